From an optimization exercise on the open Yosys and OpenROAD flow, aimed at small area; shortcuts taken in it are not production practice.
RTL that was checked went through simulation tests only; none was proved equivalent to the original.
Runs are listed by start time; runs that overlapped did not see each other's results, and the first one shown may already differ from the original design.
The series may have gaps, and a smaller design here may also do less where the tests do not look.
The RTL of runs 2 to 4 was laid out without a check of its function.
The clock cells of runs 8 to 11 come from the design's own scripts or RTL, not from TritonCTS.
The flow treats the clock pin as an ideal source. Dropping or thinning the clock tree relies on that and would not hold on a real chip.

==> flow/design.v <==
module InputProcessor (
    input clk,               
    input [2:0] switches,    
    input confirm_key1,       
input confirm_key2,
    input reset_key,       
    output reg [2:0] column, 
    output reg confirm1,       
output reg confirm2,
    output reg reset        
);
    always @(posedge clk) begin
        column <= switches; 
    end
    always @(posedge clk) begin
        confirm1 <= !confirm_key1; 
	confirm2 <= !confirm_key2;
        reset <= !reset_key;      
    end
endmodule
module gameLogic(
    input clk,
    input reset,
    input [2:0] column,
    input player,
    input confirm_move,
    output reg [1:0] win,
    output reg [1:0] winner
);
    reg [83:0] grid;
    reg [83:0] grid_next;
    reg token_placed;
    reg confirm_prev;
    reg [1:0] win_next;
    wire [1:0] token = player ? 2'b01 : 2'b10;
    wire place = confirm_move && !confirm_prev;
    integer i, j;
function automatic [1:0] checkWin(input [83:0] g, input [1:0] playerToken);
    integer col, row, count, i;
begin
    checkWin = 2'b00;
    for (row = 0; row < 6; row = row + 1) begin
        count = 0;
        for (col = 0; col < 7; col = col + 1) begin
            if (g[(col*6+row)*2 +: 2] == playerToken) begin
                count = count + 1;
                if (count == 4) begin
                    checkWin = 2'b01;
                end
            end else count = 0;
        end
    end
    for (col = 0; col < 7; col = col + 1) begin
        count = 0;
        for (row = 0; row < 6; row = row + 1) begin
            if (g[(col*6+row)*2 +: 2] == playerToken) begin
                count = count + 1;
                if (count == 4) begin
                    checkWin = 2'b01;
                end
            end else count = 0;
        end
    end
    for (row = 0; row < 3; row = row + 1) begin
        for (col = 0; col < 4; col = col + 1) begin
            count = 0;
            for (i = 0; i < 4; i = i + 1) begin
                if (g[((col+i)*6+(row+i))*2 +: 2] == playerToken) begin
                    count = count + 1;
                    if (count == 4) begin
                        checkWin = 2'b01;
                    end
                end else count = 0;
            end
        end
    end
    for (row = 3; row < 6; row = row + 1) begin
        for (col = 0; col < 4; col = col + 1) begin
            count = 0;
            for (i = 0; i < 4; i = i + 1) begin
                if (g[((col+i)*6+(row-i))*2 +: 2] == playerToken) begin
                    count = count + 1;
                    if (count == 4) begin
                        checkWin = 2'b01;
                    end
                end else count = 0;
            end
        end
    end
end
endfunction
    always @* begin
        grid_next = grid;
        token_placed = 0;
        for (i = 0; i < 7; i = i + 1) begin
            if (column == i) begin
                for (j = 0; j < 6; j = j + 1) begin
                    if (!token_placed && grid[(i*6+j)*2 +: 2] == 2'b00) begin
                        grid_next[(i*6+j)*2 +: 2] = token;
                        token_placed = 1;
                    end
                end
            end
        end
        win_next = checkWin(grid_next, token);
    end
    always @(posedge clk) begin
        confirm_prev <= confirm_move;
    end
    always @(posedge clk or posedge reset) begin
        if (reset) begin
            grid <= 84'd0;
            win <= 2'b00;
            winner <= 2'b00;
        end else if (place && token_placed) begin
            grid <= grid_next;
            win <= win_next;
            winner <= win_next[0] ? token : 2'b00;
        end
    end
endmodule
module control(
    input clk,                 
    input reset,               
    input [2:0] column_select, 
    input confirm_move1,
    input confirm_move2,       
    output reg [1:0] current_player, 
    output reg game_over,      
	 output [1:0] winner
);
    parameter IDLE_STATE = 3'b000,
              PLAYER1_TURN = 3'b001,
              PLAYER2_TURN = 3'b010,
              CHECK_MOVE = 3'b011,
				  win_state = 3'b100;
    reg [2:0] state; 
wire confirm_move = (current_player==2'b01)?confirm_move1:confirm_move2;
    wire [1:0]win;
    gameLogic game_logic(
        .clk(clk),
        .reset(reset),
        .column(column_select),
        .player(current_player == 2'b01), 
        .confirm_move(confirm_move),
        .win(win),
		  .winner(winner)
    );
    always @(posedge clk or posedge reset) begin
        if (reset) begin
            state <= IDLE_STATE;
            current_player <= 2'b01;  
            game_over <= 0;
        end
        else begin
            case (state)
                IDLE_STATE: begin
                    if (confirm_move) begin
                        state <= CHECK_MOVE;
                    end
                end
                PLAYER1_TURN: begin
                    if (confirm_move) begin
                        state <= CHECK_MOVE;
                    end
                end
                PLAYER2_TURN: begin
                    if (confirm_move) begin
                        state <= CHECK_MOVE;
                    end
                end
                CHECK_MOVE: begin
                    if (win) begin
                        state <= win_state; 
                    end else begin
                        current_player <= (current_player == 2'b01) ? 2'b10 : 2'b01;
                        state <= (current_player == 2'b01) ? PLAYER1_TURN : PLAYER2_TURN;
                    end
                end
					 win_state: begin
					 game_over <= 1; 
					 end
                default: state <= IDLE_STATE;
            endcase
        end
    end
endmodule
module TopLevelModule(
    input clk,                    
    input [2:0] switches,        
    input confirm_key1,   
input confirm_key2,     
    input reset_key,            
    output [1:0] player_led,     
    output [1:0] winner_led           
);
    wire [2:0] column_select;
    wire confirm_move1;
wire confirm_move2;
    wire reset_game;
    wire [1:0] current_player;
    wire game_over;
    InputProcessor input_proc(
        .clk(clk),
        .switches(switches),
        .confirm_key1(confirm_key1),
        .confirm_key2(confirm_key2),
        .reset_key(reset_key),
        .column(column_select),
        .confirm1(confirm_move1),
.confirm2(confirm_move2),
        .reset(reset_game)
    );
    control control_unit(
        .clk(clk),
        .reset(reset_game),
        .column_select(column_select),
        .confirm_move1(confirm_move1),
        .confirm_move2(confirm_move2),
        .current_player(current_player),
        .game_over(game_over), .winner(winner_led)
    );
    assign player_led = current_player;
endmodule
==> flow/run.sh <==
#!/bin/bash
# synth_recipe.tcl (not shown) runs the flow's synth.tcl, then flattens the netlist and writes it again
# the make line also repeats each setting of config.mk as NAME=value (left out here)
make -C /OpenROAD-flow-scripts/flow DESIGN_CONFIG=/design/flow/config.mk WORK_HOME=/design/flow/orfs CLKGATE_MAP_FILE= SYNTH_SCRIPT=/design/flow/synth_recipe.tcl finish
==> flow/config.mk <==
export PLATFORM = sky130hd
export DESIGN_NAME = TopLevelModule
export DESIGN_NICKNAME = TopLevelModule
export VERILOG_FILES = /design/flow/design.v
export SDC_FILE = /design/flow/constraint.sdc
export NUM_CORES = 4
export LEC_CHECK = 0
export CAP_MARGIN = 20
export CORE_MARGIN = 2
export CORE_UTILIZATION = 40
export SLEW_MARGIN = 20
==> flow/constraint.sdc <==
create_clock -name core_clock -period 10.0 [get_ports {clk}]
set_input_delay 2.0000 -clock core_clock [delete_from_list [all_inputs] [get_ports {clk}]]
set_output_delay 2.0000 -clock core_clock [all_outputs]
set_load 0.01 [all_outputs]
==> summary.md, run 1 <==
| Metric | Value |
|---|---|
| Core region area | `19650 um2` |
| Most common cell on crit path | `sky130_fd_sc_hd__ha_1` |
| Sequential area share after synthesis | `30.26%` |
| Cell at the root of the clock tree | `sky130_fd_sc_hd__clkbuf_16` |
| Slew @ Worst Pin | `0.9065 ns` |
| Maximum buffer depth of the clock tree | `2` |
| Reg-to-reg endpoint | `control_unit.game_logic.winner[1]` |
| Total of cells resized after clock tree synthesis | `0` |
| Placed Area | `8434 um2` |
| Post-DP HPWL | `18.95 mm` |
| Cell area after layout | `8747 um2` |
| Number of vias in the routed layout | `7655` |
| Fraction of final layout cells sized beyond drive strength 1 | `9.119%` |
| Category of the critical setup timing path | `flop to flop` |
| Post-synthesis area per instance | `8.456 um2` |
| Yosys warning total | `3` |
| Antenna violations before repair | `0` |
| Buffers added on ports | `10` |
| Global placement routability congestion | `1.008` |
| TritonCTS buffer count | `9` |
| Length in cells of the worst reg-to-reg path | `17` |
| ANT nets after route | `0` |
| Biggest cell delay along the critical path | `0.72 ns` |
| Ys async rst share | `92.93%` |
| Largest net degree at the start of global routing | `58` |
| Clock tree from TritonCTS | `built` |
| Vias per inst | `6.280` |
| Setup crit start | `control_unit.current_player[0]` |
| Hold Vio Cnt, Final | `0` |
| # nets final | `996` |
| Slew Limit Headroom | `39.56%` |
| Final-report setup violation count | `0` |
| Cells along the critical path | `nor2b_4 > buf_4 > mux2i_1 > nand2_1 > nor2_1 > ha_1 > and2_1 > ha_1 > and2_1 > ha_1 > inv_1 > o32a_1 > o2111ai_1 > nor4_1 > nand4_1 > a2111oi_4 > a21oi_1` |
| Count of inserted antenna diode cells | `0` |
| Post-synthesis instance total | `955` |
| CP Depth | `17` |
| Crit. End Element | `flop` |
| Ratio of final minimum period to clock period | `58.05%` |
| Number of distinct library cell variants in the gate-level netlist after synthesis | `97` |
| Setup crit start kind | `flop` |
| Setup tns final | `0 ns` |
| Remaining DRCs | `0` |
| Largest delay contributor family on the critical path | `simple AND/OR/NAND/NOR gates` |
| Wirelength per Cell | `20.58 um` |
| FF-to-FF Start | `control_unit.current_player[0]` |
| Vertical extent of the die | `146.1 um` |
| Number of placed I/O pins | `11` |
| Total length of routed wires | `25.09 mm` |
| Tightest Hold Check Type | `flop to async pin` |
| Result of the run | `finished clean` |
| Largest driver fanout on the critical path | `46` |
| Netlist Area Pre-Place | `8075 um2` |
| Combined buffer and inverter count along the critical path | `2` |
| CP Data Arrival Time | `6.04 ns` |
| Pre-antenna DRT Iters | `5` |
| Max cap viols | `0` |
| Fmax achieved | `172.3 MHz` |
| Number of H-tree levels | `3` |
| Total gr overflow | `0` |
| RSZ-0062 raised after global routing | `false` |
| Worst Skew | `0.005839 ns` |
| Number of DRC violations after detailed-routing iteration 0 | `672` |
| Number of hold buffers added after CTS | `0` |
| R2R Setup Slk | `4.19 ns` |
| EDFF count, synth | `0` |
| Register bit count reported by yosys | `99` |
| Critical path's slowest cell | `sky130_fd_sc_hd__dfstp_2` |
| Initial Util | `41.09%` |
| Width of the chip | `146.1 um` |
| Clk slew on worst S/H paths | `0.07 ns` |
| First-pass GRT wire length | `40.33 mm` |
| Ys flop type | `sky130_fd_sc_hd__dfrtp_1` |
| Number of max-slew violations in the final report | `0` |
| Signed area change from the synthesized netlist to the final layout | `8.320%` |
| Final period demand of the worst path | `5.805 ns` |
| Count of clock tree sinks | `99` |
| Clock latency (worst-skew pair) | `0.36 ns` |
| GRT Resource Usage Total | `23.76%` |
| Via count of the first global-routing pass | `7211` |
| Area of the die | `21340 um2` |
| Number of cell rows | `51` |
| Syn_nets | `1002` |
| CP required | `10.23 ns` |
| Buffers inserted by post-CTS timing repair | `0` |
-- worst register-to-register path, stage by stage (launching register included) --
cell,delay (ns)
sky130_fd_sc_hd__dfstp_2,0.72
sky130_fd_sc_hd__nor2b_4,0.52
sky130_fd_sc_hd__buf_4,0.62
sky130_fd_sc_hd__mux2i_1,0.68
sky130_fd_sc_hd__nand2_1,0.27
sky130_fd_sc_hd__nor2_1,0.32
sky130_fd_sc_hd__ha_1,0.31
sky130_fd_sc_hd__and2_1,0.15
sky130_fd_sc_hd__ha_1,0.31
sky130_fd_sc_hd__and2_1,0.15
sky130_fd_sc_hd__ha_1,0.21
sky130_fd_sc_hd__inv_1,0.08
sky130_fd_sc_hd__o32a_1,0.16
sky130_fd_sc_hd__o2111ai_1,0.11
sky130_fd_sc_hd__nor4_1,0.34
sky130_fd_sc_hd__nand4_1,0.19
sky130_fd_sc_hd__a2111oi_4,0.41
sky130_fd_sc_hd__a21oi_1,0.11
-- placed cells by master, fill, tap and decap left out, types with 17 or more instances in the layout --
| master | netlist | routed |
|---|---|---|
| sky130_fd_sc_hd__mux2i_1 | 18 | 18 |
| sky130_fd_sc_hd__dfrtp_1 | 91 | 91 |
| sky130_fd_sc_hd__a21oi_1 | 29 | 27 |
| sky130_fd_sc_hd__ha_1 | 40 | 40 |
| sky130_fd_sc_hd__nor2_1 | 105 | 105 |
| sky130_fd_sc_hd__o21ai_0 | 30 | 30 |
| sky130_fd_sc_hd__o31ai_1 | 39 | 39 |
| sky130_fd_sc_hd__nand2_1 | 61 | 61 |
| sky130_fd_sc_hd__inv_1 | 78 | 77 |
| sky130_fd_sc_hd__and2_1 | 29 | 29 |
| sky130_fd_sc_hd__nor3_1 | 17 | 17 |
-- stage by stage --
step	setup slack [ns]	hold WS, ns	util, %	std cells
final	4.195	0.2224	44.51	1219
after global routing	3.797	0.2854	44.51	1219
after CTS	4.314	0.2528	44.51	1219
after detailed placement	4.316	0.2464	42.91	1203
after global placement	4.563	0.2402	42.91	1203
after floorplan	5.314	0.4121	-	955
-- registers in the layout, summed over array words and instances, names as in the netlist --
name and count:
control_unit.game_logic.grid 84, control_unit.state 3, input_proc.column 3, control_unit.current_player 2
control_unit.game_logic.winner 2, control_unit.game_logic.confirm_prev 1, control_unit.game_logic.win 1, input_proc.confirm1 1
input_proc.confirm2 1, input_proc.reset 1
-- worst max path at each step --
| stage | endpoint | slack (ns) |
|---|---|---|
| 3_3_place_gp | control_unit.game_logic.win[0] | 4.56 |
| 3_5_place_dp | control_unit.game_logic.winner[0] | 4.32 |
| 4_1_cts | control_unit.game_logic.win[0] | 4.31 |
| 2_1_floorplan | control_unit.game_logic.win[0] | 5.31 |
| 6_report | control_unit.game_logic.winner[1] | 4.19 |
| 5_1_grt | control_unit.game_logic.winner[0] | 3.80 |
-- area by class of cell --
cell class | instances | area [um2]
Fill cell | 2024 | 10910
Multi-Input combinational cell | 740 | 5181
Sequential cell | 99 | 2444
Inverter | 78 | 295.3
Timing Repair Buffer | 21 | 182.7
Clock buffer | 11 | 252.7
Tap cell | 265 | 331.6
Clock inverter | 5 | 60.06
-- cells by family (layout without fill, tap and decap cells) --
kind of cell             count (synthesis)  count (layout)  synth area share, %
AND/OR/NAND/NOR                        357             357                23.60
XOR/XNOR                                 6               6               0.8213
flip-flops                              99              99                30.26
buffers and inverters                  116             115                5.764
AO/OA/AOI/OAI                          314             314                30.43
multiplexers                            23              23                2.928
adder cells (fa/ha/maj)                 40              40                6.198
-- cell usage after synthesis (16+ instances only) --
library cell               instances  share of area (%)
sky130_fd_sc_hd__a21oi_1          29                1.8
sky130_fd_sc_hd__and2_1           29                2.2
sky130_fd_sc_hd__clkbuf_1         20               0.93
sky130_fd_sc_hd__dfrtp_1          91                 28
sky130_fd_sc_hd__ha_1             40                6.2
sky130_fd_sc_hd__inv_1            78                3.6
sky130_fd_sc_hd__mux2i_1          18                2.2
sky130_fd_sc_hd__nand2_1          61                2.8
sky130_fd_sc_hd__nand3_1          16               0.99
sky130_fd_sc_hd__nor2_1          105                4.9
sky130_fd_sc_hd__nor3_1           17                1.1
sky130_fd_sc_hd__o21ai_0          30                1.9
sky130_fd_sc_hd__o31ai_1          39                3.6
-- per-layer routing --
metal,share of wire (%),up-vias,GRT usage [%]
li1,-,3633,-
met1,47,3720,33.64
met2,45,255,36.79
met3,5.5,47,3.469
met4,3.4,0,9.078
met5,0,-,0
Power of run 1 is not shown: the default activity estimate is doubtful for this run.
==> inputs of run 2 (changes only) <==
==> flow/design.v (replaced) <==
module InputProcessor (
    input clk,
    input [2:0] switches,
    input confirm_key1,
    input confirm_key2,
    input reset_key,
    output reg [2:0] column,
    output reg confirm1,
    output reg confirm2,
    output reg reset
);
    always @(posedge clk) begin
        column <= switches;
        confirm1 <= !confirm_key1;
        confirm2 <= !confirm_key2;
        reset <= !reset_key;
    end
endmodule
module gameLogic(
    input clk,
    input clear,
    input [2:0] column,
    input p2,
    input place,
    output placed,
    output line
);
    reg [48:0] board;           
    reg [41:0] mine;            
    reg [48:0] board_next;
    reg [6:0] sel;
    reg any;
    integer c, r, k;
    function automatic mc(input [41:0] m, input integer cc, input integer rr);
        mc = m[cc*6+rr];
    endfunction
    reg found;
    always @* begin
        any = 1'b0;
        for (c = 0; c < 7; c = c + 1) begin
            sel[c] = (column == c) && !board[c*7+6];
            any = any | sel[c];
        end
        board_next = board;
        for (c = 0; c < 7; c = c + 1) begin
            for (r = 0; r < 6; r = r + 1) begin
                mine[c*6+r] = ((|(board[c*7 +: 7] >> (r+1))) && (board[c*7+r] == p2))
                            || (sel[c] && board[c*7+r] && !(|(board[c*7 +: 7] >> (r+1))));
                if (sel[c] && board[c*7+r] && !(|(board[c*7 +: 7] >> (r+1)))) begin
                    board_next[c*7+r] = p2;
                    board_next[c*7+r+1] = 1'b1;
                end
            end
        end
        found = 1'b0;
        for (r = 0; r < 6; r = r + 1)
            for (c = 0; c < 4; c = c + 1)
                if (mc(mine,c,r) && mc(mine,c+1,r) && mc(mine,c+2,r) && mc(mine,c+3,r)) found = 1'b1;
        for (c = 0; c < 7; c = c + 1)
            for (r = 0; r < 3; r = r + 1)
                if (mc(mine,c,r) && mc(mine,c,r+1) && mc(mine,c,r+2) && mc(mine,c,r+3)) found = 1'b1;
        for (r = 0; r < 3; r = r + 1)
            for (c = 0; c < 4; c = c + 1) begin
                if (mc(mine,c,r) && mc(mine,c+1,r+1) && mc(mine,c+2,r+2) && mc(mine,c+3,r+3)) found = 1'b1;
                if (mc(mine,c,r+3) && mc(mine,c+1,r+2) && mc(mine,c+2,r+1) && mc(mine,c+3,r)) found = 1'b1;
            end
    end
    assign placed = any;
    assign line = found;
    always @(posedge clk) begin
        if (clear) begin
            for (c = 0; c < 7; c = c + 1) board[c*7 +: 7] <= 7'b0000001;
        end else if (place) begin
            board <= board_next;
        end
    end
endmodule
module control(
    input clk,
    input clear,
    input [2:0] column_select,
    input confirm_move1,
    input confirm_move2,
    output [1:0] player_led,
    output [1:0] winner_led
);
    reg chk, won, p2, confirm_prev;
    wire confirm_move = p2 ? confirm_move2 : confirm_move1;
    wire place = confirm_move && !confirm_prev;
    wire placed, line;
    gameLogic game_logic(
        .clk(clk),
        .clear(clear),
        .column(column_select),
        .p2(p2),
        .place(place),
        .placed(placed),
        .line(line)
    );
    always @(posedge clk) begin
        confirm_prev <= confirm_move;
    end
    always @(posedge clk) begin
        if (clear) begin
            chk <= 1'b0;
            won <= 1'b0;
            p2 <= 1'b0;
        end else begin
            chk <= !chk && !won && confirm_move;
            p2 <= p2 ^ (chk && !won);
            if (place && placed && line) won <= 1'b1;
        end
    end
    assign player_led = {p2, !p2};
    assign winner_led = {won && p2, won && !p2};
endmodule
module TopLevelModule(
    input clk,
    input [2:0] switches,
    input confirm_key1,
    input confirm_key2,
    input reset_key,
    output [1:0] player_led,
    output [1:0] winner_led
);
    wire [2:0] column_select;
    wire confirm_move1;
    wire confirm_move2;
    wire reset_game;
    InputProcessor input_proc(
        .clk(clk),
        .switches(switches),
        .confirm_key1(confirm_key1),
        .confirm_key2(confirm_key2),
        .reset_key(reset_key),
        .column(column_select),
        .confirm1(confirm_move1),
        .confirm2(confirm_move2),
        .reset(reset_game)
    );
    control control_unit(
        .clk(clk),
        .clear(reset_game | !reset_key),
        .column_select(column_select),
        .confirm_move1(confirm_move1),
        .confirm_move2(confirm_move2),
        .player_led(player_led),
        .winner_led(winner_led)
    );
endmodule
--- a/flow/config.mk
+++ b/flow/config.mk
@@ -6,4 +6,6 @@
 export NUM_CORES = 4
 export LEC_CHECK = 0
+export ABC_AREA = 1
+export ABC_CLOCK_PERIOD_IN_PS = 10000
 export CAP_MARGIN = 20
 export CORE_MARGIN = 2
==> run 2 against run 1 <==
Critical endpoint is now winner_led[1]. Largest cell class unchanged. Synthesized cell count is 15% lower. Cell area is 41% lower. Highest routed layer unchanged. Final cell count is 21% lower. Die area is 42% lower. Critical path type is now flop to primary output. First-iteration DRC count is 42% lower. Register-to-register slack better by 3.1 ns. Critical path depth is 13 lower. Flip-flop and latch count is 40 lower.
==> summary.md, run 2 <==
| Metric | Value |
|---|---|
| Result of the run | `finished clean` |
| Sequential area share after synthesis | `25.88%` |
| Worst Hold Depth | `1` |
| RSZ-0062 raised after global routing | `false` |
| Number of vias in the routed layout | `5108` |
| Area of combinational cells with multiple inputs | `2935 um2` |
| Dominant combinational cell family by area after synthesis | `simple AND/OR/NAND/NOR gates` |
| EDFF count, synth | `0` |
| Netlist Area Pre-Place | `4563 um2` |
| Slew @ Worst Pin | `0.7590 ns` |
| Cell area after layout | `5126 um2` |
| XOR/XNOR Fraction of Synth Area | `3.647%` |
| Number of H-tree levels | `3` |
| Pre-antenna DRT Iters | `5` |
| Placed Cells | `944` |
| Synth top cells by count | `256 x sky130_fd_sc_hd__nand2_1, 150 x sky130_fd_sc_hd__nor2_1, 91 x sky130_fd_sc_hd__nand3_1` |
| Min-Delay Startpoint | `control_unit.chk` |
| Maximum buffer depth of the clock tree | `2` |
| Worst Skew | `0.006423 ns` |
| Ratio of final minimum period to clock period | `39.96%` |
| Reg-to-reg endpoint | `control_unit.game_logic.board[30]` |
| Crit. End Element | `primary output` |
| Post-synthesis instance total | `811` |
| Hold Vio Cnt, Final | `0` |
| Number of hold buffers added after CTS | `0` |
| Fraction of the mapped netlist area in compound gates | `12.28%` |
| Adder-cell share of the synthesized area | `0%` |
| Clk slew on worst S/H paths | `0.06 ns` |
| Share of synthesized cell area in and, or, nand and nor gates | `48.40%` |
| R2R Setup Slk | `7.25 ns` |
| Syn_nets | `818` |
| Via count of the first global-routing pass | `4829` |
| Most common cell after layout, fill and taps aside | `sky130_fd_sc_hd__nand2_1` |
| Wirelength per Cell | `14.77 um` |
| Leading cell types in the layout, fill and taps excluded | `256 x sky130_fd_sc_hd__nand2_1, 150 x sky130_fd_sc_hd__nor2_1, 91 x sky130_fd_sc_hd__nand3_1` |
| Cell at the root of the clock tree | `sky130_fd_sc_hd__clkbuf_16` |
| Antenna violations before repair | `0` |
| Clock tree from TritonCTS | `built` |
| Largest driver fanout on the critical path | `59` |
| Number of distinct library cell variants in the gate-level netlist after synthesis | `31` |
| Post-synthesis area per instance | `5.627 um2` |
| Cell Count, Final, Fillers Out | `960` |
| Top cells by area, synth | `sky130_fd_sc_hd__dfxtp_1 26%, sky130_fd_sc_hd__nand2_1 21%, sky130_fd_sc_hd__nor2_1 12%` |
| Final period demand of the worst path | `3.996 ns` |
| Setup crit start | `control_unit.p2` |
| Setup crit start kind | `flop` |
| Number of placed I/O pins | `11` |
| Category of the critical setup timing path | `flop to primary output` |
| Vertical extent of the die | `110.8 um` |
| Initial Util | `40.48%` |
| Signed area change from the synthesized netlist to the final layout | `12.34%` |
| Final-report setup violation count | `0` |
| Total gr overflow | `0` |
| ANT nets after route | `0` |
| Remaining DRCs | `0` |
| Most common cell in the synthesized netlist | `sky130_fd_sc_hd__nand2_1` |
| Slew Limit Headroom | `49.40%` |
| Fraction of final layout cells sized beyond drive strength 1 | `5.508%` |
| TritonCTS buffer count | `9` |
| Buffers added on ports | `10` |
| Setup tns final | `0 ns` |
| Largest net degree at the start of global routing | `60` |
| Placed Area | `4785 um2` |
| Width of the chip | `110.8 um` |
| Area of the die | `12280 um2` |
| Total length of routed wires | `14.18 mm` |
| Biggest register | `control_unit.game_logic.board` |
| Core region area | `11270 um2` |
| Footprint of the flip-flops and latches | `1182 um2` |
| Largest registers | `control_unit.game_logic.board x49, input_proc.column x3` |
| Dominant cell type by area after synthesis | `sky130_fd_sc_hd__dfxtp_1` |
| Number of filler cells placed in the layout | `1170` |
| Count of inserted antenna diode cells | `0` |
| Count of clock tree sinks | `59` |
| Length in cells of the worst reg-to-reg path | `8` |
| Post-DP HPWL | `10.20 mm` |
| Clock latency (worst-skew pair) | `0.35 ns` |
| CP Data Arrival Time | `2.00 ns` |
| Number of cell rows | `39` |
| CP required | `8.00 ns` |
| Tightest Hold Check Type | `flop to flop` |
| Global placement routability congestion | `0.9780` |
| GRT Resource Usage Total | `24.28%` |
| # nets final | `819` |
| Number of max-slew violations in the final report | `0` |
| Vias per inst | `5.321` |
| Register bit count reported by yosys | `59` |
| Ys async rst share | `0%` |
| Portion of netlist area occupied by mux cells | `0%` |
| Buffers inserted by post-CTS timing repair | `0` |
| Total of cells resized after clock tree synthesis | `0` |
| Max FFs per register | `49` |
| FF-to-FF Start | `control_unit.p2` |
| Number of DRC violations after detailed-routing iteration 0 | `391` |
| Fmax achieved | `250.2 MHz` |
| Max cap viols | `0` |
| Yosys top cell area share | `25.88%` |
| Yosys warning total | `3` |
| Ys flop type | `sky130_fd_sc_hd__dfxtp_1` |
| First-pass GRT wire length | `24.04 mm` |
| Min-Delay Endpoint | `control_unit.chk` |
[run 2: how the worst max path moves through the flow]
stage               cells after the start                                 to  slack, ns
floorplan                               6                      winner_led[1]       6.77
global placement                        6  control_unit.game_logic.board[45]       5.52
detailed placement                      7  control_unit.game_logic.board[11]       5.81
CTS                                     4                      winner_led[1]       5.98
global route                            4                      winner_led[1]       5.92
finish                                  4                      winner_led[1]       6.00
[run 2: routing by layer]
layer | vias up | share of wire, % | track usage (%) | wire length [um]
met4 | 0 | 3.0 | 11.42 | 420
met1 | 2297 | 47 | 32.57 | 6710
li1 | 2628 | - | - | -
met2 | 152 | 45 | 38.81 | 6350
met3 | 31 | 4.9 | 3.062 | 701
met5 | - | 0 | 0 | 0
[run 2: logic make-up (layout without fill, tap and decap cells)]
group | after synthesis | after routing
simple gates | 533 | 533
buf+inv | 113 | 119
compound gates | 87 | 87
flops | 59 | 59
xor+xnor | 19 | 19
[run 2: area by class of cell]
cell class | count | area share [%]
Tap cell | 143 | 3.490
Multi-Input combinational cell | 639 | 57.26
Inverter | 88 | 6.444
Clock inverter | 7 | 2.270
Clock buffer | 9 | 4.393
Timing Repair Buffer | 15 | 3.075
Sequential cell | 59 | 23.07
[run 2: stage by stage]
| stage | setup WS [ns] | hold slack (ns) | utilization [%] |
|---|---|---|---|
| after floorplan | 6.774 | 0.4005 | - |
| after global placement | 5.522 | 0.4124 | 42.20 |
| after detailed placement | 5.815 | 0.4256 | 42.45 |
| after CTS | 5.980 | 0.4336 | 45.48 |
| after global routing | 5.916 | 0.4610 | 45.48 |
| final | 6.004 | 0.4293 | 45.48 |
[run 2: worst max-delay path: stages (launching register included)]
cell and delay (ns):
sky130_fd_sc_hd__dfxtp_2 0.33, sky130_fd_sc_hd__buf_4 0.59, sky130_fd_sc_hd__nand2_1 0.10, sky130_fd_sc_hd__inv_1 0.08, sky130_fd_sc_hd__clkdlybuf4s50_1 0.54
Power of run 2 is not shown: the default activity estimate is doubtful for this run.
==> inputs of run 3 (changes only) <==
--- a/flow/design.v
+++ b/flow/design.v
@@ -21,5 +21,5 @@
     input clear,
     input [2:0] column,
-    input p2,
+    input turn,
     input place,
     output placed,
@@ -29,11 +29,11 @@
     reg [41:0] mine;            
     reg [48:0] board_next;
+    reg [41:0] occ;
     reg [6:0] sel;
-    reg any;
-    integer c, r, k;
+    reg any, found;
+    integer c, r;
     function automatic mc(input [41:0] m, input integer cc, input integer rr);
         mc = m[cc*6+rr];
     endfunction
-    reg found;
     always @* begin
         any = 1'b0;
@@ -41,14 +41,18 @@
             sel[c] = (column == c) && !board[c*7+6];
             any = any | sel[c];
+            occ[c*6+5] = board[c*7+6];
+            for (r = 4; r >= 0; r = r - 1)
+                occ[c*6+r] = occ[c*6+r+1] | board[c*7+r+1];
         end
-        board_next = board;
         for (c = 0; c < 7; c = c + 1) begin
-            for (r = 0; r < 6; r = r + 1) begin
-                mine[c*6+r] = ((|(board[c*7 +: 7] >> (r+1))) && (board[c*7+r] == p2))
-                            || (sel[c] && board[c*7+r] && !(|(board[c*7 +: 7] >> (r+1))));
-                if (sel[c] && board[c*7+r] && !(|(board[c*7 +: 7] >> (r+1)))) begin
-                    board_next[c*7+r] = p2;
-                    board_next[c*7+r+1] = 1'b1;
-                end
+            for (r = 0; r < 6; r = r + 1)
+                mine[c*6+r] = board[c*7+r] && (occ[c*6+r] || sel[c]);
+            for (r = 0; r < 7; r = r + 1) begin
+                if (turn)
+                    board_next[c*7+r] = board[c*7+r] ^ (r < 6 ? occ[c*6+(r<6?r:0)] : 1'b0);
+                else if (place && r > 0)
+                    board_next[c*7+r] = board[c*7+r] | (sel[c] && board[c*7+r-1] && !occ[c*6+r-1]);
+                else
+                    board_next[c*7+r] = board[c*7+r];
             end
         end
@@ -71,5 +75,5 @@
         if (clear) begin
             for (c = 0; c < 7; c = c + 1) board[c*7 +: 7] <= 7'b0000001;
-        end else if (place) begin
+        end else begin
             board <= board_next;
         end
@@ -93,5 +97,5 @@
         .clear(clear),
         .column(column_select),
-        .p2(p2),
+        .turn(!clear && chk && !won),
         .place(place),
         .placed(placed),
--- a/flow/config.mk
+++ b/flow/config.mk
@@ -8,6 +8,6 @@
 export ABC_AREA = 1
 export ABC_CLOCK_PERIOD_IN_PS = 10000
-export CAP_MARGIN = 20
+export CAP_MARGIN = 0
 export CORE_MARGIN = 2
-export CORE_UTILIZATION = 40
-export SLEW_MARGIN = 20
+export CORE_UTILIZATION = 60
+export SLEW_MARGIN = 0
==> run 3 against run 2 <==
Highest routed layer unchanged. Register-to-register slack got worse by 0.26 ns. Flip-flop and latch count did not move. Final cell count fell by 28%. Still clean on timing, DRC and antenna. Critical path depth rose by 5.
==> summary.md, run 3 <==
| Metric | Value |
|---|---|
| Via count of the first global-routing pass | `3959` |
| Synth top cells by count | `125 x sky130_fd_sc_hd__nand2_1, 91 x sky130_fd_sc_hd__inv_1, 64 x sky130_fd_sc_hd__nor2_1` |
| Tightest Hold Check Type | `flop to flop` |
| Setup crit start kind | `input port` |
| Core region area | `6386 um2` |
| Vertical extent of the die | `85.47 um` |
| Initial Util | `62.36%` |
| Fmax achieved | `272.1 MHz` |
| Syn_nets | `650` |
| Sequential area share after synthesis | `29.66%` |
| Number of DRC violations after detailed-routing iteration 0 | `480` |
| Ys flop type | `sky130_fd_sc_hd__dfxtp_1` |
| Yosys top cell area share | `29.66%` |
| Post-synthesis instance total | `608` |
| Final period demand of the worst path | `3.676 ns` |
| TritonCTS buffer count | `9` |
| Antenna violations before repair | `0` |
| Setup tns final | `0 ns` |
| Total length of routed wires | `11.35 mm` |
| Largest registers | `control_unit.game_logic.board x49, input_proc.column x3` |
| Clock latency (worst-skew pair) | `0.35 ns` |
| Largest driver fanout on the critical path | `41` |
| Number of distinct library cell variants in the gate-level netlist after synthesis | `23` |
| Critical path's slowest cell | `sky130_fd_sc_hd__nor2_1` |
| Number of vias in the routed layout | `4288` |
| Biggest cell delay along the critical path | `0.42 ns` |
| Yosys warning total | `5` |
| Ys async rst share | `0%` |
| Biggest register | `control_unit.game_logic.board` |
| Ratio of final minimum period to clock period | `36.76%` |
| Wirelength per Cell | `16.33 um` |
| Clock tree from TritonCTS | `built` |
| First-pass GRT wire length | `19.11 mm` |
| Max FFs per register | `49` |
| Number of max-slew violations in the final report | `0` |
| Largest net degree at the start of global routing | `47` |
| Fraction of final layout cells sized beyond drive strength 1 | `5.340%` |
| Total gr overflow | `0` |
| Crit. End Element | `flop` |
| Fraction of the mapped netlist area in compound gates | `14.42%` |
| Hold Vio Cnt, Final | `0` |
| Leading cell types in the layout, fill and taps excluded | `124 x sky130_fd_sc_hd__nand2_1, 91 x sky130_fd_sc_hd__inv_1, 63 x sky130_fd_sc_hd__nor2_1` |
| RSZ-0062 raised after global routing | `false` |
| Pre-antenna DRT Iters | `6` |
| Number of cell rows | `29` |
| Global placement routability congestion | `1.099` |
| Portion of netlist area occupied by mux cells | `0%` |
| Cell at the root of the clock tree | `sky130_fd_sc_hd__clkbuf_8` |
| Number of H-tree levels | `3` |
| Buffers inserted by post-CTS timing repair | `0` |
| Most common cell in the synthesized netlist | `sky130_fd_sc_hd__nand2_1` |
| ANT nets after route | `0` |
| Remaining DRCs | `0` |
| Slew @ Worst Pin | `0.7520 ns` |
| Most common cell after layout, fill and taps aside | `sky130_fd_sc_hd__nand2_1` |
| Number of placed I/O pins | `11` |
| Worst Skew | `0.01003 ns` |
| Register bit count reported by yosys | `59` |
| Result of the run | `finished clean` |
| CP Data Arrival Time | `3.94 ns` |
| Category of the critical setup timing path | `input port to flop` |
| Clk slew on worst S/H paths | `0.07 ns` |
| Cells along the critical path | `clkdlybuf4s50_1 > inv_1 > nor2_2 > buf_4 > inv_1 > nor2_1 > nor2_1 > nand3_1 > a21oi_1` |
| EDFF count, synth | `0` |
| Netlist Area Pre-Place | `3983 um2` |
| Top cells by area, synth | `sky130_fd_sc_hd__dfxtp_1 30%, sky130_fd_sc_hd__nand2_1 12%, sky130_fd_sc_hd__ha_1 11%` |
| Post-synthesis area per instance | `6.550 um2` |
| Maximum buffer depth of the clock tree | `2` |
| Buffers added on ports | `10` |
| Final-report setup violation count | `0` |
| GRT Resource Usage Total | `32.77%` |
| CP required | `10.27 ns` |
| Area of the die | `7305 um2` |
| Max cap viols | `0` |
| Width of the chip | `85.47 um` |
| # nets final | `656` |
| Signed area change from the synthesized netlist to the final layout | `8.577%` |
| Dominant combinational cell family by area after synthesis | `simple AND/OR/NAND/NOR gates` |
| Count of clock tree sinks | `59` |
| Adder-cell share of the synthesized area | `11.00%` |
| Share of synthesized cell area in and, or, nand and nor gates | `34.46%` |
| Slew Limit Headroom | `49.69%` |
| XOR/XNOR Fraction of Synth Area | `0%` |
| Vias per inst | `6.170` |
| Dominant cell type by area after synthesis | `sky130_fd_sc_hd__dfxtp_1` |
| Number of hold buffers added after CTS | `0` |
| Post-DP HPWL | `8.367 mm` |
| Count of inserted antenna diode cells | `0` |
| Total of cells resized after clock tree synthesis | `0` |
-- run 3: changes by cell type in the layout (fill, tap and decap cells not counted), sizes merged, moves of 16 or more --
cell and change:
o21ai +19, nor2 -89, ha +35, a31oi +35, nand2 -127, nand3 -41
nand4 +34, xor2 -16
-- run 3: cell type report --
| class | instances | area, um2 |
|---|---|---|
| multi-input cells | 440 | 2390 |
| fillers | 549 | 2062 |
| well taps | 77 | 96.34 |
| repair buffers | 13 | 122.6 |
| inverters | 91 | 341.6 |
| clock buffers | 11 | 141.4 |
| flip-flops and latches | 59 | 1181 |
| clock inverters | 4 | 51.30 |
-- run 3: metrics by stage --
step | std cells | setup WS [ns] | cell area [um2] | hold slack (ns) | utilization, %
after floorplan | 608 | 7.176 | 3983 | 0.4005 | -
after global routing | 695 | 6.116 | 4324 | 0.4793 | 67.71
after detailed placement | 680 | 5.988 | 4131 | 0.4432 | 64.69
after global placement | 680 | 6.129 | 4131 | 0.4357 | 64.69
after CTS | 695 | 6.350 | 4324 | 0.4525 | 67.71
final | 695 | 6.324 | 4324 | 0.4496 | 67.71
-- run 3: worst paths after layout --
| path | start | end | slack [ns] | depth (start not counted) |
|---|---|---|---|---|
| setup / recovery | reset_key | control_unit.game_logic.board[13] | 6.32 | 9 |
| hold / removal | control_unit.chk | control_unit.chk | 0.45 | 1 |
| setup reg to reg | control_unit.game_logic.board[41] | control_unit.won | 6.99 | 17 |
| hold reg to reg | control_unit.chk | control_unit.chk | 0.45 | 1 |
-- run 3: kinds of logic after synthesis --
kind of cell             Yosys count
AO/OA/AOI/OAI                    103
adder cells (fa/ha/maj)           35
buffers and inverters            109
flip-flops                        59
AND/OR/NAND/NOR                  302
-- run 3: worst max-delay path, delay by kind of cell --
kind	cells	cell delay, ns
and+or+nand+nor	4	0.67
buffers and inverters	4	1.11
AOI/OAI and AO/OA	1	0.16
-- run 3: per-layer routing --
layer	track usage [%]	share of wire (%)	up-vias
met2	52.70	46	202
met4	13.42	2.6	0
met5	0	0	-
met1	44.20	43	1991
met3	4.669	8.3	27
li1	-	-	2068
Power of run 3 is not shown: the default activity estimate is doubtful for this run.
==> inputs of run 4 (changes only) <==
--- a/flow/config.mk
+++ b/flow/config.mk
@@ -11,3 +11,6 @@
 export CORE_MARGIN = 2
 export CORE_UTILIZATION = 60
+export CTS_BUF_LIST = sky130_fd_sc_hd__clkbuf_8
+export CTS_CLUSTER_DIAMETER = 300
+export CTS_CLUSTER_SIZE = 64
 export SLEW_MARGIN = 0
==> run 4 against run 3 <==
Cell area is the same. Flip-flop and latch count is the same. Clock skew grew 0.00062 ns. Count of clock-buffer cells in the layout shrank 1. Die area is the same. First-iteration DRC count grew 0.42%. Critical path depth is the same.
==> summary.md, run 4 <==
| Metric | Value |
|---|---|
| Synth top cells by count | `125 x sky130_fd_sc_hd__nand2_1, 91 x sky130_fd_sc_hd__inv_1, 64 x sky130_fd_sc_hd__nor2_1` |
| Fmax achieved | `269.0 MHz` |
| Buffers added on ports | `10` |
| Number of placed I/O pins | `11` |
| Portion of netlist area occupied by mux cells | `0%` |
| TritonCTS buffer count | `9` |
| EDFF count, synth | `0` |
| Largest driver fanout on the critical path | `41` |
| ANT nets after route | `0` |
| CP required | `10.26 ns` |
| RSZ-0062 raised after global routing | `false` |
| Max FFs per register | `49` |
| First-pass GRT wire length | `19.11 mm` |
| Sequential area share after synthesis | `29.66%` |
| Most common cell after layout, fill and taps aside | `sky130_fd_sc_hd__nand2_1` |
| Vias per inst | `6.168` |
| Largest delay contributor family on the critical path | `buffers and inverters` |
| CP Depth | `9` |
| Post-synthesis area per instance | `6.550 um2` |
| Number of hold buffers added after CTS | `0` |
| Adder-cell share of the synthesized area | `11.00%` |
| Yosys warning total | `5` |
| Fraction of the mapped netlist area in compound gates | `14.42%` |
| Number of cell rows | `29` |
| Max cap viols | `0` |
| Register bit count reported by yosys | `59` |
| Setup tns final | `0 ns` |
| Final-report setup violation count | `0` |
| Ratio of final minimum period to clock period | `37.17%` |
| Pre-antenna DRT Iters | `6` |
| Number of DRC violations after detailed-routing iteration 0 | `482` |
| Number of max-slew violations in the final report | `0` |
| Cell area after layout | `4324 um2` |
| Hold Vio Cnt, Final | `0` |
| CP Data Arrival Time | `3.98 ns` |
| Largest registers | `control_unit.game_logic.board x49, input_proc.column x3` |
| Yosys top cell area share | `29.66%` |
| Placed Cells | `680` |
| Count of clock tree sinks | `59` |
| Slew @ Worst Pin | `0.7490 ns` |
| Signed area change from the synthesized netlist to the final layout | `8.577%` |
| Wirelength per Cell | `16.36 um` |
| FF-to-FF Start | `control_unit.game_logic.board[41]` |
| Largest net degree at the start of global routing | `47` |
| Setup crit start kind | `input port` |
| Combined buffer and inverter count along the critical path | `4` |
| Post-synthesis instance total | `608` |
| Total gr overflow | `0` |
| Ys flop type | `sky130_fd_sc_hd__dfxtp_1` |
| Cell Count, Final, Fillers Out | `695` |
| Total length of routed wires | `11.37 mm` |
| Width of the chip | `85.47 um` |
| Fraction of final layout cells sized beyond drive strength 1 | `5.340%` |
| Dominant combinational cell family by area after synthesis | `simple AND/OR/NAND/NOR gates` |
| Number of distinct library cell variants in the gate-level netlist after synthesis | `23` |
| Critical path's slowest cell | `sky130_fd_sc_hd__nor2_1` |
| Netlist Area Pre-Place | `3983 um2` |
| Biggest register | `control_unit.game_logic.board` |
| Slew Limit Headroom | `49.89%` |
| Post-DP HPWL | `8.367 mm` |
| Category of the critical setup timing path | `input port to flop` |
| Leading cell types in the layout, fill and taps excluded | `124 x sky130_fd_sc_hd__nand2_1, 92 x sky130_fd_sc_hd__inv_1, 63 x sky130_fd_sc_hd__nor2_1` |
| GRT Resource Usage Total | `32.77%` |
| Initial Util | `62.36%` |
| Via count of the first global-routing pass | `3959` |
| Crit. End Element | `flop` |
| Buffers inserted by post-CTS timing repair | `0` |
| Length in cells of the worst reg-to-reg path | `17` |
| Area of the die | `7305 um2` |
| Placed Area | `4131 um2` |
| Worst Skew | `0.01065 ns` |
| R2R Setup Slk | `7.02 ns` |
| XOR/XNOR Fraction of Synth Area | `0%` |
| Number of vias in the routed layout | `4287` |
| Antenna violations before repair | `0` |
| Top cells by area, synth | `sky130_fd_sc_hd__dfxtp_1 30%, sky130_fd_sc_hd__nand2_1 12%, sky130_fd_sc_hd__ha_1 11%` |
| Cell at the root of the clock tree | `sky130_fd_sc_hd__clkbuf_8` |
| Vertical extent of the die | `85.47 um` |
| Count of inserted antenna diode cells | `0` |
| Total of cells resized after clock tree synthesis | `0` |
| Ys async rst share | `0%` |
| Core region area | `6386 um2` |
| Cells along the critical path | `clkdlybuf4s50_1 > inv_1 > nor2_2 > buf_4 > inv_1 > nor2_1 > nor2_1 > nand3_1 > a21oi_1` |
| Tightest Hold Check Type | `flop to flop` |
| Remaining DRCs | `0` |
| Final period demand of the worst path | `3.717 ns` |
| Syn_nets | `650` |
| Reg-to-reg endpoint | `control_unit.won` |
| Most common cell in the synthesized netlist | `sky130_fd_sc_hd__nand2_1` |
| Biggest cell delay along the critical path | `0.44 ns` |
| Global placement routability congestion | `1.099` |
| Dominant cell type by area after synthesis | `sky130_fd_sc_hd__dfxtp_1` |
| Number of H-tree levels | `3` |
| CP endpoint | `control_unit.game_logic.board[13]` |
| Share of synthesized cell area in and, or, nand and nor gates | `34.46%` |
| Maximum buffer depth of the clock tree | `2` |
| Setup crit start | `reset_key` |
| Clock tree from TritonCTS | `built` |
| Clk slew on worst S/H paths | `0.07 ns` |
| Result of the run | `finished clean` |
| # nets final | `656` |
| Clock latency (worst-skew pair) | `0.35 ns` |
## run 4: changes by cell type in the layout (fill, tap and decap cells not counted), sizes merged
cell	previous run	this run
clkbuf	11	10
inv	91	92
## run 4: logic make-up (layout without fill, tap and decap cells)
| logic type | after synthesis | count (layout) |
|---|---|---|
| AOI/OAI and AO/OA | 103 | 103 |
| adders and majority gates | 35 | 35 |
| buffers and inverters | 109 | 119 |
| DFF | 59 | 59 |
| and+or+nand+nor | 302 | 302 |
## run 4: layout make-up
type | count | area, um2
multi-input cells | 440 | 2390
fillers | 549 | 2062
flip-flops and latches | 59 | 1181
inverters | 91 | 341.6
clock buffers | 10 | 137.6
repair buffers | 13 | 122.6
well taps | 77 | 96.34
clock inverters | 5 | 55.05
## run 4: metal layers
layer	up-vias	track usage [%]	wire [um]
met1	1992	44.20	4948
li1	2068	-	-
met2	199	52.70	5258
met3	28	4.669	869
met4	0	13.42	293
met5	-	0	0
## run 4: worst min-delay path by stage
stage | from | endpoint | slack [ns] | cells after the start
floorplan | control_unit.chk | control_unit.chk | 0.40 | 1
global placement | control_unit.chk | control_unit.chk | 0.44 | 1
detailed placement | control_unit.chk | control_unit.chk | 0.44 | 1
CTS | control_unit.chk | control_unit.chk | 0.45 | 1
global route | control_unit.chk | control_unit.chk | 0.48 | 1
finish | control_unit.chk | control_unit.chk | 0.45 | 1
## run 4: worst reg2reg max path: cells and delay by family, from the launching register on
kind	cells	cell delay, ns
DFF	1	0.32
adders and majority gates	5	1.03
and+or+nand+nor	8	0.83
AOI/OAI and AO/OA	2	0.51
buffers and inverters	2	0.18
## run 4: through the flow
step | util [%] | setup WS (ns) | hold WS [ns]
global route | 67.71 | 6.116 | 0.4793
detailed placement | 64.69 | 5.988 | 0.4432
CTS | 67.71 | 6.350 | 0.4526
global placement | 64.69 | 6.129 | 0.4357
finish | 67.71 | 6.283 | 0.4489
floorplan | - | 7.176 | 0.4005
Power of run 4 is not shown: the default activity estimate is doubtful for this run.
==> inputs of run 5 (changes only) <==
==> flow/design.v (replaced) <==
module InputProcessor (
    input clk,
    input [2:0] switches,
    input confirm_key1,
    input confirm_key2,
    input reset_key,
    input next_p2,
    output reg [2:0] column,
    output reg confirm,
    output reg reset
);
    always @(posedge clk) begin
        column <= switches;
        confirm <= next_p2 ? !confirm_key2 : !confirm_key1;
        reset <= !reset_key;
    end
endmodule
module gameLogic(
    input clk,
    input clear,
    input [2:0] column,
    input turn,
    input place,
    output line
);
    reg [48:0] b;               
    reg [41:0] occ;             
    reg [41:0] m;               
    reg [48:0] d;
    reg found;
    integer c, r;
    always @* begin
        for (c = 0; c < 7; c = c + 1) begin
            occ[c*6+5] = b[c*7+6];
            for (r = 4; r >= 0; r = r - 1)
                occ[c*6+r] = occ[c*6+r+1] | b[c*7+r+1];
            for (r = 0; r < 6; r = r + 1)
                m[c*6+r] = b[c*7+r] & (occ[c*6+r] | (column == c));
            d[c*7] = clear | (b[c*7] ^ (turn & occ[c*6]));
            for (r = 1; r < 6; r = r + 1)
                d[c*7+r] = !clear & ((b[c*7+r] ^ (turn & occ[c*6+r])) |
                                     (place & (column == c) & b[c*7+r-1] & !occ[c*6+r]));
            d[c*7+6] = !clear & (b[c*7+6] | (place & (column == c) & b[c*7+5]));
        end
        found = 1'b0;
        for (r = 0; r < 6; r = r + 1)
            for (c = 0; c < 4; c = c + 1)
                if (m[c*6+r] & m[(c+1)*6+r] & m[(c+2)*6+r] & m[(c+3)*6+r]) found = 1'b1;
        for (c = 0; c < 7; c = c + 1)
            for (r = 0; r < 3; r = r + 1)
                if (m[c*6+r] & m[c*6+r+1] & m[c*6+r+2] & m[c*6+r+3]) found = 1'b1;
        for (r = 0; r < 3; r = r + 1)
            for (c = 0; c < 4; c = c + 1) begin
                if (m[c*6+r] & m[(c+1)*6+r+1] & m[(c+2)*6+r+2] & m[(c+3)*6+r+3]) found = 1'b1;
                if (m[c*6+r+3] & m[(c+1)*6+r+2] & m[(c+2)*6+r+1] & m[(c+3)*6+r]) found = 1'b1;
            end
    end
    assign line = found;
    always @(posedge clk) begin
        b <= d;
    end
endmodule
module control(
    input clk,
    input clear,
    input [2:0] column_select,
    input confirm_move,
    output next_p2,
    output [1:0] player_led,
    output [1:0] winner_led
);
    reg chk, won, p2, confirm_prev;
    wire place = confirm_move && !confirm_prev;
    wire turn = chk && !won;
    wire line;
    gameLogic game_logic(
        .clk(clk),
        .clear(clear),
        .column(column_select),
        .turn(turn),
        .place(place),
        .line(line)
    );
    assign next_p2 = !clear && (p2 ^ turn);
    always @(posedge clk) begin
        confirm_prev <= confirm_move;
    end
    always @(posedge clk) begin
        if (clear) begin
            chk <= 1'b0;
            won <= 1'b0;
        end else begin
            chk <= !chk && !won && confirm_move;
            won <= won || (place && line);
        end
        p2 <= next_p2;
    end
    assign player_led = {p2, !p2};
    assign winner_led = {won && p2, won && !p2};
endmodule
module TopLevelModule(
    input clk,
    input [2:0] switches,
    input confirm_key1,
    input confirm_key2,
    input reset_key,
    output [1:0] player_led,
    output [1:0] winner_led
);
    wire [2:0] column_select;
    wire confirm_move;
    wire reset_game;
    wire next_p2;
    InputProcessor input_proc(
        .clk(clk),
        .switches(switches),
        .confirm_key1(confirm_key1),
        .confirm_key2(confirm_key2),
        .reset_key(reset_key),
        .next_p2(next_p2),
        .column(column_select),
        .confirm(confirm_move),
        .reset(reset_game)
    );
    control control_unit(
        .clk(clk),
        .clear(reset_game | !reset_key),
        .column_select(column_select),
        .confirm_move(confirm_move),
        .next_p2(next_p2),
        .player_led(player_led),
        .winner_led(winner_led)
    );
endmodule
--- a/flow/config.mk
+++ b/flow/config.mk
@@ -11,6 +11,3 @@
 export CORE_MARGIN = 2
 export CORE_UTILIZATION = 60
-export CTS_BUF_LIST = sky130_fd_sc_hd__clkbuf_8
-export CTS_CLUSTER_DIAMETER = 300
-export CTS_CLUSTER_SIZE = 64
 export SLEW_MARGIN = 0
==> run 5 against run 4 <==
Still clean on timing, DRC and antenna. Cell area decreased by 1.9%. Utilization decreased by 0.53 points. Worst hold slack got worse by 0.098 ns. Critical path type unchanged.
==> summary.md, run 5 <==
| Metric | Value |
|---|---|
| Cell area after layout | `4242 um2` |
| Placed Area | `4059 um2` |
| Length in cells of the worst reg-to-reg path | `4` |
| Clock latency (worst-skew pair) | `0.34 ns` |
| Signed area change from the synthesized netlist to the final layout | `9.144%` |
| Count of inserted antenna diode cells | `0` |
| Crit. End Element | `flop` |
| Final-report setup violation count | `0` |
| Global placement routability congestion | `0.9906` |
| Number of cell rows | `29` |
| Top cells by area, synth | `sky130_fd_sc_hd__dfxtp_1 30%, sky130_fd_sc_hd__nand2_1 14%, sky130_fd_sc_hd__nor2_1 11%` |
| Cells along the critical path | `clkdlybuf4s50_1 > inv_1 > nor2_1 > clkinv_1 > buf_4 > a221oi_1` |
| Post-synthesis instance total | `634` |
| Fraction of final layout cells sized beyond drive strength 1 | `6.902%` |
| FF-to-FF Start | `input_proc.reset` |
| Worst Skew | `0.006773 ns` |
| Area of the die | `7137 um2` |
| Setup tns final | `0 ns` |
| Setup crit start | `reset_key` |
| Ys flop type | `sky130_fd_sc_hd__dfxtp_1` |
| Largest registers | `control_unit.game_logic.b x49, input_proc.column x3` |
| Antenna violations before repair | `0` |
| Cell at the root of the clock tree | `sky130_fd_sc_hd__clkbuf_8` |
| Number of hold buffers added after CTS | `0` |
| Highest-utilization routing layer at the global route stage | `met2` |
| Syn_nets | `641` |
| Total length of routed wires | `10.61 mm` |
| Global routing usage on met2 | `50.82%` |
| Biggest cell delay along the critical path | `0.69 ns` |
| Fmax achieved | `241.4 MHz` |
| Post-DP HPWL | `8.108 mm` |
| Biggest register | `control_unit.game_logic.b` |
| Pre-antenna DRT Iters | `5` |
| Max cap viols | `0` |
| First-pass GRT wire length | `17.77 mm` |
| Result of the run | `finished clean` |
| Max FFs per register | `49` |
| Critical path's slowest cell | `sky130_fd_sc_hd__clkinv_1` |
| TritonCTS buffer count | `9` |
| Global routing usage on met3 | `5.310%` |
| Total of cells resized after clock tree synthesis | `0` |
| CP required | `10.23 ns` |
| Largest net degree at the start of global routing | `50` |
| Hold Vio Cnt, Final | `0` |
| Count of clock tree sinks | `58` |
| CP Data Arrival Time | `4.38 ns` |
| Largest driver fanout on the critical path | `23` |
| Post-synthesis area per instance | `6.130 um2` |
| Buffers added on ports | `10` |
| Clk slew on worst S/H paths | `0.07 ns` |
| Final period demand of the worst path | `4.143 ns` |
| Synth top cells by count | `146 x sky130_fd_sc_hd__nand2_1, 109 x sky130_fd_sc_hd__nor2_1, 81 x sky130_fd_sc_hd__inv_1` |
| Total gr overflow | `0` |
| Ratio of final minimum period to clock period | `41.43%` |
| Combined buffer and inverter count along the critical path | `4` |
| Largest delay contributor family on the critical path | `buffers and inverters` |
| Slew @ Worst Pin | `0.6098 ns` |
| EDFF count, synth | `0` |
| Remaining DRCs | `0` |
| Initial Util | `61.55%` |
| Ys async rst share | `0%` |
| Vertical extent of the die | `84.48 um` |
| Dominant cell type by area after synthesis | `sky130_fd_sc_hd__dfxtp_1` |
| Most common cell after layout, fill and taps aside | `sky130_fd_sc_hd__nand2_1` |
| Core region area | `6314 um2` |
| Number of distinct library cell variants in the gate-level netlist after synthesis | `31` |
| Global routing met1 resource utilization | `39.45%` |
| CP Depth | `6` |
| Maximum buffer depth of the clock tree | `2` |
| Clock tree from TritonCTS | `built` |
| Via count of the first global-routing pass | `3762` |
| Tightest Hold Check Type | `flop to flop` |
| Category of the critical setup timing path | `input port to flop` |
| Buffers inserted by post-CTS timing repair | `0` |
| CP endpoint | `control_unit.game_logic.b[22]` |
| Wirelength per Cell | `14.55 um` |
| Most common cell in the synthesized netlist | `sky130_fd_sc_hd__nand2_1` |
| Number of DRC violations after detailed-routing iteration 0 | `211` |
| Slew Limit Headroom | `59.09%` |
| Sequential area share after synthesis | `29.88%` |
| Yosys warning total | `3` |
| RSZ-0062 raised after global routing | `false` |
| Leading cell types in the layout, fill and taps excluded | `145 x sky130_fd_sc_hd__nand2_1, 109 x sky130_fd_sc_hd__nor2_1, 81 x sky130_fd_sc_hd__inv_1` |
| Reg-to-reg endpoint | `control_unit.game_logic.b[22]` |
| Setup crit start kind | `input port` |
| Netlist Area Pre-Place | `3886 um2` |
| # nets final | `654` |
| GRT Resource Usage Total | `30.65%` |
| ANT nets after route | `0` |
| R2R Setup Slk | `7.71 ns` |
| Vias per inst | `5.550` |
| Number of vias in the routed layout | `4046` |
| Post-Route Utilization | `67.18%` |
| Yosys top cell area share | `29.88%` |
| Number of placed I/O pins | `11` |
| Number of H-tree levels | `3` |
| Width of the chip | `84.48 um` |
| Register bit count reported by yosys | `58` |
| Number of max-slew violations in the final report | `0` |
## run 5: changes by cell type in the layout (fill, tap and decap cells not counted), sizes merged, moves of 6 or more
cell and change:
nor2 +50, ha -35, a31oi -32, nand4 -31, xor2 +31, a21oi +27
nand2 +21, o21ai -20, nand3 +18, a221oi +7, inv -6
## run 5: worst register-to-register path, cell delays in order (launching register included)
cell and delay, ns:
sky130_fd_sc_hd__dfxtp_1 0.30, sky130_fd_sc_hd__nor2_1 0.48, sky130_fd_sc_hd__clkinv_1 0.69, sky130_fd_sc_hd__buf_4 0.44, sky130_fd_sc_hd__a221oi_1 0.29
## run 5: how the worst min path moves through the flow
stage          cells past startpoint                        end          startpoint
6_report                           0  control_unit.confirm_prev  input_proc.confirm
5_1_grt                            0  control_unit.confirm_prev  input_proc.confirm
4_1_cts                            0  control_unit.confirm_prev  input_proc.confirm
3_5_place_dp                       0  control_unit.confirm_prev  input_proc.confirm
3_3_place_gp                       0  control_unit.confirm_prev  input_proc.confirm
2_1_floorplan                      0  control_unit.confirm_prev  input_proc.confirm
## run 5: cells by family (layout without fill, tap and decap cells)
family,Yosys count,after routing,share of synthesized area [%]
compound gates,88,88,12.88
simple gates,358,358,40.31
xor+xnor,32,32,7.212
mux,1,1,0.2576
buf+inv,97,115,9.465
flops,58,58,29.88
## run 5: final cells by class
class | count | area (um2)
multi-input cells | 479 | 2360
fillers | 606 | 2072
flip-flops and latches | 58 | 1161
inverters | 87 | 326.6
clock buffers | 14 | 172.7
repair buffers | 12 | 115.1
well taps | 77 | 96.34
clock inverters | 2 | 10.01
## run 5: through the flow
step	hold WS (ns)	cells	setup slack [ns]
after floorplan	0.3308	634	6.890
after detailed placement	0.3369	713	5.510
after global placement	0.3375	713	5.614
after global routing	0.3534	729	5.577
final	0.3507	729	5.857
after CTS	0.3508	729	5.848
## run 5: routing by layer
layer  share of wire (%)  vias up
li1                    -     2062
met5                   0        -
met2                  47      125
met4                 3.2        0
met3                 5.3       25
met1                  45     1834
Power of run 5 is not shown: the default activity estimate is doubtful for this run.
==> inputs of run 6 (changes only) <==
==> flow/flow/run.sh (new file) <==
#!/bin/bash
# Own layout flow: the standard flow (standard.sh) with three changes that
# only affect area: synthesis maps with an area-oriented ABC script
# (flow/area.abc) instead of ORFS's abc_area.script, the port buffers are the
# smallest buffer, and clock tree synthesis adds no dummy loads.
# Everything else, including the standard flow's synthesis script, is unchanged.
set -euo pipefail
W=$(pwd)
F=$W/flow
CTS=${CTS_OVERRIDE:-"-sink_clustering_enable -repair_clock_nets -dont_use_dummy_load"}
# The standard flow's synthesis script, with yosys's abc command wrapped so it runs area.abc
{
  echo 'proc abc {args} {'
  echo '  set i [lsearch -exact $args -script]'
  echo "  if {\$i >= 0} { lset args [expr {\$i + 1}] {$F/area.abc} }"
  echo '  yosys abc {*}$args'
  echo '}'
  cat "$W/synth_recipe.tcl"
} > "$W/area_synth.tcl"
bash "$W/standard.sh" SYNTH_SCRIPT="$W/area_synth.tcl" \
  BUFFER_PORTS_ARGS="-buffer_cell sky130_fd_sc_hd__buf_1" \
  CTS_ARGS="$CTS" \
  finish > "$W/standard_flow.log" 2>&1
==> flow/flow/area.abc (new file) <==
strash
&get -n
&deepsyn -T 60
&dch -f
&nf -a -R 1000
&put
==> flow/standard.sh (new file) <==
#!/bin/bash
# synth_recipe.tcl (not shown) runs the flow's synth.tcl, then flattens the netlist and writes it again
# the make line also repeats each setting of config.mk as NAME=value (left out here)
make -C /OpenROAD-flow-scripts/flow DESIGN_CONFIG=/design/flow/config.mk WORK_HOME=/design/flow/orfs CLKGATE_MAP_FILE= SYNTH_SCRIPT=/design/flow/synth_recipe.tcl "${@:-finish}"
removed: flow/run.sh
==> run 6 against run 5 <==
Wire length is 24% lower. Highest routed layer unchanged. Flip-flop and latch count stayed put. Final cell count is 30% lower. First-iteration DRC count is 29% higher.
==> summary.md, run 6 <==
| Metric | Value |
|---|---|
| Area of the die | `5919 um2` |
| Width of the chip | `76.94 um` |
| Ys async rst share | `0%` |
| Setup tns final | `0 ns` |
| Setup crit start kind | `input port` |
| Post-DP HPWL | `5.754 mm` |
| Leading cell types in the layout, fill and taps excluded | `58 x sky130_fd_sc_hd__dfxtp_1, 56 x sky130_fd_sc_hd__a21oi_1, 53 x sky130_fd_sc_hd__o21ai_0` |
| Clock latency (worst-skew pair) | `0.34 ns` |
| Result of the run | `finished clean` |
| ANT nets after route | `0` |
| Number of max-slew violations in the final report | `0` |
| Critical path's slowest cell | `sky130_fd_sc_hd__nor3_1` |
| Number of vias in the routed layout | `3237` |
| Slew @ Worst Pin | `0.8363 ns` |
| Largest registers | `control_unit.game_logic.b x49, input_proc.column x3` |
| Max FFs per register | `49` |
| Via count of the first global-routing pass | `2854` |
| CP required | `10.26 ns` |
| Setup crit start | `reset_key` |
| Cell at the root of the clock tree | `sky130_fd_sc_hd__clkbuf_8` |
| GRT Resource Usage Total | `28.60%` |
| Signed area change from the synthesized netlist to the final layout | `8.193%` |
| Worst hold slack across all endpoints | `0.3571 ns` |
| Largest driver fanout on the critical path | `31` |
| Number of DRC violations after detailed-routing iteration 0 | `272` |
| Total of cells resized after clock tree synthesis | `0` |
| Ratio of final minimum period to clock period | `38.03%` |
| # nets final | `448` |
| Dominant cell type by area after synthesis | `sky130_fd_sc_hd__dfxtp_1` |
| Core region area | `5107 um2` |
| Yosys warning total | `3` |
| RSZ-0062 raised after global routing | `false` |
| Number of placed I/O pins | `11` |
| Initial Util | `62.49%` |
| Pre-antenna DRT Iters | `5` |
| Number of hold buffers added after CTS | `0` |
| Buffers added on ports | `10` |
| Category of the critical setup timing path | `input port to flop` |
| Maximum buffer depth of the clock tree | `2` |
| CP Data Arrival Time | `4.06 ns` |
| Min-Delay Endpoint | `control_unit.confirm_prev` |
| Reg-to-reg endpoint | `control_unit.won` |
| Largest net degree at the start of global routing | `64` |
| Number of distinct library cell variants in the gate-level netlist after synthesis | `38` |
| R2R Setup Slk | `6.99 ns` |
| Netlist Area Pre-Place | `3192 um2` |
| Number of cell rows | `26` |
| Buffers inserted by post-CTS timing repair | `0` |
| Post-synthesis instance total | `419` |
| First-pass GRT wire length | `13.50 mm` |
| Final-report setup violation count | `0` |
| Fraction of final layout cells sized beyond drive strength 1 | `2.961%` |
| Syn_nets | `426` |
| Final period demand of the worst path | `3.803 ns` |
| Total gr overflow | `0` |
| Ys flop type | `sky130_fd_sc_hd__dfxtp_1` |
| Max cap viols | `0` |
| Worst Hold Depth | `0` |
| Worst Skew | `0.007799 ns` |
| Antenna violations before repair | `0` |
| Most common cell after layout, fill and taps aside | `sky130_fd_sc_hd__dfxtp_1` |
| Remaining DRCs | `0` |
| Synth top cells by count | `58 x sky130_fd_sc_hd__dfxtp_1, 56 x sky130_fd_sc_hd__a21oi_1, 53 x sky130_fd_sc_hd__o21ai_0` |
| Tightest Hold Check Type | `flop to flop` |
| Clock tree from TritonCTS | `built` |
| Most common cell in the synthesized netlist | `sky130_fd_sc_hd__dfxtp_1` |
| Count of clock tree sinks | `58` |
| FF-to-FF Start | `control_unit.game_logic.b[20]` |
| Global placement routability congestion | `1.001` |
| Yosys top cell area share | `36.38%` |
| Length in cells of the worst reg-to-reg path | `10` |
| Crit. End Element | `flop` |
| Vertical extent of the die | `76.94 um` |
| EDFF count, synth | `0` |
| Top cells by area, synth | `sky130_fd_sc_hd__dfxtp_1 36%, sky130_fd_sc_hd__a21oi_1 8.8%, sky130_fd_sc_hd__o21ai_0 8.3%` |
| Sequential area share after synthesis | `36.38%` |
| Vias per inst | `6.360` |
| Wirelength per Cell | `15.92 um` |
| Clk slew on worst S/H paths | `0.06 ns` |
| Fmax achieved | `263.0 MHz` |
| Cells along the critical path | `buf_1 > clkinv_1 > nor2_2 > buf_4 > nand2_1 > or2_0 > nor3_1 > a22oi_1 > a21oi_1` |
| Post-synthesis area per instance | `7.618 um2` |
| Hold Vio Cnt, Final | `0` |
| TritonCTS buffer count | `9` |
| Number of H-tree levels | `3` |
| Biggest cell delay along the critical path | `0.62 ns` |
| Slew Limit Headroom | `43.77%` |
| Register bit count reported by yosys | `58` |
| Count of inserted antenna diode cells | `0` |
| Biggest register | `control_unit.game_logic.b` |
| Min-Delay Startpoint | `input_proc.confirm` |
| Total length of routed wires | `8.102 mm` |
-- run 6: final cells by class --
class / instances / area [um2]
Clock buffer: 9 / 123.9
Multi-Input combinational cell: 348 / 1983
Tap cell: 70 / 87.58
Inverter: 12 / 45.04
Timing Repair Buffer: 12 / 52.55
Sequential cell: 58 / 1161
Fill cell: 477 / 1654
-- run 6: worst max-delay path, delay by kind of cell --
family	cells	cell delay, ns
buf+inv	3	0.50
compound gates	2	0.31
simple gates	4	1.26
-- run 6: worst max-delay path by stage --
stage                                         end  slack, ns  cells after the start
global placement    control_unit.game_logic.b[44]       5.92                      9
CTS                 control_unit.game_logic.b[46]       6.20                      9
floorplan           control_unit.game_logic.b[45]       5.73                      7
detailed placement  control_unit.game_logic.b[46]       5.86                      9
finish              control_unit.game_logic.b[46]       6.20                      9
global route        control_unit.game_logic.b[46]       5.90                      9
-- run 6: metal layers --
| metal | up-vias | wire (um) | global-route usage, % | share of wire, % |
|---|---|---|---|---|
| met1 | 1486 | 3651 | 38.00 | 45 |
| li1 | 1595 | - | - | - |
| met2 | 130 | 3699 | 45.18 | 46 |
| met5 | - | 0 | 0 | 0 |
| met3 | 26 | 567 | 6.471 | 7.0 |
| met4 | 0 | 184 | 11.09 | 2.3 |
-- run 6: metrics by stage --
| stage | cell area (um2) | worst slack (ns) | cells | utilization (%) |
|---|---|---|---|---|
| 4_1_cts | 3453 | 6.197 | 509 | 67.61 |
| 5_1_grt | 3453 | 5.903 | 509 | 67.61 |
| 3_3_place_gp | 3329 | 5.919 | 500 | 65.19 |
| 2_1_floorplan | 3192 | 5.727 | 419 | - |
| 6_report | 3453 | 6.197 | 509 | 67.61 |
| 3_5_place_dp | 3329 | 5.860 | 500 | 65.19 |
-- run 6: logic make-up after synthesis --
kind of cell              after synthesis  synth area share (%)
AOI/OAI and AO/OA                     174                 32.85
muxes                                   1                0.3136
and+or+nand+nor                       150                 22.50
buffers and inverters                  13                 1.646
DFF                                    58                 36.38
xor gates and xnor gates               23                 6.311
Power of run 6 is not shown: the default activity estimate is doubtful for this run.
==> inputs of run 7 (changes only) <==
--- a/flow/design.v
+++ b/flow/design.v
@@ -1,16 +1,15 @@
 module InputProcessor (
     input clk,
-    input [2:0] switches,
     input confirm_key1,
     input confirm_key2,
     input reset_key,
     input next_p2,
-    output reg [2:0] column,
-    output reg confirm,
+    output confirm,
+    output reg confirm_prev,
     output reg reset
 );
+    assign confirm = next_p2 ? !confirm_key2 : !confirm_key1;
     always @(posedge clk) begin
-        column <= switches;
-        confirm <= next_p2 ? !confirm_key2 : !confirm_key1;
+        confirm_prev <= confirm;
         reset <= !reset_key;
     end
@@ -36,5 +35,5 @@
                 occ[c*6+r] = occ[c*6+r+1] | b[c*7+r+1];
             for (r = 0; r < 6; r = r + 1)
-                m[c*6+r] = b[c*7+r] & (occ[c*6+r] | (column == c));
+                m[c*6+r] = b[c*7+r] & occ[c*6+r];
             d[c*7] = clear | (b[c*7] ^ (turn & occ[c*6]));
             for (r = 1; r < 6; r = r + 1)
@@ -64,34 +63,28 @@
     input clk,
     input clear,
-    input [2:0] column_select,
+    input board_clear,
+    input [2:0] column,
     input confirm_move,
+    input confirm_prev,
     output next_p2,
     output [1:0] player_led,
     output [1:0] winner_led
 );
-    reg chk, won, p2, confirm_prev;
-    wire place = confirm_move && !confirm_prev;
-    wire turn = chk && !won;
+    reg chk, won, p2;
     wire line;
+    wire next_chk = !clear && !chk && !won && confirm_prev;
+    wire next_won = !clear && line;
+    assign next_p2 = !clear && (p2 ^ (chk && !won));
     gameLogic game_logic(
         .clk(clk),
-        .clear(clear),
-        .column(column_select),
-        .turn(turn),
-        .place(place),
+        .clear(board_clear),
+        .column(column),
+        .turn(next_chk && !next_won),
+        .place(confirm_move && !confirm_prev),
         .line(line)
     );
-    assign next_p2 = !clear && (p2 ^ turn);
     always @(posedge clk) begin
-        confirm_prev <= confirm_move;
-    end
-    always @(posedge clk) begin
-        if (clear) begin
-            chk <= 1'b0;
-            won <= 1'b0;
-        end else begin
-            chk <= !chk && !won && confirm_move;
-            won <= won || (place && line);
-        end
+        chk <= next_chk;
+        won <= next_won;
         p2 <= next_p2;
     end
@@ -108,17 +101,16 @@
     output [1:0] winner_led
 );
-    wire [2:0] column_select;
     wire confirm_move;
+    wire confirm_prev;
     wire reset_game;
     wire next_p2;
     InputProcessor input_proc(
         .clk(clk),
-        .switches(switches),
         .confirm_key1(confirm_key1),
         .confirm_key2(confirm_key2),
         .reset_key(reset_key),
         .next_p2(next_p2),
-        .column(column_select),
         .confirm(confirm_move),
+        .confirm_prev(confirm_prev),
         .reset(reset_game)
     );
@@ -126,6 +118,8 @@
         .clk(clk),
         .clear(reset_game | !reset_key),
-        .column_select(column_select),
+        .board_clear(!reset_key),
+        .column(switches),
         .confirm_move(confirm_move),
+        .confirm_prev(confirm_prev),
         .next_p2(next_p2),
         .player_led(player_led),
==> run 7 against run 6 <==
Die area down 6.4%. Critical path depth increased by 4. Utilization shrank 0.72 points. Non-clock buffer count rose by 1. Area after synthesis shrank 6.8%.
==> summary.md, run 7 <==
| Metric | Value |
|---|---|
| Max FFs per register | `49` |
| Result of the run | `finished clean` |
| GRT Resource Usage Total | `29.97%` |
| Category of the critical setup timing path | `flop to flop` |
| Global placement routability congestion | `0.9849` |
| Via count of the first global-routing pass | `2718` |
| Slew Limit Headroom | `39.17%` |
| Detailed route wirelength on metal3 | `563 um` |
| Vias per inst | `6.718` |
| Post-synthesis area per instance | `7.610 um2` |
| Remaining DRCs | `0` |
| Dominant cell type by area after synthesis | `sky130_fd_sc_hd__dfxtp_1` |
| Final-report setup violation count | `0` |
| DR WL met2 | `3.617 mm` |
| Most common cell after layout, fill and taps aside | `sky130_fd_sc_hd__dfxtp_1` |
| Clock tree from TritonCTS | `built` |
| Count of inserted antenna diode cells | `0` |
| Buffers added on ports | `10` |
| Register bit count reported by yosys | `54` |
| Number of distinct library cell variants in the gate-level netlist after synthesis | `41` |
| Yosys warning total | `3` |
| Total of cells resized after clock tree synthesis | `0` |
| Most common cell in the synthesized netlist | `sky130_fd_sc_hd__dfxtp_1` |
| Largest driver fanout on the critical path | `16` |
| Core region area | `4755 um2` |
| Tightest Hold Check Type | `flop to flop` |
| CP Data Arrival Time | `4.63 ns` |
| Final period demand of the worst path | `4.383 ns` |
| Clk slew on worst S/H paths | `0.09 ns` |
| Largest net degree at the start of global routing | `43` |
| Number of cell rows | `25` |
| Top cells by area, synth | `sky130_fd_sc_hd__dfxtp_1 36%, sky130_fd_sc_hd__a21oi_1 7.6%, sky130_fd_sc_hd__o21ai_0 6.9%` |
| Signed area change from the synthesized netlist to the final layout | `6.897%` |
| ANT nets after route | `0` |
| PnR worst setup slack | `5.617 ns` |
| Post-DP HPWL | `5.725 mm` |
| Synth top cells by count | `54 x sky130_fd_sc_hd__dfxtp_1, 49 x sky130_fd_sc_hd__nand2_1, 45 x sky130_fd_sc_hd__a21oi_1` |
| Worst Skew | `0.01553 ns` |
| Count of clock tree sinks | `54` |
| Number of H-tree levels | `2` |
| Width of the chip | `74.42 um` |
| Setup tns final | `0 ns` |
| Number of hold buffers added after CTS | `0` |
| EDFF count, synth | `0` |
| CP required | `10.25 ns` |
| Netlist Area Pre-Place | `2975 um2` |
| Hold Vio Cnt, Final | `0` |
| Sequential area share after synthesis | `36.33%` |
| First-pass GRT wire length | `12.95 mm` |
| RSZ-0062 raised after global routing | `false` |
| Total gr overflow | `0` |
| # nets final | `417` |
| Biggest register | `control_unit.game_logic.b` |
| Pre-antenna DRT Iters | `7` |
| Yosys top cell area share | `36.33%` |
| Uppermost layer routed | `met4` |
| Syn_nets | `398` |
| Slew @ Worst Pin | `0.9103 ns` |
| Ys flop type | `sky130_fd_sc_hd__dfxtp_1` |
| Max cap viols | `0` |
| TritonCTS buffer count | `5` |
| Initial Util | `62.58%` |
| Place WS | `5.413 ns` |
| Cell at the root of the clock tree | `sky130_fd_sc_hd__clkbuf_8` |
| Vertical extent of the die | `74.42 um` |
| Antenna violations before repair | `0` |
| Number of vias in the routed layout | `3191` |
| Crit. End Element | `flop` |
| Setup crit start kind | `flop` |
| Maximum buffer depth of the clock tree | `2` |
| Met1 wire length | `3.680 mm` |
| Number of max-slew violations in the final report | `0` |
| Fraction of final layout cells sized beyond drive strength 1 | `1.961%` |
| Number of placed I/O pins | `11` |
| Leading cell types in the layout, fill and taps excluded | `54 x sky130_fd_sc_hd__dfxtp_1, 49 x sky130_fd_sc_hd__nand2_1, 45 x sky130_fd_sc_hd__a21oi_1` |
| Post-synthesis instance total | `391` |
| Wirelength per Cell | `16.90 um` |
| Buffers inserted by post-CTS timing repair | `0` |
| Ys async rst share | `0%` |
| Number of DRC violations after detailed-routing iteration 0 | `273` |
| Fmax achieved | `228.1 MHz` |
| Clock latency (worst-skew pair) | `0.31 ns` |
| Total length of routed wires | `8.029 mm` |
| Ratio of final minimum period to clock period | `43.83%` |
| Area of the die | `5538 um2` |
-- run 7: cell types whose count changed in the layout (fill, tap and decap cells not counted), moves of 6 or more --
cell and change:
sky130_fd_sc_hd__nand2_1 +18, sky130_fd_sc_hd__a22oi_1 -15, sky130_fd_sc_hd__xor2_1 -15, sky130_fd_sc_hd__a32oi_1 +13
sky130_fd_sc_hd__a211oi_1 +12, sky130_fd_sc_hd__a311oi_1 +12, sky130_fd_sc_hd__o21ai_0 -12, sky130_fd_sc_hd__a21oi_1 -11
sky130_fd_sc_hd__or2_0 -9, sky130_fd_sc_hd__o31ai_1 -8, sky130_fd_sc_hd__nand4_1 +7, sky130_fd_sc_hd__nor2_1 -7
sky130_fd_sc_hd__nor3_1 +6
-- run 7: critical path, cell delays in order (launching register included) --
cell                        delay (ns)
sky130_fd_sc_hd__dfxtp_1          0.36
sky130_fd_sc_hd__or3_1            0.50
sky130_fd_sc_hd__or3_1            0.44
sky130_fd_sc_hd__o21ai_0          0.55
sky130_fd_sc_hd__o22a_1           0.23
sky130_fd_sc_hd__a221oi_1         0.07
sky130_fd_sc_hd__o221ai_1         0.21
sky130_fd_sc_hd__o2111ai_1        0.16
sky130_fd_sc_hd__a211oi_1         0.37
sky130_fd_sc_hd__and2_0           0.64
sky130_fd_sc_hd__buf_4            0.33
sky130_fd_sc_hd__o21ai_0          0.15
sky130_fd_sc_hd__nand2b_1         0.17
sky130_fd_sc_hd__a21oi_1          0.13
-- run 7: per-layer routing --
metal / vias up / GRT usage, %
met1: 1473 / 43.14
met5: - / 0
met2: 134 / 45.82
met4: 0 / 10.12
li1: 1562 / -
met3: 22 / 4.743
-- run 7: layout make-up --
| type | count | area [um2] |
|---|---|---|
| multi-input combinational | 327 | 1853 |
| fill | 447 | 1574 |
| sequential | 54 | 1081 |
| tap | 67 | 83.83 |
| clock buffer | 5 | 68.82 |
| timing repair buffer | 13 | 60.06 |
| inverter | 9 | 33.78 |
-- run 7: final timing paths --
kind	from	end	slack, ns	cells after the start
max	control_unit.game_logic.b[34]	control_unit.game_logic.b[36]	5.62	13
min	control_unit.chk	control_unit.chk	0.45	1
max reg2reg	control_unit.game_logic.b[34]	control_unit.game_logic.b[36]	5.62	13
min reg2reg	control_unit.chk	control_unit.chk	0.45	1
-- run 7: per-stage QoR --
step	utilization (%)	std cells	hold WS (ns)	instance area, um2
2_1_floorplan	-	391	0.4105	2975
3_3_place_gp	65.45	470	0.4418	3112
3_5_place_dp	65.45	470	0.4387	3112
4_1_cts	66.89	475	0.4521	3181
5_1_grt	66.89	475	0.4739	3181
6_report	66.89	475	0.4520	3181
-- run 7: cell families after synthesis --
logic type | count (synthesis) | synth area share [%]
flip-flops | 54 | 36.33
XOR/XNOR | 6 | 1.766
AO/OA/AOI/OAI | 154 | 33.18
buffers and inverters | 10 | 1.388
AND/OR/NAND/NOR | 166 | 27.00
multiplexers | 1 | 0.3364
Power of run 7 is not shown: the default activity estimate is doubtful for this run.
==> inputs of run 8 (changes only) <==
--- a/flow/flow/run.sh
+++ b/flow/flow/run.sh
@@ -3,5 +3,6 @@
 # only affect area: synthesis maps with an area-oriented ABC script
 # (flow/area.abc) instead of ORFS's abc_area.script, the port buffers are the
-# smallest buffer, and clock tree synthesis adds no dummy loads.
+# smallest buffer, and after clock tree synthesis flow/clock.tcl replaces the
+# tree with one level of four clock buffers fed by the clock port.
 # Everything else, including the standard flow's synthesis script, is unchanged.
 set -euo pipefail
@@ -21,3 +22,4 @@
   BUFFER_PORTS_ARGS="-buffer_cell sky130_fd_sc_hd__buf_1" \
   CTS_ARGS="$CTS" \
+  POST_CTS_TCL="$F/clock.tcl" \
   finish > "$W/standard_flow.log" 2>&1
==> flow/flow/clock.tcl (new file) <==
set nbuf [expr {[info exists ::env(FLAT_CLOCK_BUFFERS)] ? $::env(FLAT_CLOCK_BUFFERS) : 4}]
set bufcell [expr {[info exists ::env(FLAT_CLOCK_CELL)] ? $::env(FLAT_CLOCK_CELL) : "sky130_fd_sc_hd__clkbuf_8"}]
set block [ord::get_db_block]
set db [ord::get_db]
set clk [$block findNet clk]

# the flip-flops' clock pins, and the buffers CTS put between them and the port
set sinks {}
set old_insts {}
set old_nets {}
foreach inst [$block getInsts] {
  set it [$inst findITerm CLK]
  if {$it eq "NULL" || $it eq ""} { continue }
  set n [$it getNet]
  if {$n eq "NULL" || $n eq ""} { continue }
  lappend sinks $it
}
# walk from each sink's net back to the port through buffers
proc walk_back {net} {
  upvar old_insts old_insts old_nets old_nets clk clk
  while {[$net getName] ne [$clk getName]} {
    if {[lsearch -exact $old_nets $net] < 0} { lappend old_nets $net }
    set drv ""
    foreach it [$net getITerms] {
      if {[$it isOutputSignal]} { set drv [$it getInst] }
    }
    if {$drv eq ""} { error "clock net [$net getName] has no driver" }
    if {[lsearch -exact $old_insts $drv] < 0} { lappend old_insts $drv }
    set a [$drv findITerm A]
    set net [$a getNet]
  }
}
foreach it $sinks { walk_back [$it getNet] }
# dummy loads or other cells hanging on the old clock nets go too
foreach n $old_nets {
  foreach it [$n getITerms] {
    set i [$it getInst]
    if {[lsearch -exact $old_insts $i] < 0 && [lsearch -exact $sinks $it] < 0} {
      lappend old_insts $i
    }
  }
}
foreach it $sinks { $it disconnect }
foreach i $old_insts { puts "removing [$i getName] ([[$i getMaster] getName])"; odb::dbInst_destroy $i }
foreach n $old_nets { puts "removing net [$n getName]"; odb::dbNet_destroy $n }
# clk may still feed other pins (none expected)
foreach it [$clk getITerms] { puts "clk still drives [[$it getInst] getName]" }

# split the sinks into nbuf groups by position: sort by x (and by y within halves for 4)
proc sink_xy {it} {
  set b [[$it getInst] getBBox]
  return [list [expr {([$b xMin] + [$b xMax]) / 2}] [expr {([$b yMin] + [$b yMax]) / 2}]]
}
set pts {}
foreach it $sinks { lappend pts [concat [list $it] [sink_xy $it]] }
set pts [lsort -integer -index 1 $pts]
set n [llength $pts]
set groups {}
if {$nbuf == 4} {
  set h [expr {$n / 2}]
  foreach half [list [lrange $pts 0 [expr {$h - 1}]] [lrange $pts $h end]] {
    set half [lsort -integer -index 2 $half]
    set q [expr {[llength $half] / 2}]
    lappend groups [lrange $half 0 [expr {$q - 1}]] [lrange $half $q end]
  }
} else {
  for {set g 0} {$g < $nbuf} {incr g} {
    lappend groups [lrange $pts [expr {$g * $n / $nbuf}] [expr {($g + 1) * $n / $nbuf - 1}]]
  }
}
set master [$db findMaster $bufcell]
set g 0
foreach grp $groups {
  set inst [odb::dbInst_create $block $master "clkbuf_flat_$g"]
  set net [odb::dbNet_create $block "clk_flat_$g"]
  $net setSigType CLOCK
  [$inst findITerm A] connect $clk
  [$inst findITerm X] connect $net
  set sx 0; set sy 0
  foreach p $grp {
    [lindex $p 0] connect $net
    set sx [expr {$sx + [lindex $p 1]}]; set sy [expr {$sy + [lindex $p 2]}]
  }
  set k [llength $grp]
  $inst setLocation [expr {$sx / $k}] [expr {$sy / $k}]
  $inst setPlacementStatus PLACED
  puts "clkbuf_flat_$g drives $k flip-flops"
  incr g
}
global_connect
detailed_placement
check_placement -verbose
estimate_parasitics -placement
report_clock_skew
==> run 8 against run 7 <==
Cell area down 0.43%. Area after synthesis did not move. Setup slack worse by 0.073 ns. First-iteration DRC count grew 4.4%. Clock skew is 0.0097 ns lower. Final cell count shrank 0.21%. Still clean. Worst hold slack got worse by 0.0020 ns. Sequential share of layout area is 0.15 points higher. Maximum frequency fell by 1.6%. Flip-flop and latch count unchanged. Global-route usage increased by 0.11 points.
==> summary.md, run 8 <==
| Metric | Value |
|---|---|
| Dominant cell type by area after synthesis | `sky130_fd_sc_hd__dfxtp_1` |
| Cells along the critical path | `buf_1 > nand2b_1 > nor2_1 > mux2i_1 > or3b_1 > nor3b_1 > a311oi_1 > a211oi_1` |
| Via count of the first global-routing pass | `2732` |
| Total length of routed wires | `8.044 mm` |
| Yosys top cell area share | `36.33%` |
| FF-to-FF Start | `control_unit.game_logic.b[34]` |
| Final-report setup violation count | `0` |
| Ratio of final minimum period to clock period | `44.56%` |
| Hold Vio Cnt, Final | `0` |
| Highest-utilization routing layer at the global route stage | `met2` |
| Critical path's slowest cell | `sky130_fd_sc_hd__nor3b_1` |
| Buffers added on ports | `10` |
| Number of DRC violations after detailed-routing iteration 0 | `285` |
| Crit. End Element | `flop` |
| Register bit count reported by yosys | `54` |
| Antenna violations before repair | `0` |
| First-pass GRT wire length | `12.97 mm` |
| Vias per inst | `6.764` |
| Global routing usage on met2 | `46.02%` |
| Total gr overflow | `0` |
| Area of the die | `5538 um2` |
| Signed area change from the synthesized netlist to the final layout | `6.434%` |
| Initial Util | `62.58%` |
| Post-DP HPWL | `5.725 mm` |
| Count of inserted antenna diode cells | `0` |
| Number of distinct library cell variants in the gate-level netlist after synthesis | `41` |
| Global routing met1 resource utilization | `42.89%` |
| Vertical extent of the die | `74.42 um` |
| Ys flop type | `sky130_fd_sc_hd__dfxtp_1` |
| Number of max-slew violations in the final report | `0` |
| Clock latency (worst-skew pair) | `0.15 ns` |
| Width of the chip | `74.42 um` |
| Tightest Hold Check Type | `flop to flop` |
| Final period demand of the worst path | `4.456 ns` |
| Pre-antenna DRT Iters | `5` |
| PnR worst setup slack | `5.544 ns` |
| Global routing usage on met3 | `7.046%` |
| RSZ-0062 raised after global routing | `false` |
| Synth top cells by count | `54 x sky130_fd_sc_hd__dfxtp_1, 49 x sky130_fd_sc_hd__nand2_1, 45 x sky130_fd_sc_hd__a21oi_1` |
| EDFF count, synth | `0` |
| Min-Delay Startpoint | `control_unit.chk` |
| GRT Resource Usage Total | `30.09%` |
| Leading cell types in the layout, fill and taps excluded | `54 x sky130_fd_sc_hd__dfxtp_1, 49 x sky130_fd_sc_hd__nand2_1, 45 x sky130_fd_sc_hd__a21oi_1` |
| Worst Hold Depth | `1` |
| Global placement routability congestion | `0.9849` |
| Worst hold slack across all endpoints | `0.4500 ns` |
| Max cap viols | `0` |
| Worst Skew | `0.005841 ns` |
| Number of placed I/O pins | `11` |
| Netlist Area Pre-Place | `2975 um2` |
| Category of the critical setup timing path | `input port to flop` |
| Core region area | `4755 um2` |
| Biggest cell delay along the critical path | `0.72 ns` |
| Ys async rst share | `0%` |
| Top cells by area, synth | `sky130_fd_sc_hd__dfxtp_1 36%, sky130_fd_sc_hd__a21oi_1 7.6%, sky130_fd_sc_hd__o21ai_0 6.9%` |
| Yosys warning total | `3` |
| Most common cell in the synthesized netlist | `sky130_fd_sc_hd__dfxtp_1` |
| Wirelength per Cell | `16.97 um` |
| CP required | `10.07 ns` |
| Cell area after layout | `3167 um2` |
| Most common cell after layout, fill and taps aside | `sky130_fd_sc_hd__dfxtp_1` |
| # nets final | `416` |
| Combined buffer and inverter count along the critical path | `1` |
| CP Data Arrival Time | `4.52 ns` |
| Setup tns final | `0 ns` |
| Place WS | `5.413 ns` |
| Result of the run | `finished clean` |
| Slew @ Worst Pin | `0.9219 ns` |
| R2R Setup Slk | `5.56 ns` |
| Post-synthesis instance total | `391` |
| Syn_nets | `398` |
| Largest driver fanout on the critical path | `6` |
| Fmax achieved | `224.4 MHz` |
| Fraction of final layout cells sized beyond drive strength 1 | `1.720%` |
| Largest delay contributor family on the critical path | `simple AND/OR/NAND/NOR gates` |
| Biggest register | `control_unit.game_logic.b` |
| Sequential area share after synthesis | `36.33%` |
| Length in cells of the worst reg-to-reg path | `13` |
| Number of cell rows | `25` |
| Max FFs per register | `49` |
| Slew Limit Headroom | `38.39%` |
| Clk slew on worst S/H paths | `0.09 ns` |
| Min-Delay Endpoint | `control_unit.chk` |
| Reg-to-reg endpoint | `control_unit.game_logic.b[36]` |
| Placed Area | `3112 um2` |
| Setup crit start kind | `input port` |
| Remaining DRCs | `0` |
| Number of filler cells placed in the layout | `441` |
| ANT nets after route | `0` |
| Number of vias in the routed layout | `3206` |
| Count of clock tree sinks | `54` |
| Largest net degree at the start of global routing | `43` |
| Post-synthesis area per instance | `7.610 um2` |
-- run 8: worst reg2reg max path, cell delays in order (launching register included) --
cell and delay, ns:
sky130_fd_sc_hd__dfxtp_1 0.37, sky130_fd_sc_hd__or3_1 0.50, sky130_fd_sc_hd__or3_1 0.44, sky130_fd_sc_hd__o21ai_0 0.56, sky130_fd_sc_hd__o22a_1 0.25, sky130_fd_sc_hd__a221oi_1 0.07, sky130_fd_sc_hd__o221ai_1 0.22, sky130_fd_sc_hd__o2111ai_1 0.17
sky130_fd_sc_hd__a211oi_1 0.37, sky130_fd_sc_hd__and2_0 0.64, sky130_fd_sc_hd__buf_4 0.33, sky130_fd_sc_hd__o21ai_0 0.15, sky130_fd_sc_hd__nand2b_1 0.17, sky130_fd_sc_hd__a21oi_1 0.13
-- run 8: layer usage --
layer  wire length (um)  vias up
met5                  0        -
met2               3624      151
li1                   -     1559
met4                129        0
met1               3670     1481
met3                620       15
-- run 8: final cells by class --
cell class                      instances  area [um2]  area share, %
Multi-Input combinational cell        327        1853          58.51
Sequential cell                        54        1081          34.14
Tap cell                               67       83.83          2.647
Timing Repair Buffer                   13       60.06          1.896
Buffer                                  4       55.05          1.738
Inverter                                9       33.78          1.067
-- run 8: through the flow --
step	cells	utilization [%]
after global placement	470	65.45
after global routing	474	66.61
after floorplan	391	-
final	474	66.61
after detailed placement	470	65.45
-- run 8: how the worst max path moves through the flow --
stage                                     to  depth (start not counted)                          start  slack [ns]
2_1_floorplan  control_unit.game_logic.b[35]                          6                      reset_key        6.16
5_1_grt        control_unit.game_logic.b[45]                         11  control_unit.game_logic.b[34]        5.35
3_3_place_gp    control_unit.game_logic.b[8]                          8                      reset_key        5.44
6_report        control_unit.game_logic.b[8]                          8                      reset_key        5.54
3_5_place_dp    control_unit.game_logic.b[8]                          8                      reset_key        5.41
-- run 8: cell families (layout without fill, tap and decap cells) --
logic type / count (synthesis) / count (layout) / synth area share (%)
AO/OA/AOI/OAI: 154 / 154 / 33.18
AND/OR/NAND/NOR: 166 / 166 / 27.00
XOR/XNOR: 6 / 6 / 1.766
buffers and inverters: 10 / 26 / 1.388
multiplexers: 1 / 1 / 0.3364
flip-flops: 54 / 54 / 36.33
Power of run 8 is not shown: the default activity estimate is doubtful for this run.
==> inputs of run 9 (changes only) <==
==> flow/flow/run.sh (replaced) <==
#!/bin/bash
# Own layout flow: the standard flow (standard.sh) with changes that only
# affect area:
# - synthesis is the standard flow's script, but yosys's abc command is wrapped
#   (flow/abc_pick.tcl) to map with several area-oriented ABC scripts
#   (flow/*.abc) and keep the smallest result, instead of ORFS's
#   abc_area.script;
# - the port buffers are the smallest buffer;
# - after clock tree synthesis, flow/clock.tcl replaces the tree with one level
#   of four clock buffers fed by the clock port.
# Each tool's output is in standard_flow.log and orfs/logs/.
set -euo pipefail
W=$(pwd)
F=$W/flow
mkdir -p "$W/abc_pick"
{
  echo "set ::ABC_PICK_DIR {$W/abc_pick}"
  echo "set ::ABC_PICK_SCRIPTS [list $(ls "$F"/*.abc | sed 's/.*/{&}/' | tr '\n' ' ')]"
  echo "source {$F/abc_pick.tcl}"
  cat "$W/synth_recipe.tcl"
} > "$W/area_synth.tcl"
bash "$W/standard.sh" SYNTH_SCRIPT="$W/area_synth.tcl" \
  BUFFER_PORTS_ARGS="-buffer_cell sky130_fd_sc_hd__buf_1" \
  CTS_ARGS="-sink_clustering_enable -repair_clock_nets -dont_use_dummy_load" \
  POST_CTS_TCL="$F/clock.tcl" \
  finish > "$W/standard_flow.log" 2>&1
==> flow/flow/abc_pick.tcl (new file) <==
# Sourced by the synthesis script before the standard flow's: wraps yosys's abc command so
# that, instead of ORFS's abc_area.script, it maps with each script in
# ABC_PICK_SCRIPTS and keeps the result with the smallest cell area.
proc abc {args} {
  set i [lsearch -exact $args -script]
  set l [lsearch -exact $args -liberty]
  if {$i < 0 || $l < 0} { yosys abc {*}$args; return }
  set lib [lindex $args [expr {$l + 1}]]
  set best_area ""
  set best ""
  yosys design -save abc_pick_in
  foreach script $::ABC_PICK_SCRIPTS {
    yosys design -load abc_pick_in
    lset args [expr {$i + 1}] $script
    yosys abc {*}$args
    set stat_file "$::ABC_PICK_DIR/[file tail $script].stat"
    yosys tee -q -o $stat_file stat -liberty $lib
    set f [open $stat_file]
    set txt [read $f]
    close $f
    regexp {Chip area for module [^:]*: ([0-9.]+)} $txt -> area
    puts "abc_pick: [file tail $script] gives $area"
    if {$best_area eq "" || $area < $best_area} {
      set best_area $area
      set best $script
      yosys design -save abc_pick_best
    }
  }
  puts "abc_pick: keeping [file tail $best] ($best_area)"
  yosys design -load abc_pick_best
}
==> flow/flow/dc2.abc (new file) <==
strash
dc2
&get -n
&dch -f
&nf -a -R 1000
&put
==> flow/flow/ds1.abc (new file) <==
strash
&get -n
&deepsyn -T 60 -S 1
&dch -f
&nf -a -R 1000
&put
==> flow/flow/ds2.abc (new file) <==
strash
&get -n
&deepsyn -T 60 -S 2
&dch -f
&nf -a -R 1000
&put
==> flow/flow/ds3.abc (new file) <==
strash
&get -n
&deepsyn -T 60 -S 3
&dch -f
&nf -a -R 1000
&put
==> flow/flow/ds4.abc (new file) <==
strash
&get -n
&deepsyn -T 60 -S 4
&dch -f
&nf -a -R 1000
&put
--- a/flow/config.mk
+++ b/flow/config.mk
@@ -11,3 +11,4 @@
 export CORE_MARGIN = 2
 export CORE_UTILIZATION = 60
+export GPL_TIMING_DRIVEN = 0
 export SLEW_MARGIN = 0
removed: flow/flow/area.abc
==> run 9 against run 8 <==
Area after synthesis fell by 1.3%. Cell area fell by 1.6%. Via count fell by 5.1%. Wire length fell by 4.8%. Critical path depth did not move. Maximum frequency fell by 26%. Sequential share of layout area rose by 0.55 points. Critical endpoint is now control_unit.game_logic.b[5].
==> summary.md, run 9 <==
| Metric | Value |
|---|---|
| CP Data Arrival Time | `6.01 ns` |
| Crit. End Element | `flop` |
| Number of placed I/O pins | `11` |
| Biggest register | `control_unit.game_logic.b` |
| Largest driver fanout on the critical path | `41` |
| Dominant cell type by area after synthesis | `sky130_fd_sc_hd__dfxtp_1` |
| Fraction of final layout cells sized beyond drive strength 1 | `1.515%` |
| Tightest Hold Check Type | `flop to flop` |
| Worst hold slack across all endpoints | `0.4521 ns` |
| Ys async rst share | `0%` |
| Post-synthesis area per instance | `7.691 um2` |
| Yosys top cell area share | `36.80%` |
| Initial Util | `62.20%` |
| Slew Limit Headroom | `25.63%` |
| Most common cell on crit path | `sky130_fd_sc_hd__nor3b_1` |
| Critical path's slowest cell | `sky130_fd_sc_hd__clkinv_1` |
| Max FFs per register | `49` |
| Register bit count reported by yosys | `54` |
| Wirelength per Cell | `16.54 um` |
| Final period demand of the worst path | `5.987 ns` |
| Setup crit start kind | `input port` |
| Yosys warning total | `3` |
| Clock latency (worst-skew pair) | `0.15 ns` |
| Cell Count, Final, Fillers Out | `463` |
| Result of the run | `finished clean` |
| Vertical extent of the die | `73.98 um` |
| Clk slew on worst S/H paths | `0.09 ns` |
| Area of the die | `5472 um2` |
| Top cells by area, synth | `sky130_fd_sc_hd__dfxtp_1 37%, sky130_fd_sc_hd__a21oi_1 9.5%, sky130_fd_sc_hd__o21ai_0 7.7%` |
| Ratio of final minimum period to clock period | `59.87%` |
| Signed area change from the synthesized netlist to the final layout | `6.090%` |
| Worst Skew | `0.006515 ns` |
| Total gr overflow | `0` |
| Category of the critical setup timing path | `input port to flop` |
| First-pass GRT wire length | `12.40 mm` |
| CP required | `10.03 ns` |
| Largest net degree at the start of global routing | `42` |
| Via count of the first global-routing pass | `2663` |
| Netlist Area Pre-Place | `2938 um2` |
| Post-synthesis instance total | `382` |
| # nets final | `405` |
| Vias per inst | `6.575` |
| Number of vias in the routed layout | `3044` |
| Pre-antenna DRT Iters | `5` |
| Footprint of the flip-flops and latches | `1081 um2` |
| Number of cell rows | `25` |
| R2R Setup Slk | `5.33 ns` |
| Placed Cells | `459` |
| Count of inserted antenna diode cells | `0` |
| Final-report setup violation count | `0` |
| Number of filler cells placed in the layout | `435` |
| Slew @ Worst Pin | `1.109 ns` |
| Syn_nets | `389` |
| GRT Resource Usage Total | `28.88%` |
| Ys flop type | `sky130_fd_sc_hd__dfxtp_1` |
| Leading cell types in the layout, fill and taps excluded | `56 x sky130_fd_sc_hd__a21oi_1, 54 x sky130_fd_sc_hd__dfxtp_1, 45 x sky130_fd_sc_hd__o21ai_0` |
| Biggest cell delay along the critical path | `1.08 ns` |
| Most common cell in the synthesized netlist | `sky130_fd_sc_hd__a21oi_1` |
| Number of DRC violations after detailed-routing iteration 0 | `223` |
| Most common cell after layout, fill and taps aside | `sky130_fd_sc_hd__a21oi_1` |
| Cells along the critical path | `buf_1 > clkinv_1 > nor3_1 > mux2i_1 > nor3b_1 > nor3b_1 > a31oi_1 > a221oi_1` |
| Antenna violations before repair | `0` |
| EDFF count, synth | `0` |
| Width of the chip | `73.98 um` |
| Post-DP HPWL | `5.493 mm` |
| Count of clock tree sinks | `54` |
| Area of combinational cells with multiple inputs | `1807 um2` |
| Number of max-slew violations in the final report | `0` |
| Hold Vio Cnt, Final | `0` |
| Fmax achieved | `167.0 MHz` |
| Number of distinct library cell variants in the gate-level netlist after synthesis | `42` |
| Global placement routability congestion | `1.061` |
| Total length of routed wires | `7.657 mm` |
| Max cap viols | `0` |
| Sequential area share after synthesis | `36.80%` |
| Buffers added on ports | `10` |
| Synth top cells by count | `56 x sky130_fd_sc_hd__a21oi_1, 54 x sky130_fd_sc_hd__dfxtp_1, 45 x sky130_fd_sc_hd__o21ai_0` |
| ANT nets after route | `0` |
| Remaining DRCs | `0` |
| RSZ-0062 raised after global routing | `false` |
| Core region area | `4723 um2` |
| Setup tns final | `0 ns` |
-- run 9: worst max-delay path, delay by kind of cell --
kind	cells	cell delay, ns
AND/OR/NAND/NOR	3	1.66
buffers and inverters	2	1.57
multiplexers	1	0.32
AO/OA/AOI/OAI	2	0.45
-- run 9: per-layer routing --
metal / share of wire [%] / vias up / GRT usage, %
met1: 47 / 1415 / 39.31
met5: 0 / - / 0
met3: 6.4 / 18 / 6.098
met2: 45 / 103 / 45.93
li1: - / 1508 / -
met4: 2.0 / 0 / 9.495
-- run 9: layout make-up --
cell class,instances,area share (%)
Inverter,12,1.445
Multi-Input combinational cell,315,57.97
Buffer,5,2.007
Timing Repair Buffer,10,1.204
Sequential cell,54,34.68
Tap cell,67,2.690
-- run 9: through the flow --
stage               utilization [%]  setup WS (ns)  cell area (um2)
floorplan                         -          5.617             2938
global placement              64.77          3.911             3059
detailed placement            64.82          3.851             3062
global route                  65.99          3.568             3117
finish                        65.99          4.013             3117
-- run 9: worst paths after layout --
| kind | cells past startpoint | to | from |
|---|---|---|---|
| min reg2reg | 1 | control_unit.won | input_proc.reset |
| max | 8 | control_unit.game_logic.b[5] | reset_key |
| min | 1 | control_unit.won | input_proc.reset |
| max reg2reg | 12 | control_unit.game_logic.b[42] | control_unit.game_logic.b[34] |
-- run 9: logic make-up (layout without fill, tap and decap cells) --
| group | Yosys count | in the layout | synth area share, % |
|---|---|---|---|
| AND/OR/NAND/NOR | 144 | 144 | 24.92 |
| AO/OA/AOI/OAI | 159 | 159 | 32.88 |
| flip-flops | 54 | 54 | 36.80 |
| multiplexers | 1 | 1 | 0.3407 |
| buffers and inverters | 13 | 27 | 1.789 |
| XOR/XNOR | 11 | 11 | 3.279 |
Power of run 9 is not shown: the default activity estimate is doubtful for this run.
==> inputs of run 10 (changes only) <==
--- a/flow/flow/run.sh
+++ b/flow/flow/run.sh
@@ -7,6 +7,7 @@
 #   abc_area.script;
 # - the port buffers are the smallest buffer;
-# - after clock tree synthesis, flow/clock.tcl replaces the tree with one level
-#   of four clock buffers fed by the clock port.
+# - after clock tree synthesis, flow/clock.tcl replaces the tree with a root
+#   inverter fed by the clock port and three leaf inverters that drive the
+#   flip-flops.
 # Each tool's output is in standard_flow.log and orfs/logs/.
 set -euo pipefail
--- a/flow/flow/clock.tcl
+++ b/flow/flow/clock.tcl
@@ -1,4 +1,6 @@
-set nbuf [expr {[info exists ::env(FLAT_CLOCK_BUFFERS)] ? $::env(FLAT_CLOCK_BUFFERS) : 4}]
-set bufcell [expr {[info exists ::env(FLAT_CLOCK_CELL)] ? $::env(FLAT_CLOCK_CELL) : "sky130_fd_sc_hd__clkbuf_8"}]
+set nbuf [expr {[info exists ::env(FLAT_CLOCK_BUFFERS)] ? $::env(FLAT_CLOCK_BUFFERS) : 3}]
+set bufcell [expr {[info exists ::env(FLAT_CLOCK_CELL)] ? $::env(FLAT_CLOCK_CELL) : "sky130_fd_sc_hd__inv_8"}]
+# with a root inverter, the leaf cells are inverters too, so the clock keeps its sense
+set rootcell [expr {[info exists ::env(FLAT_CLOCK_ROOT)] ? $::env(FLAT_CLOCK_ROOT) : "sky130_fd_sc_hd__inv_2"}]
 set block [ord::get_db_block]
 set db [ord::get_db]
@@ -70,11 +72,22 @@
 }
 set master [$db findMaster $bufcell]
+set inpin A
+set outpin [expr {[string match "*inv*" $bufcell] ? "Y" : "X"}]
+set leafsrc $clk
+if {$rootcell ne ""} {
+  set root [odb::dbInst_create $block [$db findMaster $rootcell] "clkinv_flat_root"]
+  set leafsrc [odb::dbNet_create $block "clk_flat_root"]
+  $leafsrc setSigType CLOCK
+  [$root findITerm A] connect $clk
+  [$root findITerm Y] connect $leafsrc
+}
 set g 0
+set allx 0; set ally 0
 foreach grp $groups {
   set inst [odb::dbInst_create $block $master "clkbuf_flat_$g"]
   set net [odb::dbNet_create $block "clk_flat_$g"]
   $net setSigType CLOCK
-  [$inst findITerm A] connect $clk
-  [$inst findITerm X] connect $net
+  [$inst findITerm $inpin] connect $leafsrc
+  [$inst findITerm $outpin] connect $net
   set sx 0; set sy 0
   foreach p $grp {
@@ -84,7 +97,12 @@
   set k [llength $grp]
   $inst setLocation [expr {$sx / $k}] [expr {$sy / $k}]
+  set allx [expr {$allx + $sx / $k}]; set ally [expr {$ally + $sy / $k}]
   $inst setPlacementStatus PLACED
   puts "clkbuf_flat_$g drives $k flip-flops"
   incr g
+}
+if {$rootcell ne ""} {
+  $root setLocation [expr {$allx / $nbuf}] [expr {$ally / $nbuf}]
+  $root setPlacementStatus PLACED
 }
 global_connect
==> flow/flow/ds5.abc (new file) <==
strash
&get -n
&deepsyn -T 60 -S 5
&dch -f
&nf -a -R 1000
&put
==> flow/flow/ds6.abc (new file) <==
strash
&get -n
&deepsyn -T 60 -S 6
&dch -f
&nf -a -R 1000
&put
==> run 10 against run 9 <==
Global-route usage is 0.25 points lower. Cell area fell by 0.56%. Utilization decreased by 0.37 points. Via count decreased by 0.49%. Highest routed layer unchanged.
==> summary.md, run 10 <==
| Metric | Value |
|---|---|
| Count of clock tree sinks | `54` |
| Worst hold slack across all endpoints | `0.4522 ns` |
| # nets final | `405` |
| Max FFs per register | `49` |
| Global routing usage on met2 | `46.33%` |
| First-pass GRT wire length | `12.48 mm` |
| Place WS | `3.851 ns` |
| Fraction of final layout cells sized beyond drive strength 1 | `1.515%` |
| Clk slew on worst S/H paths | `0.09 ns` |
| Final-report setup violation count | `0` |
| Largest net degree at the start of global routing | `42` |
| Register bit count reported by yosys | `54` |
| Number of filler cells placed in the layout | `435` |
| Fmax achieved | `169.0 MHz` |
| Synth top cells by count | `56 x sky130_fd_sc_hd__a21oi_1, 54 x sky130_fd_sc_hd__dfxtp_1, 45 x sky130_fd_sc_hd__o21ai_0` |
| Syn_nets | `389` |
| Biggest cell delay along the critical path | `1.07 ns` |
| Tightest Hold Check Type | `flop to flop` |
| Pre-antenna DRT Iters | `6` |
| PnR worst setup slack | `4.082 ns` |
| Worst Skew | `0.01700 ns` |
| Global placement routability congestion | `1.061` |
| Sequential area share after synthesis | `36.80%` |
| Via count of the first global-routing pass | `2688` |
| CP Data Arrival Time | `6.05 ns` |
| Total length of routed wires | `7.667 mm` |
| Biggest register | `control_unit.game_logic.b` |
| Largest driver fanout on the critical path | `41` |
| Count of inserted antenna diode cells | `0` |
| Post-synthesis area per instance | `7.691 um2` |
| Ys flop type | `sky130_fd_sc_hd__dfxtp_1` |
| Number of DRC violations after detailed-routing iteration 0 | `274` |
| Crit. End Element | `flop` |
| Max cap viols | `0` |
| Ys async rst share | `0%` |
| Buffers added on ports | `10` |
| Critical path's slowest cell | `sky130_fd_sc_hd__clkinv_1` |
| Top cells by area, synth | `sky130_fd_sc_hd__dfxtp_1 37%, sky130_fd_sc_hd__a21oi_1 9.5%, sky130_fd_sc_hd__o21ai_0 7.7%` |
| RSZ-0062 raised after global routing | `false` |
| Global routing met1 resource utilization | `38.72%` |
| Result of the run | `finished clean` |
| Total gr overflow | `0` |
| Vertical extent of the die | `73.98 um` |
| Category of the critical setup timing path | `input port to flop` |
| Number of vias in the routed layout | `3029` |
| Netlist Area Pre-Place | `2938 um2` |
| Wirelength per Cell | `16.56 um` |
| Area of the die | `5472 um2` |
| Dominant cell type by area after synthesis | `sky130_fd_sc_hd__dfxtp_1` |
| Number of cell rows | `25` |
| Cells along the critical path | `buf_1 > clkinv_1 > nor3_1 > mux2i_1 > nor3b_1 > nor3b_1 > nor2b_1 > nand2_1 > a21oi_1` |
| EDFF count, synth | `0` |
| Highest-utilization routing layer at the global route stage | `met2` |
| Post-DP HPWL | `5.493 mm` |
| Ratio of final minimum period to clock period | `59.18%` |
| Number of placed I/O pins | `11` |
| Most common cell on crit path | `sky130_fd_sc_hd__nor3b_1` |
| Signed area change from the synthesized netlist to the final layout | `5.494%` |
| Number of max-slew violations in the final report | `0` |
| Cell Count, Final, Fillers Out | `463` |
| Setup crit start kind | `input port` |
| Yosys top cell area share | `36.80%` |
| Vias per inst | `6.542` |
| Hold Vio Cnt, Final | `0` |
| Antenna violations before repair | `0` |
| ANT nets after route | `0` |
| Global routing usage on met3 | `6.369%` |
| Area of combinational cells with multiple inputs | `1807 um2` |
| Clock latency (worst-skew pair) | `0.26 ns` |
| Setup tns final | `0 ns` |
| Number of distinct library cell variants in the gate-level netlist after synthesis | `42` |
| Yosys warning total | `3` |
| Final period demand of the worst path | `5.918 ns` |
| Slew Limit Headroom | `25.85%` |
| Most common cell after layout, fill and taps aside | `sky130_fd_sc_hd__a21oi_1` |
| GRT Resource Usage Total | `28.62%` |
| Remaining DRCs | `0` |
| CP required | `10.13 ns` |
| Post-synthesis instance total | `382` |
| Placed Cells | `459` |
| Slew @ Worst Pin | `1.105 ns` |
| Most common cell in the synthesized netlist | `sky130_fd_sc_hd__a21oi_1` |
| Core region area | `4723 um2` |
| Width of the chip | `73.98 um` |
| Initial Util | `62.20%` |
| Footprint of the flip-flops and latches | `1081 um2` |
| Leading cell types in the layout, fill and taps excluded | `56 x sky130_fd_sc_hd__a21oi_1, 54 x sky130_fd_sc_hd__dfxtp_1, 45 x sky130_fd_sc_hd__o21ai_0` |
-- run 10: layout make-up --
cell class | count | share of cell area, %
inverters | 16 | 2.665
repair buffers | 10 | 1.211
flip-flops and latches | 54 | 34.88
multi-input cells | 315 | 58.30
plain buffers | 1 | 0.2422
well taps | 67 | 2.705
-- run 10: kinds of logic (layout without fill, tap and decap cells) --
family | Yosys count | count (layout) | synth area share (%)
buffers and inverters | 13 | 27 | 1.789
AO/OA/AOI/OAI | 159 | 159 | 32.88
XOR/XNOR | 11 | 11 | 3.279
flip-flops | 54 | 54 | 36.80
multiplexers | 1 | 1 | 0.3407
AND/OR/NAND/NOR | 144 | 144 | 24.92
-- run 10: routing by layer --
layer  wire length (um)  part of all wire, %
met5                  0                    0
met4                145                  1.9
met3                680                  8.9
met2               3449                   45
met1               3391                   44
-- run 10: final timing paths --
| check | from | end | slack [ns] | depth (start not counted) |
|---|---|---|---|---|
| hold reg to reg | input_proc.reset | control_unit.won | 0.45 | 1 |
| hold / removal | input_proc.reset | control_unit.won | 0.45 | 1 |
| setup reg to reg | control_unit.game_logic.b[34] | control_unit.game_logic.b[42] | 5.27 | 12 |
| setup / recovery | reset_key | control_unit.game_logic.b[1] | 4.08 | 9 |
-- run 10: metrics by stage --
step | util [%] | instance area [um2]
after floorplan | - | 2938
after global placement | 64.77 | 3059
after detailed placement | 64.82 | 3062
after global routing | 65.62 | 3099
final | 65.62 | 3099
-- run 10: critical path, delay by kind of cell --
kind	cells	cell delay, ns
AND/OR/NAND/NOR	5	2.01
buffers and inverters	2	1.56
multiplexers	1	0.32
AO/OA/AOI/OAI	1	0.16
Power of run 10 is not shown: the default activity estimate is doubtful for this run.
==> inputs of run 11 (changes only) <==
--- a/flow/flow/run.sh
+++ b/flow/flow/run.sh
@@ -6,5 +6,6 @@
 #   (flow/*.abc) and keep the smallest result, instead of ORFS's
 #   abc_area.script;
-# - the port buffers are the smallest buffer;
+# - no buffer is put between a register and an output port in synthesis, and
+#   the port buffers placement adds are the smallest buffer;
 # - after clock tree synthesis, flow/clock.tcl replaces the tree with a root
 #   inverter fed by the clock port and three leaf inverters that drive the
@@ -22,4 +23,5 @@
 } > "$W/area_synth.tcl"
 bash "$W/standard.sh" SYNTH_SCRIPT="$W/area_synth.tcl" \
+  SYNTH_INSBUF=0 \
   BUFFER_PORTS_ARGS="-buffer_cell sky130_fd_sc_hd__buf_1" \
   CTS_ARGS="-sink_clustering_enable -repair_clock_nets -dont_use_dummy_load" \
==> flow/flow/ds11.abc (new file) <==
strash
&get -n
&deepsyn -T 60 -S 11
&dch -f
&nf -a -R 1000
&put
==> flow/flow/ds14.abc (new file) <==
strash
&get -n
&deepsyn -T 60 -S 14
&dch -f
&nf -a -R 1000
&put
==> flow/flow/ds7.abc (new file) <==
strash
&get -n
&deepsyn -T 60 -S 7
&dch -f
&nf -a -R 1000
&put
removed: flow/flow/ds1.abc
removed: flow/flow/ds4.abc
removed: flow/flow/ds5.abc
removed: flow/flow/ds6.abc
==> run 11 against run 10 <==
First-iteration DRC count rose by 4.0%. Sequential share of layout area rose by 0.63 points. Utilization fell by 0.74 points. Maximum frequency fell by 5.1%. Synthesized cell count rose by 2.4%. Global-route usage rose by 1.7 points. Critical path depth fell by 1. Clock skew fell by 0.0027 ns. Critical path type unchanged.
==> summary.md, run 11 <==
| Metric | Value |
|---|---|
| Result of the run | `finished clean` |
| Combined buffer and inverter count along the critical path | `2` |
| Number of vias in the routed layout | `3167` |
| Vertical extent of the die | `73.54 um` |
| Dominant cell type by area after synthesis | `sky130_fd_sc_hd__dfxtp_1` |
| Wirelength per Cell | `17.69 um` |
| Max cap viols | `0` |
| Final period demand of the worst path | `6.237 ns` |
| Largest driver fanout on the critical path | `30` |
| Setup crit start kind | `input port` |
| Synth top cells by count | `69 x sky130_fd_sc_hd__o21ai_0, 60 x sky130_fd_sc_hd__a21oi_1, 54 x sky130_fd_sc_hd__dfxtp_1` |
| Final-report setup violation count | `0` |
| Cells along the critical path | `buf_1 > nand2b_1 > nor4b_1 > and2_0 > clkinv_1 > or2_0 > o21ai_0 > o21a_1` |
| Count of clock tree sinks | `54` |
| Signed area change from the synthesized netlist to the final layout | `4.916%` |
| Slew Limit Headroom | `10.78%` |
| Most common cell in the synthesized netlist | `sky130_fd_sc_hd__o21ai_0` |
| Number of max-slew violations in the final report | `0` |
| Reg-to-reg endpoint | `control_unit.game_logic.b[18]` |
| Global placement routability congestion | `0.9720` |
| Width of the chip | `73.54 um` |
| Vias per inst | `6.900` |
| Initial Util | `61.84%` |
| Fraction of final layout cells sized beyond drive strength 1 | `0.9877%` |
| Number of placed I/O pins | `11` |
| Via count of the first global-routing pass | `2688` |
| FF-to-FF Start | `control_unit.game_logic.b[6]` |
| Tightest Hold Check Type | `flop to flop` |
| Max FFs per register | `49` |
| Setup tns final | `0 ns` |
| CP required | `10.21 ns` |
| Post-synthesis area per instance | `7.421 um2` |
| RSZ-0062 raised after global routing | `false` |
| ANT nets after route | `0` |
| Biggest register | `control_unit.game_logic.b` |
| Ratio of final minimum period to clock period | `62.37%` |
| Number of distinct library cell variants in the gate-level netlist after synthesis | `38` |
| Length in cells of the worst reg-to-reg path | `12` |
| Min-Delay Endpoint | `control_unit.chk` |
| Number of cell rows | `25` |
| Antenna violations before repair | `0` |
| Leading cell types in the layout, fill and taps excluded | `69 x sky130_fd_sc_hd__o21ai_0, 60 x sky130_fd_sc_hd__a21oi_1, 54 x sky130_fd_sc_hd__dfxtp_1` |
| Ys async rst share | `0%` |
| Count of inserted antenna diode cells | `0` |
| Largest net degree at the start of global routing | `31` |
| # nets final | `414` |
| Syn_nets | `398` |
| CP Data Arrival Time | `6.45 ns` |
| Top cells by area, synth | `sky130_fd_sc_hd__dfxtp_1 37%, sky130_fd_sc_hd__o21ai_0 12%, sky130_fd_sc_hd__a21oi_1 10%` |
| Buffers added on ports | `10` |
| Pre-antenna DRT Iters | `5` |
| Register bit count reported by yosys | `54` |
| Largest delay contributor family on the critical path | `simple AND/OR/NAND/NOR gates` |
| Hold Vio Cnt, Final | `0` |
| Min-Delay Startpoint | `control_unit.chk` |
| Remaining DRCs | `0` |
| Worst Hold Depth | `1` |
| Critical path's slowest cell | `sky130_fd_sc_hd__and2_0` |
| Clock latency (worst-skew pair) | `0.26 ns` |
| Post-synthesis instance total | `391` |
| Core region area | `4692 um2` |
| Sequential area share after synthesis | `37.26%` |
| Post-DP HPWL | `5.748 mm` |
| Clk slew on worst S/H paths | `0.11 ns` |
| Netlist Area Pre-Place | `2902 um2` |
| EDFF count, synth | `0` |
| Most common cell after layout, fill and taps aside | `sky130_fd_sc_hd__o21ai_0` |
| Slew @ Worst Pin | `1.338 ns` |
| Yosys top cell area share | `37.26%` |
| Ys flop type | `sky130_fd_sc_hd__dfxtp_1` |
| Yosys warning total | `3` |
| Worst Skew | `0.01431 ns` |
| Crit. End Element | `flop` |
| Number of filler cells placed in the layout | `446` |
| Number of DRC violations after detailed-routing iteration 0 | `285` |
| Area of combinational cells with multiple inputs | `1760 um2` |
| Total gr overflow | `0` |
| Footprint of the flip-flops and latches | `1081 um2` |
| GRT Resource Usage Total | `30.37%` |
| Total length of routed wires | `8.118 mm` |
| Category of the critical setup timing path | `input port to flop` |
| First-pass GRT wire length | `13.02 mm` |
| R2R Setup Slk | `3.97 ns` |
| Fmax achieved | `160.3 MHz` |
| Biggest cell delay along the critical path | `1.08 ns` |
| Area of the die | `5408 um2` |
## run 11: worst register-to-register path, delay by kind of cell, from the launching register on
| family | cells | cell delay (ns) |
|---|---|---|
| DFF | 1 | 0.38 |
| AOI/OAI and AO/OA | 6 | 1.42 |
| buffers and inverters | 1 | 1.03 |
| and+or+nand+nor | 5 | 3.16 |
## run 11: worst max-delay path by stage
stage               from                             to  cells after the start
3_3_place_gp   reset_key  control_unit.game_logic.b[18]                      7
3_5_place_dp   reset_key  control_unit.game_logic.b[18]                      7
6_report       reset_key  control_unit.game_logic.b[18]                      8
2_1_floorplan  reset_key  control_unit.game_logic.b[18]                      6
5_1_grt        reset_key  control_unit.game_logic.b[18]                      8
## run 11: layout make-up
class                           instances  share of cell area [%]
Timing Repair Buffer                   10                   1.233
Tap cell                               54                   2.219
Inverter                               20                   3.206
Sequential cell                        54                   35.51
Multi-Input combinational cell        321                   57.83
## run 11: per-stage QoR
stage | hold WS (ns) | setup WS [ns] | std cells | util [%] | instance area (um2)
after floorplan | 0.3992 | 5.826 | 391 | - | 2902
after global placement | 0.4096 | 3.710 | 455 | 64.08 | 3007
after detailed placement | 0.4517 | 3.619 | 455 | 64.08 | 3007
after global routing | 0.4979 | 3.311 | 459 | 64.88 | 3044
final | 0.4558 | 3.763 | 459 | 64.88 | 3044
## run 11: logic make-up after synthesis
| group | Yosys count | share of synthesized area, % |
|---|---|---|
| AO/OA/AOI/OAI | 189 | 37.95 |
| AND/OR/NAND/NOR | 127 | 21.17 |
| buffers and inverters | 16 | 2.070 |
| flip-flops | 54 | 37.26 |
| multiplexers | 1 | 0.3450 |
| XOR/XNOR | 4 | 1.208 |
## run 11: layer usage
| layer | GRT usage [%] | share of wire (%) | vias to the layer above |
|---|---|---|---|
| met5 | 0 | 0 | - |
| met4 | 9.899 | 3.0 | 0 |
| met3 | 5.350 | 9.1 | 30 |
| met2 | 46.63 | 43 | 169 |
| met1 | 43.17 | 45 | 1446 |
| li1 | - | - | 1522 |
Power of run 11 is not shown: the default activity estimate is doubtful for this run.

==> afterwards: timing with drivers on the ports <==
The flow's constraints put no driver on any port. The routed layouts listed below were extracted and timed again, unchanged, in two steps.
Step 1, drivers: a clkbuf_16 drives clk and a buf_2 each remaining input, both assumed.
Step 2 adds t to the input delays and takes it off the output delays; t is the mean of the earliest and latest rising clock arrival at the registers after step 1. Input paths then give back, and output paths get back, about the clock's delay inside the block.
Three values: ideal, step 1, step 2; two values: the first two.
run	shift t [ns]	slack for setup (ns)	worst register clock-pin slew, ns	worst slew at a driven data input, ns
run 1	0.402	4.195 / 4.195 / 4.195	0.07 / 0.07	0.03
run 2	0.383	6.004 / 5.963 / 5.730	0.06 / 0.06	0.04
run 3	0.374	6.324 / 6.332 / 5.957	0.07 / 0.07	0.05
run 4	0.372	6.283 / 6.290 / 5.918	0.07 / 0.07	0.05
run 5	0.362	5.857 / 5.859 / 5.497	0.07 / 0.07	0.03
run 6	0.362	6.197 / 6.205 / 5.842	0.06 / 0.06	0.03
run 7	0.334	5.617 / 5.617 / 5.380	0.09 / 0.09	0.03
run 8	0.204	5.544 / 5.560 / 5.378	0.09 / 0.09	0.03
run 9	0.206	4.013 / 4.049 / 3.843	0.09 / 0.09	0.03
run 10	0.278	4.082 / 4.087 / 3.809	0.11 / 0.11	0.03
run 11	0.285	3.763 / 3.762 / 3.477	0.11 / 0.11	0.03
After both steps every run listed still meets setup and hold. The setup slack of run 3, which loses most, moves by +0.008 ns with the drivers and by -0.367 ns with both steps.
